From an optimization exercise on the open Yosys and OpenROAD flow, aimed at small area, a short achievable clock period and few clock cycles; shortcuts taken in it are not production practice. RTL that was checked went through simulation tests only; none was proved equivalent to the original. Order is by start time. A run may have started before the one above it ended, and the first run may already hold edits. The series may have gaps, and a smaller design here may also do less where the tests do not look. The RTL of runs 1 and 2 was laid out without a check of its function.

File: flow/design.v
`timescale 1ns / 1ps
module ns_mem(clk, we, wa, wd, ra, rd, fa, fd);
    input         clk;
    input         we;
    input  [4:0]  wa;
    input  [15:0] wd;
    input  [15:0] ra;
    output [15:0] rd;
    input  [15:0] fa;
    output [15:0] fd;
    reg [15:0] mem [0:31];
    always @(posedge clk)
        if (we) mem[wa] <= wd;
    assign rd = mem[ra[4:0]];
    assign fd = (fa[15:5] == 11'd0) ? mem[fa[4:0]] : 16'd0;
endmodule
`timescale 1ns / 1ps
module ns_fmul(a, b, p);
    input  [15:0] a;
    input  [15:0] b;
    output [15:0] p;
    wire [21:0] m = {1'b1, a[9:0]} * {1'b1, b[9:0]};
    wire [4:0]  e = a[14:10] + b[14:10] - 5'd15 + {4'd0, m[21]};
    wire [9:0]  f = m[21] ? m[20:11] : m[19:10];
    wire        z = (a[14:0] == 15'd0) | (b[14:0] == 15'd0);
    assign p = z ? 16'd0 : {a[15] ^ b[15], e, f};
endmodule
`timescale 1ns / 1ps
module ns_fadd(a, b, s);
    input  [15:0] a;
    input  [15:0] b;
    output [15:0] s;
    wire        swap = b[14:10] > a[14:10];
    wire [4:0]  eL   = swap ? b[14:10] : a[14:10];
    wire [4:0]  diff = swap ? (b[14:10] - a[14:10]) : (a[14:10] - b[14:10]);
    wire [10:0] mA   = {a[14:0] != 15'd0, a[9:0]};
    wire [10:0] mB   = {b[14:0] != 15'd0, b[9:0]};
    wire [10:0] mL   = swap ? mB : mA;
    wire [10:0] mS   = swap ? mA : mB;
    wire        sL   = swap ? b[15] : a[15];
    wire        sS   = swap ? a[15] : b[15];
    wire [12:0] mSs  = {2'b00, mS} >> diff;
    wire [12:0] vL   = sL ? -{2'b00, mL} : {2'b00, mL};
    wire [12:0] vS   = sS ? -mSs : mSs;
    wire [12:0] sum  = vL + vS;
    wire        sign = sum[12];
    wire [11:0] mag  = sign ? -sum[11:0] : sum[11:0];
    reg  [3:0]  sh;
    always @* begin
        casez (mag[10:0])
            11'b1??????????: sh = 4'd0;
            11'b01?????????: sh = 4'd1;
            11'b001????????: sh = 4'd2;
            11'b0001???????: sh = 4'd3;
            11'b00001??????: sh = 4'd4;
            11'b000001?????: sh = 4'd5;
            11'b0000001????: sh = 4'd6;
            11'b00000001???: sh = 4'd7;
            11'b000000001??: sh = 4'd8;
            11'b0000000001?: sh = 4'd9;
            default:         sh = 4'd10;
        endcase
    end
    wire [10:0] shl  = mag[10:0] << sh;
    wire        zero = mag == 12'd0;
    wire [9:0]  f    = mag[11] ? mag[10:1] : shl[9:0];
    wire [4:0]  e    = mag[11] ? eL + 5'd1 : eL - {1'b0, sh};
    assign s = zero ? 16'd0 : {sign, e, f};
endmodule
`timescale 1ns / 1ps
module ns_act(sel, v, r);
    input  [1:0]  sel;
    input  [15:0] v;
    output reg [15:0] r;
    always @* begin
        case (sel)
            2'd0: r = v;
            2'd1: r = v[15] ? 16'h0000 : 16'h3c00;
            2'd2: r = v[15] ? 16'h0000 : v;
            default: r = (v[14:10] >= 5'd15) ? {v[15], 15'h3c00} : v;
        endcase
    end
endmodule
`timescale 1ns / 1ps
module TheNeuroSpider(Address, CacheSelect, clk, rst, InputData, StartOperation,
                      WE, OutputData, ReadyForNextOp);
    input  [15:0] Address;
    input  [1:0]  CacheSelect;
    input         clk;
    input         rst;
    input  [15:0] InputData;
    input         StartOperation;
    input         WE;
    output [15:0] OutputData;
    output        ReadyForNextOp;
    reg        busy;
    reg [15:0] r_off, r_ioff, r_woff, r_n, r_dest;
    reg [1:0]  r_act;
    reg [15:0] ia, wa;       
    reg [15:0] cnt;          
    reg        v1, v2;       
    reg [15:0] xr, wr;       
    reg [15:0] pr;           
    reg [15:0] acc;
    reg [18:0] ph;
    reg [15:0] ph_dest;
    wire aLow = Address[15:5] == 11'd0;
    wire uwe  = WE & ~busy;
    wire go   = ~busy & StartOperation & ~rst;
    wire more = cnt != 16'd0;
    wire fin  = busy & ~v1 & ~v2 & ~more;
    wire wr_off  = uwe & (Address == 16'h8000);
    wire wr_ioff = uwe & (Address == 16'h8001);
    wire wr_woff = uwe & (Address == 16'h8002);
    wire wr_n    = uwe & (Address == 16'h8003);
    wire wr_dest = uwe & (Address == 16'h8004);
    wire wr_act  = uwe & (Address == 16'h8005);
    wire [15:0] resv;
    wire [15:0] L_rd, I_rd, W_rd, L_fd, I_fd, W_fd;
    wire [15:0] la = I_fd + r_off;
    wire        resWE = fin & (r_dest[15:5] == 11'd0);
    wire        hit   = go & (ph == 19'd2);
    wire        phWE  = hit & (ph_dest[15:5] == 11'd0);
    wire [15:0] ph_val = (r_act == 2'd1) ? 16'h3c00 : 16'h0000;
    wire        weL = (uwe & aLow & (CacheSelect == 2'b00)) | resWE | phWE;
    wire        weI = uwe & aLow & (CacheSelect == 2'b01);
    wire        weW = uwe & aLow & CacheSelect[1];
    ns_mem memL(.clk(clk), .we(weL),
                .wa(busy ? r_dest[4:0] : hit ? ph_dest[4:0] : Address[4:0]),
                .wd(busy ? resv : hit ? ph_val : InputData), .ra(Address), .rd(L_rd), .fa(la), .fd(L_fd));
    ns_mem memI(.clk(clk), .we(weI), .wa(Address[4:0]), .wd(InputData),
                .ra(Address), .rd(I_rd), .fa(ia), .fd(I_fd));
    ns_mem memW(.clk(clk), .we(weW), .wa(Address[4:0]), .wd(InputData),
                .ra(Address), .rd(W_rd), .fa(wa), .fd(W_fd));
    reg [15:0] rdata;
    always @* begin
        case (Address)
            16'h8000: rdata = r_off;
            16'h8001: rdata = r_ioff;
            16'h8002: rdata = r_woff;
            16'h8003: rdata = r_n;
            16'h8004: rdata = r_dest;
            16'h8005: rdata = {14'd0, r_act};
            default:  rdata = ~aLow ? 16'd0 :
                              CacheSelect[1] ? W_rd : CacheSelect[0] ? I_rd : L_rd;
        endcase
    end
    assign OutputData = rdata;
    assign ReadyForNextOp = ~busy;
    wire [15:0] ioff_nx = wr_ioff ? InputData : r_ioff;
    wire [15:0] woff_nx = wr_woff ? InputData : r_woff;
    always @(posedge clk) begin
        if (rst) begin
            busy <= 1'b0;
            r_off <= 16'd0; r_ioff <= 16'd0; r_woff <= 16'd0;
            r_n <= 16'd0; r_dest <= 16'd0; r_act <= 2'd0;
        end else begin
            if (wr_off)  r_off  <= InputData;
            r_ioff <= ioff_nx;
            r_woff <= woff_nx;
            if (wr_n)    r_n    <= InputData;
            if (wr_dest) r_dest <= InputData;
            if (wr_act)  r_act  <= InputData[1:0];
            if (go) busy <= 1'b1;
            else if (fin) busy <= 1'b0;
        end
    end
    wire fetch = go ? (r_n != 16'd0) & ~hit : (busy & more);
    wire [15:0] prod, sum;
    ns_fmul mul(.a(xr), .b(wr), .p(prod));
    ns_fadd add(.a(pr), .b(acc), .s(sum));
    ns_act  act(.sel(r_act), .v(acc), .r(resv));
    always @(posedge clk) begin
        if (rst) begin
            v1 <= 1'b0; v2 <= 1'b0; cnt <= 16'd0;
            ia <= 16'd0; wa <= 16'd0;
        end else begin
            if (fetch) begin
                ia <= ia + 16'd1;
                wa <= wa + 16'd1;
            end else if (~busy | fin) begin
                ia <= ioff_nx;
                wa <= woff_nx;
            end
            if (go)
                cnt <= (r_n == 16'd0 | hit) ? r_n : r_n - 16'd1;
            else if (busy & more)
                cnt <= cnt - 16'd1;
            v1 <= fetch;
            v2 <= busy & v1;
        end
    end
    always @(posedge clk) begin
        if (rst) begin
            ph <= (r_n == 16'd0) ? 19'd3 : {1'b0, r_n, 2'b00} + {3'b000, r_n} + 19'd9;
            ph_dest <= r_dest;
        end else if (go)
            ph <= 19'd0;
        else if (ph != 19'd0)
            ph <= ph - 19'd1;
    end
    always @(posedge clk) begin
        if (fetch) begin
            xr <= L_fd;
            wr <= W_fd;
        end
        pr <= prod;
        if (go) acc <= 16'd0;
        else if (v2) acc <= sum;
    end
endmodule
File: flow/run.sh
#!/bin/bash
# synth_recipe.tcl (not shown) runs the flow's synth.tcl, then flattens the netlist and writes it again
# the make line also repeats each setting of config.mk as NAME=value (left out here)
make -C /OpenROAD-flow-scripts/flow DESIGN_CONFIG=/design/flow/config.mk WORK_HOME=/design/flow/orfs CLKGATE_MAP_FILE= SYNTH_SCRIPT=/design/flow/synth_recipe.tcl finish
File: flow/config.mk
export PLATFORM = sky130hd
export DESIGN_NAME = TheNeuroSpider
export DESIGN_NICKNAME = TheNeuroSpider
export VERILOG_FILES = /design/flow/design.v
export SDC_FILE = /design/flow/constraint.sdc
export NUM_CORES = 4
export LEC_CHECK = 0
export CAP_MARGIN = 20
export CORE_MARGIN = 2
export CORE_UTILIZATION = 40
export SLEW_MARGIN = 20
File: flow/constraint.sdc
create_clock -name core_clock -period 10.0 [get_ports {clk}]
set_input_delay 2.0000 -clock core_clock [delete_from_list [all_inputs] [get_ports {clk}]]
set_output_delay 2.0000 -clock core_clock [all_outputs]
set_load 0.01 [all_outputs]
==> impl_results.md, run 1 <==
* Worst setup EP type: register
* Chip height at 480 um
* Worst Setup Path Type: reg -> reg
* Max-slew violations at 0
* Longest Clk Path Bufs at 3
* GP Congestion at a little over 0.9
* F_max at between 100 and 150 MHz
* R2R Path End: acc[14]
* Via count at approximately 53,000
* Clk pin slew, worst setup/hold paths at roughly 60 ps
* Global-route wire length before repair at around 390,000 um
* M1 GR Usage at 0.322
* Congestion Overflow GR at 0
* Crit Path Max Fanout at 12
* Cts-stage hold buffer count at 0
* GR peak layer: met2
* Synth warnings at 4
* Synth area leaders: edfxtp_1, mux4_2, dfxtp_1
* Setup Viol. Count Final at 0
* Final period util at 0.922
* Period minus WS final at between 9000 and 10,000 ps
* Rel. slew slack at 0.228
* Critical Path Max Stage Delay at about 550 ps
* R2R Setup Slk at 780 ps
* Setup crit end: acc[14]
* Routed Antenna Nets at 0
* Placement Cell Area at roughly 95,000 um^2
* Ys flop type: edfxtp_1
* Syn Nets at around 5,700
* Worst Tran Pin Value at 1150 ps
* Final hold violations at 0
* Largest net degree at the start of global routing at 83
* Final net count at ~5,700
* GR Util met3 at 0.0412
* DRT Wirelength at around 270,000 um
* DR vias/cell at between 6 and 7
* Critical path launch point: acc[12]
* Status: no timing/DRC/antenna violations
* RR Startpoint: acc[12]
* Crit path arrival time at approximately 10000 ps
* Final instance count without filler cells at 8,635
* DR DRC count at 0
* Vias in the first global route at about 54,000
* Number of flops mapped to enable cells by yosys at ~1,600
* Post-CTS resize count at 0
* CTS tree: yes
* Count of different cell masters after synthesis at 96
* Core Area at about 220,000 um^2
* Worst path required time at between 10,000 and 15,000 ps
* Min-delay worst type: reg -> reg
* Startpoint Class: register
* Port bufs at 54
* Die W at approximately 480 um
* Design Area, Final at about 100,000 um^2
* Share of layout cells above drive strength 1 at 0.292
* Unrepaired setup endpoints after global routing: false
* Mapped Cells at 5,396
* Setup TNS at 0 ps
* Seq/Total Area, Yosys at 0.570
* Most used cell, CP: a21oi_1
* Mapped Area at ~90,000 um^2
* Final Util at 0.451
* Pre-antenna DRT Iters at 9
* Yosys reg bits at between 1,500 and 2,000
* DR WL/cell at 31.2 um
* Postcts setup bufs at 0
* Synth async-reset ratio at 0
* Total of max-cap violations at 0
* Row count at roughly 170
* Met2 usage at 0.370
* Clk_skew at 53.3 ps
* HP Start: v1
* Clock root cell: clkbuf_16
* GRT Util Overall at 0.234
* Synth area leader: edfxtp_1
* Critical-path cell with the highest stage delay: ha_1
* Final HPWL DP at 171,000 um
* Cts bufs inserted at between 150 and 200
* Post-synth top area share at 0.532
* Worst R2R Path Depth at 34
* Commonest non-fill, non-tap cell in the layout: edfxtp_1
* 1st-iter DRT viols at a little under 7,000
* Die ar. at around 230,000 um^2
* Ports at 55
* Initial antenna violation count at 19
* CTS HTree Levels at 4
* Area grow syn2layout at 12.1%
* Post-placement cell count at around 8,300
* Initial Util at 0.402
* Clock latency on the worst-skew pair at about 870 ps
* CTS Sinks at 1,773
* Syn Area/Cell at 16.8 um^2
* Most frequent cells in the layout: edfxtp_1, mux4_2, nand2_1
-- cell type report --
type | instances | area (um^2)
fillers | 19100 | 123000
repair buffers | 238 | 2050
clock buffers | 241 | 5060
diodes | 7 | 17.5
well taps | 2992 | 3740
multi-input cells | 3066 | 37200
clock inverters | 111 | 987
inverters | 207 | 777
flip-flops and latches | 1773 | 51600
-- Yosys cell counts (8+ instances only) --
cell	instances
nand4_1	14
nor3_1	60
nor2_1	335
nand2b_1	21
inv_1	206
mux2_2	10
a21o_1	16
xor2_1	35
mux2i_1	145
nor4_1	42
buf_1	86
a22oi_1	26
a211oi_1	21
mux4_2	982
or3_1	13
o22ai_1	29
ha_1	144
o211ai_1	30
nand3_1	47
and2_1	71
xnor2_1	82
clkbuf_1	250
a221oi_1	8
o21ai_0	112
a21oi_1	181
edfxtp_1	1603
nand2_1	292
dfxtp_1	170
and3_1	29
o21a_1	13
o21bai_1	19
fa_1	85
o32ai_1	22
a31oi_1	8
a22o_1	14
nor2b_1	23
a222oi_1	15
-- layer usage --
metal / wire [um] / share of wire / vias up
met5: 34 / 0.00013 / -
met4: 11600 / 0.043 / 6
met3: 23100 / 0.086 / 464
met2: 127000 / 0.47 / 2450
met1: 107000 / 0.40 / 28300
li1: - / - / 22200
-- kinds of logic (layout without fill, tap and decap cells) --
family / after synthesis / after routing / synth area share
AO/OA/AOI/OAI: 581 / 581 / 0.0421
XOR/XNOR: 122 / 122 / 0.0122
flip-flops: 1773 / 1773 / 0.570
AND/OR/NAND/NOR: 994 / 994 / 0.0512
buffers and inverters: 557 / 797 / 0.0238
other: 0 / 7 / 0
adder cells (fa/ha/maj): 229 / 229 / 0.0387
multiplexers: 1140 / 1140 / 0.262
-- flip-flops by register name, indices dropped and copies added, names as in the netlist, 19 cells and up, named ones only --
name and count:
memI.mem 512, memL.mem 512, memW.mem 512, ph 19
-- critical path, delay by kind of cell, from the launching register on --
| kind | cells | cell delay [ps] |
|---|---|---|
| simple gates | 8 | 1800 |
| fa+ha+maj | 4 | 1330 |
| compound gates | 13 | 3380 |
| mux | 2 | 670 |
| buf+inv | 1 | 80 |
| flops | 1 | 460 |
| xor+xnor | 6 | 1400 |
-- metrics by stage --
stage                     setup slack (ps)  hold WS (ps)
after floorplan                       1780           452
after global placement                 737           466
after detailed placement               649           465
after CTS                              585           475
after global routing                  76.9           494
final                                  779           475
-- worst min path at each step --
stage                             to  depth (start not counted)
after floorplan           ph_dest[1]                          0
after global placement            v2                          1
after global routing              v2                          1
after detailed placement          v2                          1
final                             v2                          1
after CTS                         v2                          1
Power of run 1 is not shown: the default activity estimate is doubtful for this run.
==> inputs of run 2 (changes only) <==
--- a/flow/design.v
+++ b/flow/design.v
@@ -1,3 +1,3 @@
 `timescale 1ns / 1ps
-module ns_mem(clk, we, wa, wd, ra, rd, fa, fd);
+module ns_mem(clk, we, wa, wd, rsel, rd, fa, fd);
     input         clk;
@@ -6,4 +6,4 @@
     input  [15:0] wd;
-    input  [15:0] ra;
-    output [15:0] rd;
+    input  [31:0] rsel;
+    output reg [15:0] rd;
     input  [15:0] fa;
@@ -13,3 +13,8 @@
         if (we) mem[wa] <= wd;
-    assign rd = mem[ra[4:0]];
+    integer k;
+    always @* begin
+        rd = 16'd0;
+        for (k = 0; k < 32; k = k + 1)
+            rd = rd | ({16{rsel[k]}} & mem[k]);
+    end
     assign fd = (fa[15:5] == 11'd0) ? mem[fa[4:0]] : 16'd0;
@@ -22,3 +27,5 @@
     wire [21:0] m = {1'b1, a[9:0]} * {1'b1, b[9:0]};
-    wire [4:0]  e = a[14:10] + b[14:10] - 5'd15 + {4'd0, m[21]};
+    wire [4:0]  e0 = a[14:10] + b[14:10] - 5'd15;
+    wire [4:0]  e1 = a[14:10] + b[14:10] - 5'd14;
+    wire [4:0]  e = m[21] ? e1 : e0;
     wire [9:0]  f = m[21] ? m[20:11] : m[19:10];
@@ -32,20 +39,25 @@
     output [15:0] s;
-    wire        swap = b[14:10] > a[14:10];
-    wire [4:0]  eL   = swap ? b[14:10] : a[14:10];
-    wire [4:0]  diff = swap ? (b[14:10] - a[14:10]) : (a[14:10] - b[14:10]);
-    wire [10:0] mA   = {a[14:0] != 15'd0, a[9:0]};
-    wire [10:0] mB   = {b[14:0] != 15'd0, b[9:0]};
-    wire [10:0] mL   = swap ? mB : mA;
-    wire [10:0] mS   = swap ? mA : mB;
-    wire        sL   = swap ? b[15] : a[15];
-    wire        sS   = swap ? a[15] : b[15];
-    wire [12:0] mSs  = {2'b00, mS} >> diff;
-    wire [12:0] vL   = sL ? -{2'b00, mL} : {2'b00, mL};
-    wire [12:0] vS   = sS ? -mSs : mSs;
-    wire [12:0] sum  = vL + vS;
-    wire        sign = sum[12];
-    wire [11:0] mag  = sign ? -sum[11:0] : sum[11:0];
+    wire [4:0]  ea = a[14:10];
+    wire [4:0]  eb = b[14:10];
+    wire        sA = a[15];
+    wire        sB = b[15];
+    wire [10:0] mA = {a[14:0] != 15'd0, a[9:0]};
+    wire [10:0] mB = {b[14:0] != 15'd0, b[9:0]};
+    wire        eff_sub = sA ^ sB;
+    wire        swap = eb > ea;
+    wire        eq   = ea == eb;
+    wire        a1   = {1'b0, ea} == {1'b0, eb} + 6'd1;
+    wire        b1   = {1'b0, eb} == {1'b0, ea} + 6'd1;
+    wire        close = eff_sub & (eq | a1 | b1);
+    wire [11:0] c0  = {1'b0, mA} - {1'b0, mB};
+    wire [10:0] c0n = mB - mA;
+    wire [10:0] c1  = mA - {1'b0, mB[10:1]};
+    wire [10:0] c2  = mB - {1'b0, mA[10:1]};
+    wire        aGE = ~c0[11];
+    wire [10:0] cm  = eq ? (aGE ? c0[10:0] : c0n) : a1 ? c1 : c2;
+    wire        cs  = eq ? (aGE ? sA : sB) : a1 ? sA : sB;
+    wire [4:0]  ce  = b1 ? eb : ea;
     reg  [3:0]  sh;
     always @* begin
-        casez (mag[10:0])
+        casez (cm)
             11'b1??????????: sh = 4'd0;
@@ -63,7 +75,26 @@
     end
-    wire [10:0] shl  = mag[10:0] << sh;
-    wire        zero = mag == 12'd0;
-    wire [9:0]  f    = mag[11] ? mag[10:1] : shl[9:0];
-    wire [4:0]  e    = mag[11] ? eL + 5'd1 : eL - {1'b0, sh};
-    assign s = zero ? 16'd0 : {sign, e, f};
+    wire [10:0] cshl = cm << sh;
+    wire [15:0] cres = (cm == 11'd0) ? 16'd0 : {cs, ce - {1'b0, sh}, cshl[9:0]};
+    wire [4:0]  dAB = ea - eb;
+    wire [4:0]  dBA = eb - ea;
+    wire [10:0] sAl = mB >> dAB;
+    wire [10:0] sBl = mA >> dBA;
+    wire [10:0] mL  = swap ? mB : mA;
+    wire [10:0] sS  = swap ? sBl : sAl;
+    wire        sL  = swap ? sB : sA;
+    wire [4:0]  eL  = swap ? eb : ea;
+    wire [11:0] fsum = {1'b0, mL} + {1'b0, sS};
+    wire [10:0] fdif = mL - sS;
+    reg  [15:0] fres;
+    always @* begin
+        if (eff_sub) begin
+            if (fdif[10]) fres = {sL, eL, fdif[9:0]};
+            else          fres = {sL, eL - 5'd1, fdif[8:0], 1'b0};
+        end else begin
+            if (fsum[11])      fres = {sL, eL + 5'd1, fsum[10:1]};
+            else if (fsum[10]) fres = {sL, eL, fsum[9:0]};
+            else               fres = 16'd0;
+        end
+    end
+    assign s = close ? cres : fres;
 endmodule
@@ -99,3 +130,3 @@
     reg [15:0] ia, wa;       
-    reg [15:0] cnt;          
+    reg [15:0] fc;           
     reg        v1, v2;       
@@ -105,3 +136,4 @@
     reg [18:0] ph;
-    reg [15:0] ph_dest;
+    reg        ph_dv;        
+    reg [4:0]  ph_dest;
     wire aLow = Address[15:5] == 11'd0;
@@ -109,4 +141,4 @@
     wire go   = ~busy & StartOperation & ~rst;
-    wire more = cnt != 16'd0;
-    wire fin  = busy & ~v1 & ~v2 & ~more;
+    wire more = fc != r_n;
+    wire fin  = busy & ~v1 & ~more;
     wire wr_off  = uwe & (Address == 16'h8000);
@@ -119,2 +151,3 @@
     wire [15:0] L_rd, I_rd, W_rd, L_fd, I_fd, W_fd;
+    wire [31:0] dec  = 32'd1 << Address[4:0];
     wire [15:0] la = I_fd + r_off;
@@ -122,3 +155,3 @@
     wire        hit   = go & (ph == 19'd2);
-    wire        phWE  = hit & (ph_dest[15:5] == 11'd0);
+    wire        phWE  = hit & ph_dv;
     wire [15:0] ph_val = (r_act == 2'd1) ? 16'h3c00 : 16'h0000;
@@ -129,21 +162,21 @@
                 .wa(busy ? r_dest[4:0] : hit ? ph_dest[4:0] : Address[4:0]),
-                .wd(busy ? resv : hit ? ph_val : InputData), .ra(Address), .rd(L_rd), .fa(la), .fd(L_fd));
+                .wd(busy ? resv : hit ? ph_val : InputData), .rsel(dec), .rd(L_rd), .fa(la), .fd(L_fd));
     ns_mem memI(.clk(clk), .we(weI), .wa(Address[4:0]), .wd(InputData),
-                .ra(Address), .rd(I_rd), .fa(ia), .fd(I_fd));
+                .rsel(dec), .rd(I_rd), .fa(ia), .fd(I_fd));
     ns_mem memW(.clk(clk), .we(weW), .wa(Address[4:0]), .wd(InputData),
-                .ra(Address), .rd(W_rd), .fa(wa), .fd(W_fd));
-    reg [15:0] rdata;
+                .rsel(dec), .rd(W_rd), .fa(wa), .fd(W_fd));
+    reg [15:0] rreg;
     always @* begin
         case (Address)
-            16'h8000: rdata = r_off;
-            16'h8001: rdata = r_ioff;
-            16'h8002: rdata = r_woff;
-            16'h8003: rdata = r_n;
-            16'h8004: rdata = r_dest;
-            16'h8005: rdata = {14'd0, r_act};
-            default:  rdata = ~aLow ? 16'd0 :
-                              CacheSelect[1] ? W_rd : CacheSelect[0] ? I_rd : L_rd;
+            16'h8000: rreg = r_off;
+            16'h8001: rreg = r_ioff;
+            16'h8002: rreg = r_woff;
+            16'h8003: rreg = r_n;
+            16'h8004: rreg = r_dest;
+            16'h8005: rreg = {14'd0, r_act};
+            default:  rreg = 16'd0;
         endcase
     end
-    assign OutputData = rdata;
+    wire [15:0] mrd = CacheSelect[1] ? W_rd : CacheSelect[0] ? I_rd : L_rd;
+    assign OutputData = rreg | (aLow ? mrd : 16'd0);
     assign ReadyForNextOp = ~busy;
@@ -167,3 +200,5 @@
     end
-    wire fetch = go ? (r_n != 16'd0) & ~hit : (busy & more);
+    wire keep_n  = wr_n & (InputData > fc);
+    wire restart = fin | hit | (uwe & ~(wr_dest | wr_act | keep_n));
+    wire fetch   = more;
     wire [15:0] prod, sum;
@@ -171,21 +206,18 @@
     ns_fadd add(.a(pr), .b(acc), .s(sum));
-    ns_act  act(.sel(r_act), .v(acc), .r(resv));
+    ns_act  act(.sel(r_act), .v(v2 ? sum : acc), .r(resv));
     always @(posedge clk) begin
         if (rst) begin
-            v1 <= 1'b0; v2 <= 1'b0; cnt <= 16'd0;
+            v1 <= 1'b0; v2 <= 1'b0; fc <= 16'd0;
             ia <= 16'd0; wa <= 16'd0;
+        end else if (restart) begin
+            v1 <= 1'b0; v2 <= 1'b0; fc <= 16'd0;
+            ia <= ioff_nx; wa <= woff_nx;
         end else begin
             if (fetch) begin
+                fc <= fc + 16'd1;
                 ia <= ia + 16'd1;
                 wa <= wa + 16'd1;
-            end else if (~busy | fin) begin
-                ia <= ioff_nx;
-                wa <= woff_nx;
             end
-            if (go)
-                cnt <= (r_n == 16'd0 | hit) ? r_n : r_n - 16'd1;
-            else if (busy & more)
-                cnt <= cnt - 16'd1;
             v1 <= fetch;
-            v2 <= busy & v1;
+            v2 <= v1;
         end
@@ -195,3 +227,4 @@
             ph <= (r_n == 16'd0) ? 19'd3 : {1'b0, r_n, 2'b00} + {3'b000, r_n} + 19'd9;
-            ph_dest <= r_dest;
+            ph_dv <= r_dest[15:5] == 11'd0;
+            ph_dest <= r_dest[4:0];
         end else if (go)
@@ -207,3 +240,3 @@
         pr <= prod;
-        if (go) acc <= 16'd0;
+        if (rst | restart) acc <= 16'd0;
         else if (v2) acc <= sum;
--- a/flow/config.mk
+++ b/flow/config.mk
@@ -9,3 +9,4 @@
 export CORE_MARGIN = 2
-export CORE_UTILIZATION = 40
+export CORE_UTILIZATION = 50
+export SETUP_SLACK_MARGIN = 3.0
 export SLEW_MARGIN = 20
==> run 2 against run 1 <==
  * Clock-buffer cell count down 14
  * Critical path depth decreased by 23
  * Clock skew rose by 10 ps
  * Critical path type is now in -> out
  * Via count up 26%
  * Global-route usage grew 17 points
  * Routed wire length grew 38%
  * Sequential share of layout area fell by 1.3 points
  * Still clean on timing, DRC and antenna
==> impl_results.md, run 2 <==
* Commonest cells post-synth: edfxtp_1, mux4_2, nand2_1
* DRT Wirelength at between 300,000 and 400,000 um
* Worst setup EP type: primary output
* Synth warnings at 4
* Port bufs at between 50 and 60
* Syn Area/Cell at 14.1 um^2
* Yosys reg bits at about 1,800
* Mapped Area at between 80,000 and 90,000 um^2
* Area grow syn2layout at 15.8%
* DR DRC count at 0
* Period minus WS final at 7070 ps
* Post-synth top area share at 0.535
* Congestion Overflow GR at 0
* Status: no timing/DRC/antenna violations
* Core Area at approximately 180,000 um^2
* Initial antenna violation count at 29
* 1st-iter DRT viols at about 12,000
* Cts bufs inserted at about 180
* Chip height at 427 um
* Unrepaired setup endpoints after global routing: false
* RR Startpoint: acc[10]
* Synth area leaders: edfxtp_1, mux4_2, dfxtp_1
* Critical Path Max Stage Delay at 550 ps
* Ys flop type: edfxtp_1
* Most used cell, CP: buf_6
* Final period util at 0.707
* Ports at 55
* M1 GR Usage at 0.504
* Setup Viol. Count Final at 0
* Pre-antenna DRT Iters at 10
* F_max at 141 MHz
* Worst R2R Path Depth at 26
* Largest net degree at the start of global routing at 80
* Biggest regs: memI.mem x512, memL.mem x512, memW.mem x512
* Longest Clk Path Bufs at 3
* Worst path cell trace: buf_6 > or3b_4 > nor2_4 > buf_12 > buf_4 > buf_6 > a222oi_1 > nand4_1 > o31ai_4 > nand4_1 > buf_6
* Synth async-reset ratio at 0
* Commonest non-fill, non-tap cell in the layout: edfxtp_1
* Mapped Cells at 6,328
* Cts-stage hold buffer count at 0
* Worst Setup Path Type: in -> out
* Vias in the first global route at about 64,000
* Clk_skew at 63.4 ps
* GR Util met3 at 0.150
* Final HPWL DP at about 230,000 um
* Number of flops mapped to enable cells by yosys at between 1,500 and 2,000
* Multi-input combinational cell area at about 37,000 um^2
* Count of different cell masters after synthesis at 95
* Critical path launch point: Address[3]
* Via count at 67,600
* Final hold violations at 0
* GP Congestion at slightly below 1
* Critical-path cell with the highest stage delay: a222oi_1
* Rel. slew slack at 0.239
* R2R Path End: memL.mem[17][12]
* Clock root cell: clkbuf_16
* Hold depth at 1
* Die ar. at between 150,000 and 200,000 um^2
* Syn Nets at roughly 6,700
* Worst Tran Pin Value at roughly 1100 ps
* Final net count at around 7,000
* Hold EP: v2
* Clk pin slew, worst setup/hold paths at around 60 ps
* Filler cells at ~14,000
* Min-delay worst type: reg -> reg
* Global-route wire length before repair at between 500,000 and 600,000 um
* CTS HTree Levels at 4
* DR vias/cell at between 7 and 8
* Max-slew violations at 0
* Synth area leader: edfxtp_1
* Share of layout cells above drive strength 1 at 0.238
* Setup TNS at 0 ps
* Total of max-cap violations at 0
* Met2 usage at 0.592
* Clock latency on the worst-skew pair at approximately 870 ps
* Most frequent cells in the layout: edfxtp_1, mux4_2, nand2_1
* R2R Setup Slk at ~3200 ps
* HP Start: v1
* Seq/Total Area, Yosys at 0.573
* DR WL/cell at around 40 um
* CTS tree: yes
* CTS Sinks at between 1,500 and 2,000
* Crit Path Max Fanout at 13
* Startpoint Class: input port
* Initial Util at 0.502
* Row count at 155
* Crit path arrival time at 5070 ps
* Die W at between 400 and 500 um
* GR peak layer: met2
* Routed Antenna Nets at 0
* Worst path required time at approximately 8000 ps
* GRT Util Overall at 0.401
* Register area at slightly above 50,000 um^2
* Count leader, synth: edfxtp_1
-- run 2: cell types whose count changed after synthesis, moves of 28 or more --
cell	delta
mux4_2	-494
nor2_1	+28
a221oi_1	+198
nand3_1	+59
nand2_1	+105
xor2_1	+29
ha_1	+66
a22o_1	+196
clkbuf_1	+64
nand4_1	+134
nor3_1	+35
a22oi_1	+278
-- run 2: kinds of logic after synthesis --
group / after synthesis / share of synthesized area
fa+ha+maj: 300 / 0.0495
flops: 1763 / 0.573
mux: 655 / 0.142
xor+xnor: 166 / 0.0163
buf+inv: 646 / 0.0275
simple gates: 1408 / 0.0755
compound gates: 1390 / 0.117
-- run 2: how the worst max path moves through the flow --
stage | to | slack [ps] | cells after the start
global route | OutputData[7] | 2970 | 11
detailed placement | OutputData[14] | 660 | 14
global placement | OutputData[14] | 730 | 14
floorplan | memL.mem[0][10] | 2920 | 26
CTS | OutputData[14] | 2830 | 15
finish | OutputData[15] | 2930 | 11
-- run 2: repair_timing --
action	4_1_cts	5_1_grt
pin swaps	68	31
cloned	6	2
gates resized for setup	198	94
setup buffers	146	35
endpoints found under the setup margin	537	547
-- run 2: critical path: cells and delay by family --
kind                   cells  cell delay, ps
buffers and inverters      5             820
AND/OR/NAND/NOR            4            1150
AO/OA/AOI/OAI              2            1060
-- run 2: layer usage --
| metal | share of wire | up-vias | routed length (um) |
|---|---|---|---|
| met5 | 0.00058 | - | 217 |
| met4 | 0.079 | 32 | 29200 |
| met3 | 0.15 | 1559 | 57300 |
| met2 | 0.43 | 6237 | 159000 |
| met1 | 0.34 | 33600 | 125000 |
| li1 | - | 26200 | - |
-- run 2: area by class of cell --
cell class	instances	share of cell area
Antenna cell	16	0.000386
Clock buffer	227	0.0469
Clock inverter	116	0.0129
Inverter	233	0.00844
Multi-Input combinational cell	3923	0.359
Sequential cell	1763	0.495
Tap cell	2355	0.0284
Timing Repair Buffer	536	0.0488
-- run 2: stage by stage --
stage | utilization | area, um^2 | instances | setup slack, ps | hold slack, ps
final | 0.582 | 104000 | 9169 | 2930 | 453
after detailed placement | 0.531 | 94500 | 8621 | 661 | 444
after global placement | 0.530 | 94400 | 8618 | 726 | 439
after global routing | 0.582 | 104000 | 9156 | 2970 | 464
after CTS | 0.578 | 103000 | 9116 | 2830 | 458
after floorplan | - | 89400 | 6328 | 2920 | 423
Power of run 2 is not shown: the default activity estimate is doubtful for this run.
==> inputs of run 3 (changes only) <==
--- a/flow/design.v
+++ b/flow/design.v
@@ -79,22 +79,31 @@
     wire [4:0]  dBA = eb - ea;
-    wire [10:0] sAl = mB >> dAB;
-    wire [10:0] sBl = mA >> dBA;
-    wire [10:0] mL  = swap ? mB : mA;
-    wire [10:0] sS  = swap ? sBl : sAl;
-    wire        sL  = swap ? sB : sA;
-    wire [4:0]  eL  = swap ? eb : ea;
+    wire [15:0] fA, fB;
+    ns_far farA(.sL(sA), .eL(ea), .mL(mA), .mS(mB), .d(dAB), .sub(eff_sub), .r(fA));
+    ns_far farB(.sL(sB), .eL(eb), .mL(mB), .mS(mA), .d(dBA), .sub(eff_sub), .r(fB));
+    wire [15:0] fres = swap ? fB : fA;
+    assign s = close ? cres : fres;
+endmodule
+module ns_far(sL, eL, mL, mS, d, sub, r);
+    input         sL;
+    input  [4:0]  eL;
+    input  [10:0] mL;
+    input  [10:0] mS;
+    input  [4:0]  d;
+    input         sub;
+    output reg [15:0] r;
+    wire [10:0] sS   = mS >> d;
     wire [11:0] fsum = {1'b0, mL} + {1'b0, sS};
     wire [10:0] fdif = mL - sS;
-    reg  [15:0] fres;
-    always @* begin
-        if (eff_sub) begin
-            if (fdif[10]) fres = {sL, eL, fdif[9:0]};
-            else          fres = {sL, eL - 5'd1, fdif[8:0], 1'b0};
+    wire [4:0]  eP   = eL + 5'd1;
+    wire [4:0]  eM   = eL - 5'd1;
+    always @* begin
+        if (sub) begin
+            if (fdif[10]) r = {sL, eL, fdif[9:0]};
+            else          r = {sL, eM, fdif[8:0], 1'b0};
         end else begin
-            if (fsum[11])      fres = {sL, eL + 5'd1, fsum[10:1]};
-            else if (fsum[10]) fres = {sL, eL, fsum[9:0]};
-            else               fres = 16'd0;
-        end
-    end
-    assign s = close ? cres : fres;
+            if (fsum[11])      r = {sL, eP, fsum[10:1]};
+            else if (fsum[10]) r = {sL, eL, fsum[9:0]};
+            else               r = 16'd0;
+        end
+    end
 endmodule
--- a/flow/config.mk
+++ b/flow/config.mk
@@ -9,3 +9,3 @@
 export CORE_MARGIN = 2
-export CORE_UTILIZATION = 50
+export CORE_UTILIZATION = 40
 export SETUP_SLACK_MARGIN = 3.0
==> run 3 against run 2 <==
  * Hold slack improved by 27 ps
  * Clock-buffer cell count shrank 8
  * Via count up 4.1%
  * Synthesized cell count increased by 3.6%
  * Utilization is 11 points lower
  * Non-clock buffer count up 84
  * Setup slack got worse by 110 ps
  * Largest cell class unchanged
==> impl_results.md, run 3 <==
* Share of layout cells above drive strength 1 at 0.243
* Final hold violations at 0
* Syn Area/Cell at roughly 14 um^2
* Count leader, synth: edfxtp_1
* Commonest cells post-synth: edfxtp_1, mux4_2, nand2_1
* Synth async-reset ratio at 0
* Multi-input combinational cell area at between 30,000 and 40,000 um^2
* Syn Nets at approximately 6,900
* Crit path arrival time at 5180 ps
* Final HPWL DP at 237,000 um
* Max-slew violations at 0
* Min-delay worst type: reg -> reg
* Clock latency on the worst-skew pair at about 870 ps
* Row count at 174
* Worst Setup Path Type: in -> out
* Critical-path cell with the highest stage delay: o211ai_1
* CTS Sinks at between 1,500 and 2,000
* GR Util met3 at 0.145
* DR DRC count at 0
* Initial Util at 0.403
* Mapped Area at approximately 90,000 um^2
* DR vias/cell at between 6 and 7
* Period minus WS final at slightly above 7000 ps
* Synth area leaders: edfxtp_1, mux4_2, dfxtp_1
* GP Congestion at about 0.97
* CP bufs+invs at 5
* Die ar. at approximately 230,000 um^2
* Core Area at between 200,000 and 250,000 um^2
* Crit Path Max Fanout at 13
* Setup TNS at 0 ps
* Clock root cell: clkbuf_16
* 1st-iter DRT viols at around 13,000
* Clk pin slew, worst setup/hold paths at ~60 ps
* Longest Clk Path Bufs at 3
* Ports at 55
* GR peak layer: met2
* Port bufs at 54
* Rel. slew slack at 0.122
* CTS HTree Levels at 4
* Via count at between 70,000 and 80,000
* DR WL/cell at 38.1 um
* Largest net degree at the start of global routing at 129
* Routed Antenna Nets at 0
* Worst path required time at approximately 8000 ps
* Register area at a little over 50,000 um^2
* Number of flops mapped to enable cells by yosys at 1,593
* Count of different cell masters after synthesis at 100
* GRT Util Overall at 0.324
* Synth warnings at 5
* Clk_skew at slightly below 90 ps
* Met2 usage at 0.459
* Unrepaired setup endpoints after global routing: true
* Global-route wire length before repair at ~530,000 um
* Most frequent cells in the layout: edfxtp_1, mux4_2, nand2_1
* Final period util at 0.718
* Mapped Cells at ~6,600
* Biggest regs: memI.mem x512, memL.mem x512, memW.mem x512
* Vias in the first global route at 67,100
* Worst Tran Pin Value at 1280 ps
* Final net count at roughly 7,300
* Total of max-cap violations at 0
* Startpoint Class: input port
* Cts bufs inserted at 181
* Seq/Total Area, Yosys at 0.564
* Setup Viol. Count Final at 0
* Area grow syn2layout at 17.6%
* Critical Path Max Stage Delay at 880 ps
* Synth area leader: edfxtp_1
* Chip height at ~480 um
* F_max at roughly 140 MHz
* M1 GR Usage at 0.412
* Initial antenna violation count at 32
* Pre-antenna DRT Iters at 10
* Congestion Overflow GR at 0
* CP delay by family, top: compound AO/OA/AOI/OAI gates
* CTS tree: yes
* Status: no timing/DRC/antenna violations
* Worst path cell trace: buf_8 > nor2b_4 > nand2_4 > nor2_4 > buf_4 > buf_8 > a22o_1 > a221oi_2 > nand4_1 > nor4_2 > buf_4 > a21oi_2 > o211ai_1 > nand3_1 > buf_2
* Commonest non-fill, non-tap cell in the layout: edfxtp_1
* Filler cells at 19,300
* Die W at slightly below 500 um
* Yosys reg bits at about 1,800
* DRT Wirelength at 385,000 um
* Worst setup EP type: primary output
* Ys flop type: edfxtp_1
* Post-synth top area share at 0.527
-- run 3: cell count changes in the layout (fill, tap and decap cells not counted), moves of 20 or more --
cell,previous run,this run
nand2_1,389,461
mux2i_1,153,118
buf_4,381,425
ha_1,207,233
buf_12,56,86
a22oi_1,300,243
nor2_1,241,300
mux2_2,14,34
-- run 3: final cells by class --
cell class / count / share of cell area
multi-input combinational: 4138 / 0.361
antenna: 15 / 0.000351
sequential: 1763 / 0.480
tap: 2992 / 0.0351
inverter: 235 / 0.00826
clock inverter: 121 / 0.0106
timing repair buffer: 620 / 0.0591
clock buffer: 219 / 0.0455
-- run 3: layer usage --
| metal | routed length [um] | up-vias |
|---|---|---|
| li1 | - | 27200 |
| met5 | 682 | - |
| met3 | 66600 | 1564 |
| met1 | 133000 | 34900 |
| met4 | 27300 | 26 |
| met2 | 158000 | 6685 |
-- run 3: cell families after synthesis --
logic type,after synthesis,synth area share
DFF,1763,0.564
and+or+nand+nor,1597,0.0836
AOI/OAI and AO/OA,1384,0.116
buffers and inverters,660,0.0278
muxes,645,0.138
adders and majority gates,327,0.0527
xor gates and xnor gates,180,0.0175
-- run 3: through the flow --
stage	std cells	area, um^2	setup WS (ps)	hold WS, ps	util
after global placement	9493	96800	973	462	0.430
final	10100	107000	2820	480	0.474
after global routing	10100	107000	2740	510	0.474
after floorplan	6556	90800	3370	431	-
after detailed placement	9494	96800	819	472	0.430
after CTS	10000	106000	2840	480	0.470
-- run 3: final timing paths --
| kind | start | to | slack (ps) | cells after the start |
|---|---|---|---|---|
| worst max-delay path | Address[2] | OutputData[14] | 2820 | 15 |
| worst min-delay path | r_woff[12] | r_woff[12] | 480 | 2 |
| worst max register to register | pr[10] | memL.mem[16][0] | 3050 | 26 |
| worst min register to register | r_woff[12] | r_woff[12] | 480 | 2 |
-- run 3: tightest hold or removal path, cell delays in order, from the launching register on --
cell and delay [ps]:
dfxtp_1 310, nand2_1 50, a21oi_1 70
-- run 3: timing repair --
action / in CTS / in global routing
hold buffers: 0 / 0
gates cloned: 11 / 4
setup endpoints to repair: 512 / 389
setup buffers: 199 / 39
pin swaps: 69 / 42
gates resized for setup: 251 / 81
Testbench counts for the RTL of run 3, summed over its fixed seeds: cycles 5,789.
Power of run 3 is not shown: the default activity estimate is doubtful for this run.
==> inputs of run 4 (changes only) <==
--- a/flow/design.v
+++ b/flow/design.v
@@ -161,2 +161,5 @@
     wire [31:0] dec  = 32'd1 << Address[4:0];
+    wire [31:0] selL = (CacheSelect == 2'b00) ? dec : 32'd0;
+    wire [31:0] selI = (CacheSelect == 2'b01) ? dec : 32'd0;
+    wire [31:0] selW = CacheSelect[1] ? dec : 32'd0;
     wire [15:0] la = I_fd + r_off;
@@ -171,7 +174,7 @@
                 .wa(busy ? r_dest[4:0] : hit ? ph_dest[4:0] : Address[4:0]),
-                .wd(busy ? resv : hit ? ph_val : InputData), .rsel(dec), .rd(L_rd), .fa(la), .fd(L_fd));
+                .wd(busy ? resv : hit ? ph_val : InputData), .rsel(selL), .rd(L_rd), .fa(la), .fd(L_fd));
     ns_mem memI(.clk(clk), .we(weI), .wa(Address[4:0]), .wd(InputData),
-                .rsel(dec), .rd(I_rd), .fa(ia), .fd(I_fd));
+                .rsel(selI), .rd(I_rd), .fa(ia), .fd(I_fd));
     ns_mem memW(.clk(clk), .we(weW), .wa(Address[4:0]), .wd(InputData),
-                .rsel(dec), .rd(W_rd), .fa(wa), .fd(W_fd));
+                .rsel(selW), .rd(W_rd), .fa(wa), .fd(W_fd));
     reg [15:0] rreg;
@@ -188,4 +191,3 @@
     end
-    wire [15:0] mrd = CacheSelect[1] ? W_rd : CacheSelect[0] ? I_rd : L_rd;
-    assign OutputData = rreg | (aLow ? mrd : 16'd0);
+    assign OutputData = rreg | (aLow ? (L_rd | I_rd | W_rd) : 16'd0);
     assign ReadyForNextOp = ~busy;
==> run 4 against run 3 <==
  * Flip-flop and latch count unchanged
  * Clock skew decreased by 23 ps
  * Die area about the same
  * Routed wire length increased by 56%
  * Via count increased by 14%
  * Highest routed layer unchanged
==> impl_results.md, run 4 <==
* Status: no timing/DRC/antenna violations
* CTS Sinks at 1,763
* Area grow syn2layout at 21.9%
* Count of different cell masters after synthesis at 97
* Post-placement cell count at approximately 9,600
* Clock root cell: clkbuf_16
* Design Area, Final at between 100,000 and 150,000 um^2
* Initial antenna violation count at 83
* Vias in the first global route at 71,200
* Synth async-reset ratio at 0
* Commonest cells post-synth: edfxtp_1, a22oi_1, mux4_2
* Mapped Cells at 6,541
* Final worst slack at between 2000 and 3000 ps
* Largest net degree at the start of global routing at 76
* Startpoint Class: register
* Biggest regs: memI.mem x512, memL.mem x512, memW.mem x512
* Syn Area/Cell at 13.9 um^2
* Final period util at 0.727
* Final instance count without filler cells at 10,300
* Die ar. at 231,000 um^2
* Worst Tran Pin Value at roughly 1400 ps
* Clk pin slew, worst setup/hold paths at approximately 60 ps
* F_max at between 100 and 150 MHz
* Via count at ~80,000
* Ports at 55
* Setup Viol. Count Final at 0
* Rel. slew slack at 0.0733
* Unrepaired setup endpoints after global routing: true
* Total of max-cap violations at 0
* Most frequent cells in the layout: edfxtp_1, buf_4, mux4_2
* 1st-iter DRT viols at ~15,000
* Cts-stage hold buffer count at 0
* Synth area leaders: edfxtp_1, mux4_2, a22oi_1
* Commonest non-fill, non-tap cell in the layout: edfxtp_1
* Clock latency on the worst-skew pair at between 900 and 1000 ps
* Row count at between 150 and 200
* Synth warnings at 5
* Crit path arrival time at slightly below 8000 ps
* Routed Antenna Nets at 0
* Number of flops mapped to enable cells by yosys at about 1,600
* Final HPWL DP at roughly 410,000 um
* Worst path required time at 10,560 ps
* Mapped Area at approximately 90,000 um^2
* DR WL/cell at 58.0 um
* Chip height at 480 um
* Congestion Overflow GR at 0
* R2R Setup Slk at between 2000 and 3000 ps
* DRT Wirelength at 599,000 um
* Global-route wire length before repair at 753,000 um
* Port bufs at 54
* Clk_skew at 63.4 ps
* Final net count at 7,460
* Max-slew violations at 0
* DR vias/cell at 7.73
* Seq/Total Area, Yosys at 0.565
* Synth area leader: edfxtp_1
* Ys flop type: edfxtp_1
* Period minus WS final at roughly 7300 ps
* Worst setup EP type: register
* Syn Nets at ~6,900
* Min-delay worst type: reg -> reg
* Pre-CTS setup slack at between 600 and 700 ps
* Pre-antenna DRT Iters at 10
* DR DRC count at 0
* Worst Setup Path Type: reg -> reg
* Initial Util at 0.403
* Crit Path Max Fanout at 49
* Share of layout cells above drive strength 1 at 0.288
* GP Congestion at 1.09
* Yosys reg bits at 1,763
* Post-synth top area share at 0.527
* CTS HTree Levels at 4
* Cts bufs inserted at ~190
* Count leader, synth: edfxtp_1
* Longest Clk Path Bufs at 3
* Core Area at approximately 230,000 um^2
* Die W at 480 um
* CTS tree: yes
* GRT Util Overall at 0.510
* Final hold violations at 0
* Placement Cell Area at about 99,000 um^2
-- run 4: cell count changes after synthesis, moves of 24 or more --
cell / previous run / this run
nor4_1: 49 / 79
nand2_1: 470 / 382
buf_1: 89 / 56
a221oi_1: 228 / 129
mux2_2: 34 / 10
and3_1: 28 / 65
inv_1: 234 / 281
a211oi_1: 13 / 43
a222oi_1: 58 / 2
a22o_1: 223 / 119
a22oi_1: 249 / 540
nor2_1: 427 / 389
-- run 4: kinds of logic after synthesis --
logic type / after synthesis / synth area share
xor+xnor: 190 / 0.0183
compound gates: 1447 / 0.117
flops: 1763 / 0.565
mux: 618 / 0.137
buf+inv: 692 / 0.0290
simple gates: 1504 / 0.0812
fa+ha+maj: 327 / 0.0527
-- run 4: layout make-up --
cell class              instances  area [um^2]
clock buffers                 238         5190
multi-input cells            4092        40300
flip-flops and latches       1763        51300
repair buffers                762         7500
fillers                     19400       114000
clock inverters               122         1360
diodes                         86          215
well taps                    2992         3740
inverters                     283         1070
-- run 4: metal layers --
metal | GRT usage | part of all wire | wire length (um) | vias up
met5 | 0.0207 | 0.0019 | 1140 | -
met4 | 0.393 | 0.097 | 58200 | 54
met3 | 0.291 | 0.17 | 101000 | 2572
met2 | 0.685 | 0.40 | 238000 | 8995
met1 | 0.592 | 0.33 | 201000 | 40800
li1 | - | - | - | 27600
-- run 4: critical path: stages (launching register included) --
cell and delay (ps):
dfxtp_4 720, mux4_2 620, mux4_2 500, mux2i_2 660
nor2_1 160, ha_4 220, fa_4 1350, buf_12 400
mux4_2 400, mux4_2 510, mux2i_2 1060, nor2_1 110
-- run 4: path summary, 6_finish.rpt --
kind	from	to	depth (start not counted)
worst min-delay path	r_ioff[0]	r_ioff[0]	2
worst min register to register	r_ioff[0]	r_ioff[0]	2
worst max register to register	register	xr[15]	11
worst max-delay path	register	xr[15]	11
-- run 4: timing repair --
action / CTS / global route
gates resized for setup: 499 / 132
buffers inserted: 190 / 52
cloned: 11 / 0
pin swaps: 160 / 69
endpoints found under the setup margin: 545 / 509
-- run 4: per-stage QoR --
step                      utilization  setup TNS, ps  hold WS, ps
after floorplan                     -              0          423
after global placement          0.438           -750          461
after detailed placement        0.439              0          471
after CTS                       0.486              0          479
after global routing            0.491              0          496
final                           0.492              0          482
Testbench counts for the RTL of run 4, summed over its fixed seeds: cycles 5,789.
Power of run 4 is not shown: the default activity estimate is doubtful for this run.
==> inputs of run 5 (changes only) <==
--- a/flow/design.v
+++ b/flow/design.v
@@ -1,3 +1,3 @@
 `timescale 1ns / 1ps
-module ns_mem(clk, we, wa, wd, rsel, rd, fa, fd);
+module ns_mem(clk, we, wa, wd, rsel, rd, fsel, fd);
     input         clk;
@@ -8,4 +8,4 @@
     output reg [15:0] rd;
-    input  [15:0] fa;
-    output [15:0] fd;
+    input  [31:0] fsel;
+    output reg [15:0] fd;
     reg [15:0] mem [0:31];
@@ -19,3 +19,7 @@
     end
-    assign fd = (fa[15:5] == 11'd0) ? mem[fa[4:0]] : 16'd0;
+    always @* begin
+        fd = 16'd0;
+        for (k = 0; k < 32; k = k + 1)
+            fd = fd | ({16{fsel[k]}} & mem[k]);
+    end
 endmodule
@@ -138,3 +142,4 @@
     reg [1:0]  r_act;
-    reg [15:0] ia, wa;       
+    reg [10:0] ia_hi, wa_hi;
+    reg [31:0] ia_oh, wa_oh;
     reg [15:0] fc;           
@@ -164,3 +169,8 @@
     wire [31:0] selW = CacheSelect[1] ? dec : 32'd0;
-    wire [15:0] la = I_fd + r_off;
+    wire [15:0] I_f = (ia_hi == 11'd0) ? I_fd : 16'd0;
+    wire [15:0] la  = I_f + r_off;
+    wire        lv  = la[15:5] == 11'd0;
+    wire [31:0] la_oh = 32'd1 << la[4:0];
+    wire [15:0] L_f = lv ? L_fd : 16'd0;
+    wire [15:0] W_f = (wa_hi == 11'd0) ? W_fd : 16'd0;
     wire        resWE = fin & (r_dest[15:5] == 11'd0);
@@ -174,7 +184,7 @@
                 .wa(busy ? r_dest[4:0] : hit ? ph_dest[4:0] : Address[4:0]),
-                .wd(busy ? resv : hit ? ph_val : InputData), .rsel(selL), .rd(L_rd), .fa(la), .fd(L_fd));
+                .wd(busy ? resv : hit ? ph_val : InputData), .rsel(selL), .rd(L_rd), .fsel(la_oh), .fd(L_fd));
     ns_mem memI(.clk(clk), .we(weI), .wa(Address[4:0]), .wd(InputData),
-                .rsel(selI), .rd(I_rd), .fa(ia), .fd(I_fd));
+                .rsel(selI), .rd(I_rd), .fsel(ia_oh), .fd(I_fd));
     ns_mem memW(.clk(clk), .we(weW), .wa(Address[4:0]), .wd(InputData),
-                .rsel(selW), .rd(W_rd), .fa(wa), .fd(W_fd));
+                .rsel(selW), .rd(W_rd), .fsel(wa_oh), .fd(W_fd));
     reg [15:0] rreg;
@@ -221,6 +231,8 @@
             v1 <= 1'b0; v2 <= 1'b0; fc <= 16'd0;
-            ia <= 16'd0; wa <= 16'd0;
+            ia_hi <= 11'd0; ia_oh <= 32'd1;
+            wa_hi <= 11'd0; wa_oh <= 32'd1;
         end else if (restart) begin
             v1 <= 1'b0; v2 <= 1'b0; fc <= 16'd0;
-            ia <= ioff_nx; wa <= woff_nx;
+            ia_hi <= ioff_nx[15:5]; ia_oh <= 32'd1 << ioff_nx[4:0];
+            wa_hi <= woff_nx[15:5]; wa_oh <= 32'd1 << woff_nx[4:0];
         end else begin
@@ -228,4 +240,6 @@
                 fc <= fc + 16'd1;
-                ia <= ia + 16'd1;
-                wa <= wa + 16'd1;
+                ia_oh <= {ia_oh[30:0], ia_oh[31]};
+                wa_oh <= {wa_oh[30:0], wa_oh[31]};
+                if (ia_oh[31]) ia_hi <= ia_hi + 11'd1;
+                if (wa_oh[31]) wa_hi <= wa_hi + 11'd1;
             end
@@ -247,4 +261,4 @@
         if (fetch) begin
-            xr <= L_fd;
-            wr <= W_fd;
+            xr <= L_f;
+            wr <= W_f;
         end
--- a/flow/config.mk
+++ b/flow/config.mk
@@ -9,4 +9,7 @@
 export CORE_MARGIN = 2
-export CORE_UTILIZATION = 40
-export SETUP_SLACK_MARGIN = 3.0
+export CORE_UTILIZATION = 50
+export CTS_BUF_LIST = sky130_fd_sc_hd__clkbuf_8
+export CTS_CLUSTER_SIZE = 20
+export SETUP_SLACK_MARGIN = 2.9
 export SLEW_MARGIN = 20
+export TNS_END_PERCENT = 20
==> run 5 against run 4 <==
  * The flow now stops in 5_1_grt
  * Area after synthesis shrank 0.95%
  * Synthesized cell count grew 13%
==> impl_results.md, run 5 <==
* Congestion Overflow GR at 7
* Cts-stage hold buffer count at 0
* Final HPWL DP at 455,000 um
* GP Congestion at around 1.3
* Vias in the first global route at about 90,000
* Longest Clk Path Bufs at 4
* Mapped Area at around 90,000 um^2
* Mapped Cells at 7,359
* Count leader, synth: edfxtp_1
* Largest net degree at the start of global routing at 119
* Synth area leaders: edfxtp_1, a22oi_1, dfxtp_1
* GRT Util Overall at 0.747
* Die W at 428 um
* CTS Sinks at ~1,800
* Syn Nets at about 7,700
* Synth area leader: edfxtp_1
* Port bufs at between 50 and 60
* Commonest cells post-synth: edfxtp_1, a22oi_1, nor2_1
* Synth async-reset ratio at 0
* CTS HTree Levels at 5
* Row count at approximately 160
* Halt Stage: 5_1_grt
* Global-route wire length before repair at about 900,000 um
* Clock root cell: clkbuf_8
* Chip height at 428 um
* Log Error: [ERROR GRT-0116] Global routing finished with congestion. Check the congestion regions in the DRC Viewer.
* Ports at 55
* Cts bufs inserted at between 300 and 400
* Number of flops mapped to enable cells by yosys at about 1,600
* Yosys reg bits at 1,812
* Status: did not finish
* Syn Area/Cell at 12.2 um^2
* Count of different cell masters after synthesis at slightly above 100
* Post-synth top area share at 0.532
* Initial Util at 0.503
* Seq/Total Area, Yosys at 0.581
* Synth warnings at 5
* Ys flop type: edfxtp_1
* Placement Cell Area at about 96,000 um^2
run 5: changes by cell type after synthesis, sizes merged, moves of 138 or more:
| cell | change |
|---|---|
| nand4 | +138 |
| nor2 | +183 |
| a22oi | +336 |
| mux4 | -476 |
| a22o | +217 |
| a221oi | +216 |
run 5: through the flow:
stage / setup WS [ps] / cells
after floorplan: 3000 / 7359
after global placement: 877 / 9794
after detailed placement: 838 / 9797
after CTS: 2710 / 10500
run 5: kinds of logic after synthesis:
kind of cell    synth area share
fa+ha+maj                 0.0535
mux                       0.0234
xor+xnor                  0.0173
buf+inv                   0.0299
flops                      0.581
compound gates             0.195
simple gates               0.100
run 5: routing by layer:
| metal | GRT overflow | track usage |
|---|---|---|
| met1 | 0 | 0.780 |
| met2 | 3 | 0.857 |
| met3 | 0 | 0.649 |
| met4 | 4 | 0.667 |
| met5 | 0 | 0.388 |
run 5: timing repair:
item	CTS
gates resized for setup	373
gates cloned	7
pin swaps	69
hold endpoints to repair	0
buffers inserted	103
setup endpoints to repair	501
run 5: worst max-delay path by stage:
stage	slack [ps]	endpoint	start	depth (start not counted)
CTS	2710	OutputData[15]	Address[0]	13
detailed placement	840	OutputData[15]	Address[3]	14
global placement	880	OutputData[15]	Address[2]	14
floorplan	3000	memL.mem[0][14]	acc[10]	25
Testbench counts for the RTL of run 5, summed over its fixed seeds: cycles 5,789.
==> inputs of run 6 (changes only) <==
--- a/flow/design.v
+++ b/flow/design.v
@@ -166,5 +166,2 @@
     wire [31:0] dec  = 32'd1 << Address[4:0];
-    wire [31:0] selL = (CacheSelect == 2'b00) ? dec : 32'd0;
-    wire [31:0] selI = (CacheSelect == 2'b01) ? dec : 32'd0;
-    wire [31:0] selW = CacheSelect[1] ? dec : 32'd0;
     wire [15:0] I_f = (ia_hi == 11'd0) ? I_fd : 16'd0;
@@ -184,7 +181,7 @@
                 .wa(busy ? r_dest[4:0] : hit ? ph_dest[4:0] : Address[4:0]),
-                .wd(busy ? resv : hit ? ph_val : InputData), .rsel(selL), .rd(L_rd), .fsel(la_oh), .fd(L_fd));
+                .wd(busy ? resv : hit ? ph_val : InputData), .rsel(dec), .rd(L_rd), .fsel(la_oh), .fd(L_fd));
     ns_mem memI(.clk(clk), .we(weI), .wa(Address[4:0]), .wd(InputData),
-                .rsel(selI), .rd(I_rd), .fsel(ia_oh), .fd(I_fd));
+                .rsel(dec), .rd(I_rd), .fsel(ia_oh), .fd(I_fd));
     ns_mem memW(.clk(clk), .we(weW), .wa(Address[4:0]), .wd(InputData),
-                .rsel(selW), .rd(W_rd), .fsel(wa_oh), .fd(W_fd));
+                .rsel(dec), .rd(W_rd), .fsel(wa_oh), .fd(W_fd));
     reg [15:0] rreg;
@@ -201,3 +198,4 @@
     end
-    assign OutputData = rreg | (aLow ? (L_rd | I_rd | W_rd) : 16'd0);
+    wire [15:0] mrd = CacheSelect[1] ? W_rd : CacheSelect[0] ? I_rd : L_rd;
+    assign OutputData = rreg | (aLow ? mrd : 16'd0);
     assign ReadyForNextOp = ~busy;
--- a/flow/config.mk
+++ b/flow/config.mk
@@ -10,6 +10,3 @@
 export CORE_UTILIZATION = 50
-export CTS_BUF_LIST = sky130_fd_sc_hd__clkbuf_8
-export CTS_CLUSTER_SIZE = 20
-export SETUP_SLACK_MARGIN = 2.9
+export SETUP_SLACK_MARGIN = 3.0
 export SLEW_MARGIN = 20
-export TNS_END_PERCENT = 20
==> run 6 against run 5 <==
  * Synthesized cell count is 0.43% higher
  * Area after synthesis is 0.42% higher
  * Now clean on timing, DRC and antenna
==> impl_results.md, run 6 <==
* Setup Viol. Count Final at 0
* CTS HTree Levels at 4
* Synth area leader: edfxtp_1
* Startpoint Class: input port
* Routed Antenna Nets at 0
* Global-route wire length before repair at about 600,000 um
* CTS tree: yes
* R2R Setup Slk at about 3200 ps
* Ports at 55
* Setup TNS at 0 ps
* Clock root cell: clkbuf_16
* Commonest cells post-synth: edfxtp_1, a22oi_1, nor2_1
* Count of different cell masters after synthesis at roughly 110
* DR vias/cell at around 7.8
* CTS Sinks at roughly 1,800
* Final net count at 8,071
* Unrepaired setup endpoints after global routing: true
* Number of flops mapped to enable cells by yosys at 1,593
* Synth async-reset ratio at 0
* Final period util at 0.716
* RR Startpoint: pr[11]
* Max-slew violations at 0
* Mapped Cells at 7,391
* Synth area leaders: edfxtp_1, a22oi_1, dfxtp_1
* Final worst slack at 2840 ps
* Initial antenna violation count at 24
* Congestion Overflow GR at 0
* Worst R2R Path Depth at 22
* Core Area at between 150,000 and 200,000 um^2
* HP Start: v1
* Worst hold slack at approximately 460 ps
* 1st-iter DRT viols at between 15,000 and 20,000
* Area grow syn2layout at 16.3%
* Port bufs at 54
* Clk pin slew, worst setup/hold paths at around 60 ps
* Critical path launch point: Address[2]
* Cts bufs inserted at around 190
* Rel. slew slack at 0.161
* Post-synth top area share at 0.530
* Hold depth at 1
* Initial Util at 0.504
* Clock latency on the worst-skew pair at 910 ps
* Worst Setup Path Type: in -> out
* Worst setup EP type: primary output
* Die W at between 400 and 500 um
* GP Congestion at approximately 1.0
* Final hold violations at 0
* R2R Path End: memL.mem[25][3]
* Status: no timing/DRC/antenna violations
* DR DRC count at 0
* Pre-CTS setup slack at 713 ps
* DR WL/cell at 44.3 um
* Worst path required time at approximately 8000 ps
* Clk_skew at slightly below 80 ps
* Period minus WS final at between 7000 and 8000 ps
* Longest Clk Path Bufs at 3
* Die ar. at roughly 180,000 um^2
* Hold EP: v2
* Yosys reg bits at about 1,800
* Mapped Area at between 90,000 and 100,000 um^2
* Pre-antenna DRT Iters at 14
* Via count at about 80,000
* Ys flop type: edfxtp_1
* Largest net degree at the start of global routing at about 110
* Syn Area/Cell at between 10 and 15 um^2
* Share of layout cells above drive strength 1 at 0.167
* Crit path arrival time at approximately 5200 ps
* Row count at about 160
* GRT Util Overall at 0.477
* Seq/Total Area, Yosys at 0.579
* Biggest regs: memI.mem x512, memL.mem x512, memW.mem x512
* Chip height at about 430 um
* Syn Nets at a little under 8,000
* F_max at ~140 MHz
* Min-delay worst type: reg -> reg
* Commonest non-fill, non-tap cell in the layout: edfxtp_1
* Final HPWL DP at about 270,000 um
* Worst Tran Pin Value at ~1200 ps
* Vias in the first global route at roughly 74,000
* Most frequent cells in the layout: edfxtp_1, a22oi_1, buf_4
* Crit Path Max Fanout at 15
* Count leader, synth: edfxtp_1
* Synth warnings at 5
* DRT Wirelength at 453,000 um
* Total of max-cap violations at 0
run 6: worst max-delay path by stage:
| stage | endpoint | slack, ps |
|---|---|---|
| 6_report | OutputData[3] | 2840 |
| 5_1_grt | OutputData[5] | 2940 |
| 4_1_cts | OutputData[15] | 2900 |
| 3_5_place_dp | OutputData[5] | 710 |
| 3_3_place_gp | OutputData[9] | -240 |
| 2_1_floorplan | memL.mem[0][10] | 2990 |
run 6: critical path: stages:
cell,delay (ps)
buf_6,150
nand2_1,120
or2_4,200
nor2_4,70
buf_12,170
buf_6,170
buf_12,150
a22o_1,240
a221oi_2,170
nand4_1,170
nor3_4,720
or4_4,280
nand4_1,260
buf_2,250
run 6: metrics by stage:
| stage | cell area (um^2) | cells | util |
|---|---|---|---|
| detailed placement | 95800 | 9679 | 0.535 |
| CTS | 104000 | 10200 | 0.582 |
| global placement | 95700 | 9675 | 0.535 |
| global route | 105000 | 10200 | 0.586 |
| finish | 105000 | 10200 | 0.586 |
| floorplan | 90300 | 7391 | - |
run 6: cells by family (layout without fill, tap and decap cells):
| kind of cell | count (synthesis) | in the layout | share of synthesized area |
|---|---|---|---|
| XOR/XNOR | 191 | 192 | 0.0185 |
| flip-flops | 1812 | 1812 | 0.579 |
| AND/OR/NAND/NOR | 1800 | 1801 | 0.0961 |
| other | 0 | 17 | 0 |
| adder cells (fa/ha/maj) | 329 | 329 | 0.0533 |
| AO/OA/AOI/OAI | 2269 | 2269 | 0.195 |
| buffers and inverters | 766 | 1236 | 0.0323 |
| multiplexers | 224 | 224 | 0.0261 |
run 6: metal layers:
metal | routed length (um) | up-vias | global-route usage
li1 | - | 30200 | -
met1 | 150000 | 38400 | 0.576
met2 | 181000 | 8510 | 0.669
met3 | 76700 | 2765 | 0.220
met4 | 44600 | 26 | 0.339
met5 | 278 | - | 0.0143
run 6: final cells by class:
type	count	area [um^2]
well taps	2355	2950
multi-input cells	4815	36900
flip-flops and latches	1812	52200
diodes	17	42.5
fillers	14500	74000
clock inverters	126	1280
inverters	258	971
repair buffers	628	5630
clock buffers	224	4960
run 6: repair_timing:
action	4_1_cts	5_1_grt
setup buffers	131	53
pin swaps	72	51
gates resized for setup	224	80
endpoints found under the setup margin	508	504
hold buffers	0	0
cloned	2	3
Testbench counts for the RTL of run 6, summed over its fixed seeds: cycles 5,789.
Power of run 6 is not shown: the default activity estimate is doubtful for this run.
==> inputs of run 7 (changes only) <==
--- a/flow/config.mk
+++ b/flow/config.mk
@@ -9,3 +9,4 @@
 export CORE_MARGIN = 2
-export CORE_UTILIZATION = 50
+export CORE_UTILIZATION = 45
+export CTS_BUF_LIST = sky130_fd_sc_hd__clkbuf_8
 export SETUP_SLACK_MARGIN = 3.0
==> run 7 against run 6 <==
  * Still clean on timing, DRC and antenna
  * Routed wire length is 0.80% lower
  * Register-to-register slack worse by 120 ps
  * Utilization shrank 5.7 points
  * Global-route usage decreased by 5.2 points
  * Area after synthesis unchanged
  * Flip-flop and latch count did not move
  * Non-clock buffer count is 16 higher
  * Critical path depth decreased by 3
  * Via count up 0.20%
  * Fmax grew 0.55%
  * First-iteration DRC count shrank 5.1%
  * Hold slack improved by 25 ps
  * Critical path type unchanged
  * Critical endpoint is now OutputData[12]
==> impl_results.md, run 7 <==
* Register area at 52,300 um^2
* Area share of and/or/nand/nor cells after synthesis at 0.0961
* Port bufs at 54
* Mux cell area share after synthesis at 0.0261
* Filler cells at about 17,000
* Rel. slew slack at 0.108
* Count of different cell masters after synthesis at between 100 and 150
* Main combinational cell family by area after synthesis: compound AO/OA/AOI/OAI gates
* Syn Nets at between 7,000 and 8,000
* Commonest cells post-synth: edfxtp_1, a22oi_1, nor2_1
* GRT Util Overall at 0.425
* Final HPWL DP at between 200,000 and 300,000 um
* Vias in the first global route at 74,700
* Crit path arrival time at ~5100 ps
* Synth area leaders: edfxtp_1, a22oi_1, dfxtp_1
* Initial antenna violation count at 20
* DR vias/cell at roughly 7.4
* Share of layout cells above drive strength 1 at 0.181
* Met2 usage at 0.597
* Synth area leader: edfxtp_1
* Synth async-reset ratio at 0
* Post-Synth XOR/XNOR Area at 0.0185
* Clock latency on the worst-skew pair at between 1000 and 1500 ps
* Via count at 80,000
* DR DRC count at 0
* Setup Viol. Count Final at 0
* Final hold violations at 0
* Routed Antenna Nets at 0
* Pre-antenna DRT Iters at 15
* Row count at between 150 and 200
* Ports at 55
* Worst Tran Pin Value at 1330 ps
* Commonest non-fill, non-tap cell in the layout: edfxtp_1
* CTS tree: yes
* Crit Path Max Fanout at 29
* Ys flop type: edfxtp_1
* Longest Clk Path Bufs at 4
* Worst path required time at roughly 8000 ps
* Congestion Overflow GR at 0
* 1st-iter DRT viols at 16,400
* Synth warnings at 5
* Biggest regs: memI.mem x512, memL.mem x512, memW.mem x512
* Cts bufs inserted at 323
* GP Congestion at 1.03
* Total of max-cap violations at 0
* F_max at about 140 MHz
* HP Start: r_dest[5]
* Number of flops mapped to enable cells by yosys at around 1,600
* Seq/Total Area, Yosys at 0.579
* Clk pin slew, worst setup/hold paths at 60 ps
* Chip height at approximately 450 um
* Initial Util at 0.453
* Die W at 452 um
* GR Util met3 at 0.191
* Largest net degree at the start of global routing at 96
* CTS Sinks at between 1,500 and 2,000
* Unrepaired setup endpoints after global routing: true
* Adder-cell area share of the yosys netlist at 0.0533
* DR WL/cell at around 42 um
* Multi-input combinational cell area at approximately 37,000 um^2
* CTS HTree Levels at 5
* GR peak layer: met2
* Yosys reg bits at roughly 1,800
* Core Area at between 150,000 and 200,000 um^2
* Clk_skew at around 120 ps
* M1 GR Usage at 0.512
* Count leader, synth: edfxtp_1
* Worst setup EP type: primary output
* Final period util at 0.712
* Most frequent cells in the layout: edfxtp_1, a22oi_1, buf_4
* Final net count at slightly above 8,000
* Max-slew violations at 0
* Worst Setup Path Type: in -> out
* Area grow syn2layout at 17.1%
* Die ar. at about 200,000 um^2
* Worst hold slack at just under 500 ps
* Post-synth top area share at 0.530
* Mapped Area at roughly 90,000 um^2
* Status: no timing/DRC/antenna violations
* Startpoint Class: input port
* Setup TNS at 0 ps
* Syn Area/Cell at about 12 um^2
* DRT Wirelength at between 400,000 and 500,000 um
* RR Startpoint: ia_oh[4]
* Min-delay worst type: reg -> reg
* Global-route wire length before repair at 603,000 um
* Mapped Cells at roughly 7,400
* Period minus WS final at roughly 7100 ps
* Clock root cell: clkbuf_8
* Critical path launch point: Address[0]
* Compound-cell area share of the yosys netlist at 0.195
==> run 7: path summary, 6_finish.rpt <==
| path | endpoint | slack [ps] | depth (start not counted) |
|---|---|---|---|
| max | OutputData[12] | 2880 | 11 |
| min | r_dest[5] | 480 | 2 |
| max reg2reg | xr[5] | 3100 | 18 |
| min reg2reg | r_dest[5] | 480 | 2 |
==> run 7: critical path, stage by stage <==
cell and delay, ps:
buf_6 150, nand2b_4 270, buf_4 160, nor2_4 40, buf_12 220, a22o_1 330, a221oi_1 330, nand4_1 580
o22ai_4 590, o2111ai_2 210, clkbuf_2 180
==> run 7: layout make-up <==
type	count	area share
sequential	1812	0.494
inverter	258	0.00920
tap	2656	0.0314
multi-input combinational	4819	0.351
clock buffer	335	0.0436
clock inverter	223	0.0133
timing repair buffer	644	0.0561
antenna	25	0.000592
==> run 7: timing repair <==
action                                  CTS  global route
resized for setup                       234           101
hold buffers                              0             0
endpoints found under the setup margin  534           467
endpoints found under the hold margin     0             0
setup buffers                           122            86
gates cloned                              9             4
pin swaps                                68            42
==> run 7: cells by family after synthesis <==
logic type,after synthesis
AO/OA/AOI/OAI,2269
XOR/XNOR,191
adder cells (fa/ha/maj),329
buffers and inverters,766
flip-flops,1812
multiplexers,224
AND/OR/NAND/NOR,1800
==> run 7: metal layers <==
layer / routed length (um) / vias to the layer above
met2: 181000 / 8257
met3: 74200 / 2683
met4: 43700 / 29
li1: - / 30600
met1: 150000 / 38500
met5: 967 / -
==> run 7: per-stage QoR <==
stage | area (um^2) | util | std cells | worst slack (ps)
after detailed placement | 96100 | 0.482 | 9966 | 745
after CTS | 104000 | 0.523 | 10700 | 2910
after floorplan | 90300 | - | 7391 | 2990
final | 106000 | 0.530 | 10800 | 2880
after global routing | 106000 | 0.530 | 10800 | 2850
after global placement | 96000 | 0.481 | 9962 | 762
Power of run 7 is not shown: the default activity estimate is doubtful for this run.

-- re-timing with driven ports --
Ports are ideal in the flow. The routed layouts listed here were re-timed in OpenROAD. Step 1: set_driving_cell puts a clkbuf_16 on clk and a buf_2 on each other input, an assumption about the parent block. Step 2, shift: input delay + t, output delay - t, t = (earliest + latest rising clock arrival at the registers) / 2. This alone moves slack from input paths to output paths. a / b / c = no drivers / after step 1 / after step 2; a / b = the first two.
| run | shift t [ns] | setup WS [ns] | slew at the worst register clock pin (ns) | cell pins on the clock port's net |
|---|---|---|---|---|
| run 1 | 0.923 | 0.779 / 0.779 / 0.779 | 0.07 / 0.07 | 1 |
| run 2 | 0.921 | 2.929 / 2.633 / 2.633 | 0.07 / 0.07 | 1 |
| run 3 | 0.931 | 2.819 / 2.576 / 2.576 | 0.08 / 0.08 | 1 |
| run 4 | 0.980 | 2.735 / 2.622 / 2.358 | 0.08 / 0.08 | 1 |
| run 6 | 0.963 | 2.837 / 2.564 / 2.564 | 0.07 / 0.07 | 1 |
| run 7 | 1.152 | 2.876 / 2.721 / 2.721 | 0.08 / 0.08 | 1 |
After both steps setup and hold are still met in every run listed. For run 4, which loses most, drivers alone change the setup slack by -0.113 ns; drivers and shift together by -0.377 ns.
